Source: an optimization exercise on an open RTL-to-GDS flow (aim: a short achievable clock period and few clock cycles). Production flows keep margins and buffers that such runs may drop.
In this exercise RTL edits were held to simulation tests only and were not proved equivalent to the original.
The runs stand in the order in which they began. Some may have run side by side, so a run need not build on the results above it, and the first need not be the original design.
Not every run is shown, and edits may drop behaviour that the tests do not exercise.
Power figures rest on the tool's default switching activity, not on a simulated workload.

## config.mk

```make
export PLATFORM = sky130hd
export DESIGN_NAME = KGP_RISC
export DESIGN_NICKNAME = KGP_RISC
export VERILOG_FILES = /design/flow/design.v
export SDC_FILE = /design/flow/constraint.sdc
export NUM_CORES = 4
export LEC_CHECK = 0
export CAP_MARGIN = 20
export CORE_MARGIN = 2
export CORE_UTILIZATION = 40
export SETUP_SLACK_MARGIN = 0.8
export SLEW_MARGIN = 20
```

## constraint.sdc

```tcl
create_clock -name core_clock -period 12.0 [get_ports {clk}]
set_input_delay 2.4000 -clock core_clock [delete_from_list [all_inputs] [get_ports {clk}]]
set_output_delay 2.4000 -clock core_clock [all_outputs]
set_load 0.01 [all_outputs]
```

## design.v

```verilog
`timescale 1ns / 1ps
module CLA(
    input a,
    input b,
    input in,
    output S,
    output G,
    output P
    );
	xor G1(P,a,b); 
	and G2(G,a,b); 
	xor G0(S,P,in); 
endmodule
`timescale 1ns / 1ps
module CLA4(A,B,in,S,C,G,P);
	input [3:0] A;
	input [3:0] B;
	input in;
	output [3:0] S;
	output C;	
	output G;
	output P;
	wire w1,w2,w3,w4,w5,w6,w9,w10,w11,w12;
	wire C0,C1,C2,P0,P1,P2,P3,G0,G1,G2,G3;
	CLA U1(A[0],B[0],in,S[0],G0,P0);	
	and U5(w1,in,P0);
	or U6(C0,G0,w1);
	CLA U2(A[1],B[1],C0,S[1],G1,P1);	
	and U7(w2,G0,P1);
	and U11(w5,P1,P0,in);
	or U8(C1,G1,w2,w5);
	CLA U3(A[2],B[2],C1,S[2],G2,P2);	
	and U9(w3,G1,P2);
	and U12(w6,G0,P2,P1);
	and U13(w7,P2,P1,P0,in);
	or U10(C2,G2,w3,w6,w7);
	CLA U4(A[3],B[3],C2,S[3],G3,P3);	
	and U14(w8,G2,P3);
	and U15(w9,G1,P3,P2);
	and U16(w10,G0,P3,P2,P1);
	and U17(w11,P3,P2,P1,P0,in);
	or U18(C,G3,w8,w9,w10,w11);
	and U19(P,P3,P2,P1,P0);
	or U20(G,G3,w8,w9,w10);
endmodule
`timescale 1ns / 1ps
module LCU(P,G,in,C,Pout,Gout);
	input [3:0] P;
	input [3:0] G; 
	input in;
	output [3:0] C;
	output Pout,Gout;
	wire w1,w2,w3,w4;
	and U5(w1,in,P[0]);
	or U6(C[0],G[0],w1);
	and U7(w2,G[0],P[1]);
	and U11(w5,P[1],P[0],in);
	or U8(C[1],G[1],w2,w5);
	and U9(w3,G[1],P[2]);
	and U12(w6,G[0],P[2],P[1]);
	and U13(w7,P[2],P[1],P[0],in);
	or U10(C[2],G[2],w3,w6,w7);;
	and U14(w8,G[2],P[3]);
	and U15(w9,G[1],P[3],P[2]);
	and U16(w10,G[0],P[3],P[2],P[1]);
	and U17(w11,P[3],P[2],P[1],P[0],in);
	or U18(C[3],G[3],w8,w9,w10,w11);
	and U19(Pout,P[3],P[2],P[1],P[0]);
	or U20(Gout,G[3],w8,w9,w10);
endmodule
`timescale 1ns / 1ps
module CLA16_CLU(A,B,in,S,Cout,Pout,Gout);
	input [15:0] A,B;
	input in;
	output[15:0] S;
	output Pout,Gout,Cout;
	wire [3 :0] P;
	wire	[3:0] G;
	wire [3:0] C;
	wire w1,w2,w3,w4;
	CLA4 U1(A[3:0],B[3:0],in,S[3:0],C5,G[0],P[0]);	
	CLA4 U2(A[7:4],B[7:4],C[0],S[7:4],C6,G[1],P[1]);	
	CLA4 U3(A[11:8],B[11:8],C[1],S[11:8],C7,G[2],P[2]);	
	CLA4 U4(A[15:12],B[15:12],C[2],S[15:12],C8,G[3],P[3]);	
	LCU U5(P,G,in,C,Pout,Gout);
	assign Cout = C[3];
endmodule
`timescale 1ns / 1ps
module mux_2_1_1(A0,A1,res,sel);
	input sel,A0,A1;
	output reg res;
	always @(*)
	begin
			if(sel)
			begin
				res = A1;
			end
			else
			begin
				res = A0;
			end			
	end
endmodule
`timescale 1ns / 1ps
module mux_2_1_5(A0,A1,sel,res);
	input sel;
	output reg [4:0] res;
	input [4:0] A0,A1;
	always @(*)
	begin
		if(sel)
		begin
			res = A1;
		end
		else
		begin
			res = A0;
		end
	end
endmodule
`timescale 1ns / 1ps
module mux_2_1_32(A0,A1,sel,res);
	output reg [31:0] res;
	 input  sel;
	 input [31:0] A0,A1;
	 always @(*)
	 begin
		if(sel)
		begin
			res = A1;
		end
		else 
		begin
			res = A0;
		end
	 end
endmodule
`timescale 1ns / 1ps
module mux_3_1_32(A0,A1,A2,sel,res
    );
	 output reg [31:0] res;
	 input [1:0] sel;
	 input [31:0] A0,A1,A2;
	 always @(*)
	 begin
		if(sel==2'b00)
		begin
			res = A0;
		end
		else if(sel==2'b01)
		begin
			res = A1;
		end
		else
		begin
			res = A2;
		end
	 end
endmodule
`timescale 1ns / 1ps
module mux_4_1_1(A0,A1,A2,A3,sel,res
    );
	output reg  res;
	 input [1:0] sel;
	 input  A0,A1,A2,A3;
	 always @(*)
	 begin
		if(sel==2'b00)
		begin
			res = A0;
		end
		else if(sel==2'b01)
		begin
			res = A1;
		end
		else if(sel==2'b10)
		begin
			res = A2;
		end
		else 
		begin
			res = A3;
		end
	 end
endmodule
`timescale 1ns / 1ps
module mux_4_1_32(A0,A1,A2,A3,sel,res);
	output reg [31:0] res;
	 input [1:0] sel;
	 input [31:0] A0,A1,A2,A3;
	 always @(*)
	 begin
		if(sel==2'b00)
		begin
			res = A0;
		end
		else if(sel==2'b01)
		begin
			res = A1;
		end
		else if(sel==2'b10)
		begin
			res = A2;
		end
		else 
		begin
			res = A3;
		end
	 end
endmodule
`timescale 1ns / 1ps
module mux_32_1_32(Datain,Out,Sel);
	input [1023:0] Datain;
	output reg [31:0] Out;
	input [4:0] Sel;
	always @(*)
	begin
		case(Sel)
			5'b00000: Out = Datain[31:0];
			5'b00001: Out = Datain[63:32];
			5'b00010: Out = Datain[95:64];
			5'b00011: Out = Datain[127:96];
			5'b00100: Out = Datain[159:128];
			5'b00101: Out = Datain[191:160];
			5'b00110: Out = Datain[223:192];
			5'b00111: Out = Datain[255:224];
			5'b01000: Out = Datain[287:256];
			5'b01001: Out = Datain[319:288];
			5'b01010: Out = Datain[351:320];
			5'b01011: Out = Datain[383:352];
			5'b01100: Out = Datain[415:384];
			5'b01101: Out = Datain[447:416];
			5'b01110: Out = Datain[479:448];
			5'b01111: Out = Datain[511:480];
			5'b10000: Out = Datain[543:512];
			5'b10001: Out = Datain[575:544];
			5'b10010: Out = Datain[607:576];
			5'b10011: Out = Datain[639:608];
			5'b10100: Out = Datain[671:640];
			5'b10101: Out = Datain[703:672];
			5'b10110: Out = Datain[735:704];
			5'b10111: Out = Datain[767:736];
			5'b11000: Out = Datain[799:768];
			5'b11001: Out = Datain[831:800];
			5'b11010: Out = Datain[863:832];
			5'b11011: Out = Datain[895:864];
			5'b11100: Out = Datain[927:896];
			5'b11101: Out = Datain[959:928];
			5'b11110: Out = Datain[991:960];
			5'b11111: Out = Datain[1023:992];
			default :Out = 32'b0;
		endcase
	end
endmodule
`timescale 1ns / 1ps
module ALU_decoder(In,Out);
	input [2:0] In;
	output reg [1:0]  Out;
	always @(*)
	begin
		if(In==3'b011)
		begin
			Out = 2'b01;
		end
		else if(In==3'b100)
		begin
			Out = 2'b10;
		end
		else if(In==3'b101)
		begin
			Out = 2'b11;
		end
		else
		begin
			Out = 2'b00;
		end
	end
endmodule
`timescale 1ns / 1ps
module ALU_32bit(
		A,B,Cin,Op,B_inv,BranchType,Cout,Result,willBranch
    );
	 input [31:0] A, B;
	 input B_inv;
	 input [2:0]Op;
	 input [1:0]BranchType;
	 input Cin;
	 output Cout;
	 output [31:0]Result;
	 output willBranch;
	 wire [31:0] S;
	 wire Cout1;
	 wire [31:0] B_xor;
	 assign B_xor = B ^ {32{B_inv}};
	 wire  Pout1, Gout1;
	 wire  Pout2, Gout2;
	 CLA16_CLU U1(.A(A[15:0]),.B(B_xor[15:0]),.in(Cin),.S(S[15:0]),.Cout(Cout1),.Pout(Pout1),.Gout(Gout1));
	 CLA16_CLU U2(.A(A[31:16]),.B(B_xor[31:16]),.in(Cout1),.S(S[31:16]),.Cout(Cout),.Pout(Pout2),.Gout(Gout2));
	 wire [31:0] S_xor,S_and;
	 wire [31:0] Res1;
	 assign S_xor = A ^ B;
	 assign S_and = A & B;
	 mux_3_1_32 U6(.A0(S_and),.A1(S_xor),.A2(S),.sel(Op[1:0]),.res(Res1));
	 wire [1:0] select1;
	 ALU_decoder U7(.In(Op),.Out(select1));
	 wire [31:0] S_sll,S_slr,S_sra;
	 assign S_sll = A<<B;  
	 assign S_slr = A>>B;  
	 assign S_sra = $signed(A)>>>B;  
	 mux_4_1_32 U8(.A0(Res1),.A1(S_sll),.A2(S_slr),.A3(S_sra),.sel(select1),.res(Result));
	 wire w1,w2,w3,w4,w5,w6;
	 or U9(w1,S[0],S[1],S[2],S[3],S[4],S[5],S[6],S[7],S[8]);
	 or U10(w2,S[9],S[10],S[11],S[12],S[13],S[14],S[15],S[16],S[17]);
	 or U11(w3,S[18],S[19],S[20],S[21],S[22],S[23],S[24],S[25],S[26]);
	 or U12(w4,S[27],S[28],S[29],S[30],S[31]);
	 or U13(w5,w1,w2,w3,w4);
	 not U14(w6,w5);
	 mux_4_1_1 U15(.A0(w6),.A1(w5),.A2(S[31]),.A3(1'b0),.sel(BranchType),.res(willBranch));
endmodule
`timescale 1ns / 1ps
module ALU_Control(
	input[2:0] alu_op,
	input[5:0] func,
	output reg[6:0] alu_control  
    );
	always @(alu_op, func)
		begin
		 if(alu_op == 3'b000)
			begin
			 case(func)
					6'b00000:  
						begin
							alu_control = 7'b0100011;
						end
					6'b00001:  
						begin
							alu_control = 7'b0101111;
						end
					6'b00010:  
						begin
							alu_control = 7'b0000011;
						end
					6'b00011:  
						begin
							alu_control = 7'b0010011;
						end
					6'b00100:  
						begin
							alu_control = 7'b0110011;
						end
					6'b00101:  
						begin
							alu_control = 7'b1000011;
						end
					6'b00110:  
						begin
							alu_control = 7'b1010011;
						end
					default:
						begin
							alu_control = 7'b0;
						end
					endcase
				end
			else if(alu_op == 3'b001)  
				begin
					alu_control = 7'b0100011;
				end
			else if(alu_op == 3'b010)  
				begin
					alu_control = 7'b0100010;
				end
			else if(alu_op == 3'b011)  
				begin
					alu_control = 7'b0100000;
				end
			else if(alu_op == 3'b100)  
				begin
					alu_control = 7'b0100001;
				end
			else if(alu_op==3'b101) 
			begin
				alu_control = 7'b0100011;
			end
			else if(alu_op==3'b110) 
			begin
				alu_control = 7'b0101111;
			end
			else
				begin
					alu_control = 7'b0;
				end
		end
endmodule
`timescale 1ns / 1ps
module controller(
	input[5:0] opcode,
	output reg[2:0] alu_op,
	output reg[1:0] alusrc,
	output reg memWrite, memToReg, branch, jump, regWrite, write_rs, A_0, B_0, write31, chkcarry,carryval
    );
	 always @(opcode)
	 begin
			case(opcode)
				6'b000000:
					begin
						alusrc = 2'b00;
						alu_op = 3'b000;
						memWrite = 1'b0;
						memToReg = 1'b0;
						branch = 1'b0;
						jump = 1'b0;
						regWrite = 1'b1;
						write_rs = 1'b0;
						A_0 = 1'b0;
						B_0 = 1'b0;
						write31 = 1'b0;
						chkcarry = 1'b0;
						carryval = 1'b0;
					end
				6'b000001:
					begin
						alusrc = 2'b00;
						alu_op = 3'b000;
						memWrite = 1'b0;
						memToReg = 1'b0;
						branch = 1'b0;
						jump = 1'b0;
						regWrite = 1'b1;
						write_rs = 1'b0;
						A_0 = 1'b1;
						B_0 = 1'b0;
						write31 = 1'b0;
						chkcarry = 1'b0;
						carryval = 1'b0;
					end
				6'b000010:
					begin
						alusrc = 2'b01;
						alu_op = 3'b101;
						memWrite = 1'b0;
						memToReg = 1'b0;
						branch = 1'b0;
						jump = 1'b0;
						regWrite = 1'b1;
						write_rs = 1'b0;
						A_0 = 1'b0;
						B_0 = 1'b0;
						write31 = 1'b0;
						chkcarry = 1'b0;
						carryval = 1'b0;
					end
				6'b000011:
					begin
						alusrc = 2'b01;
						alu_op = 3'b110;
						memWrite = 1'b0;
						memToReg = 1'b0;
						branch = 1'b0;
						jump = 1'b0;
						regWrite = 1'b1;
						write_rs = 1'b0;
						A_0 = 1'b1;
						B_0 = 1'b0;
						write31 = 1'b0;
						chkcarry = 1'b0;
						carryval = 1'b0;
					end
				6'b000100:
					begin
						alusrc = 2'b10;
						alu_op = 3'b000;
						memWrite = 1'b0;
						memToReg = 1'b0;
						branch = 1'b0;
						jump = 1'b0;
						regWrite = 1'b1;
						write_rs = 1'b0;
						A_0 = 1'b0;
						B_0 = 1'b0;
						write31 = 1'b0;
						chkcarry = 1'b0;
						carryval = 1'b0;
					end
				6'b000101:
					begin
						alusrc = 2'b00;
						alu_op = 3'b000;
						memWrite = 1'b0;
						memToReg = 1'b0;
						branch = 1'b0;
						jump = 1'b1;
						regWrite = 1'b0;
						write_rs = 1'b0;
						A_0 = 1'b0;
						B_0 = 1'b0;
						write31 = 1'b0;
						chkcarry = 1'b0;						
						carryval = 1'b0;
					end
				6'b000110:
					begin
						alusrc = 2'b00;
						alu_op = 3'b000;
						memWrite = 1'b0;
						memToReg = 1'b0;
						branch = 1'b0;
						jump = 1'b1;
						regWrite = 1'b1;
						write_rs = 1'b0;
						A_0 = 1'b0;
						B_0 = 1'b0;
						write31 = 1'b1;
						chkcarry = 1'b0;
						carryval = 1'b0;
					end
				6'b000111:
					begin
						alusrc = 2'b00;
						alu_op = 3'b000;
						memWrite = 1'b0;
						memToReg = 1'b0;
						branch = 1'b0;
						jump = 1'b1;
						regWrite = 1'b0;
						write_rs = 1'b0;
						A_0 = 1'b0;
						B_0 = 1'b0;
						write31 = 1'b0;
						chkcarry = 1'b1;
						carryval = 1'b1;
					end
				6'b001000:
					begin
						alusrc = 2'b00;
						alu_op = 3'b000;
						memWrite = 1'b0;
						memToReg = 1'b0;
						branch = 1'b0;
						jump = 1'b1;
						regWrite = 1'b0;
						write_rs = 1'b0;
						A_0 = 1'b0;
						B_0 = 1'b0;
						write31 = 1'b0;
						chkcarry = 1'b1;
						carryval = 1'b0;
					end
				6'b001001:
					begin
						alusrc = 2'b01;
						alu_op = 3'b001;
						memWrite = 1'b0;
						memToReg = 1'b1;
						branch = 1'b0;
						jump = 1'b0;
						regWrite = 1'b1;
						write_rs = 1'b1;
						A_0 = 1'b0;
						B_0 = 1'b0;
						write31 = 1'b0;
						chkcarry = 1'b0;
						carryval = 1'b0;
					end
				6'b001010:
					begin
						alusrc = 2'b01;
						alu_op = 3'b001;
						memWrite = 1'b1;
						memToReg = 1'b0;
						branch = 1'b0;
						jump = 1'b0;
						regWrite = 1'b0;
						write_rs = 1'b0;
						A_0 = 1'b0;
						B_0 = 1'b0;
						write31 = 1'b0;
						chkcarry = 1'b0;
						carryval = 1'b0;
					end
				6'b001011:
					begin
						alusrc = 2'b00;
						alu_op = 3'b000;
						memWrite = 1'b0;
						memToReg = 1'b0;
						branch = 1'b1;
						jump = 1'b1;
						regWrite = 1'b0;
						write_rs = 1'b0;
						A_0 = 1'b0;
						B_0 = 1'b0;
						write31 = 1'b0;
						chkcarry = 1'b0;
						carryval = 1'b0;
					end
				6'b001100:
					begin
						alusrc = 2'b00; 
						alu_op = 3'b010;
						memWrite = 1'b0;
						memToReg = 1'b0;
						branch = 1'b1;
						jump = 1'b0;
						regWrite = 1'b0;
						write_rs = 1'b0; 
						A_0 = 1'b0;
						B_0 = 1'b1;
						write31 = 1'b0;
						chkcarry = 1'b0;
						carryval = 1'b0;
					end
				6'b001101:
					begin
						alusrc = 2'b00; 
						alu_op = 3'b011;
						memWrite = 1'b0;
						memToReg = 1'b0;
						branch = 1'b1;
						jump = 1'b0;
						regWrite = 1'b0;
						write_rs = 1'b0; 
						A_0 = 1'b0;
						B_0 = 1'b1;
						write31 = 1'b0;
						chkcarry = 1'b0;
						carryval = 1'b0;
					end
				6'b001110:
					begin
						alusrc = 2'b00; 
						alu_op = 3'b100;
						memWrite = 1'b0;
						memToReg = 1'b0;
						branch = 1'b1;
						jump = 1'b0;
						regWrite = 1'b0;
						write_rs = 1'b0; 
						A_0 = 1'b0;
						B_0 = 1'b1;
						write31 = 1'b0;
						chkcarry = 1'b0;
						carryval = 1'b0;
					end
				default:
					begin
						alusrc = 2'b00;
						alu_op = 3'b000;
						memWrite = 1'b0;
						memToReg = 1'b0;
						branch = 1'b0;
						jump = 1'b0;
						regWrite = 1'b0;
						write_rs = 1'b0;
						A_0 = 1'b0;
						B_0 = 1'b0;
						write31 = 1'b0;
						chkcarry = 1'b0;
						carryval = 1'b0;
					end
			endcase
	 end
endmodule
`timescale 1ns / 1ps
module DFF_32(D,Q,rst,clk);	
	input [31:0] D;
	output reg [31:0] Q;
	input rst,clk;
	always @(posedge clk or posedge rst)
	begin
		if(rst)
		begin
			Q <= 32'b0;
		end
		else
		begin
			Q <= D; 
		end
	end
endmodule
`timescale 1ns / 1ps
module RegDecoder(RegWrite,WriteReg,WriteFlag);
	input RegWrite;
	input [4:0] WriteReg;
	output [31:0] WriteFlag;
	wire [31:0] w1;
	assign w1 = 1<<WriteReg;
	assign WriteFlag = RegWrite?w1:32'b0;
endmodule
`timescale 1ns / 1ps
module RegFile(WriteReg,WriteData,RegWrite,ReadReg1,ReadReg2,ReadData1,ReadData2,rst,Clk,rout);
	input [4:0] WriteReg;
	input Clk;
	input [31:0] WriteData;	
	input rst;
	input RegWrite;
	output [31:0] rout; 
	input [4:0] ReadReg1,ReadReg2;
	output  [31:0] ReadData1,ReadData2;
	wire [31:0] writeOneHot;
	RegDecoder U1(.RegWrite(RegWrite),.WriteReg(WriteReg),.WriteFlag(writeOneHot));
	wire [1023:0] D; 
	wire [1023:0] Q; 
	mux_2_1_32 U2(.A0(Q[31:0]),.A1(WriteData),.sel(writeOneHot[0]),.res(D[31:0]));
	mux_2_1_32 U3(.A0(Q[63:32]),.A1(WriteData),.sel(writeOneHot[1]),.res(D[63:32]));
	mux_2_1_32 U4(.A0(Q[95:64]),.A1(WriteData),.sel(writeOneHot[2]),.res(D[95:64]));
	mux_2_1_32 U5(.A0(Q[127:96]),.A1(WriteData),.sel(writeOneHot[3]),.res(D[127:96]));
	mux_2_1_32 U6(.A0(Q[159:128]),.A1(WriteData),.sel(writeOneHot[4]),.res(D[159:128]));
	mux_2_1_32 U7(.A0(Q[191:160]),.A1(WriteData),.sel(writeOneHot[5]),.res(D[191:160]));
	mux_2_1_32 U8(.A0(Q[223:192]),.A1(WriteData),.sel(writeOneHot[6]),.res(D[223:192]));
	mux_2_1_32 U9(.A0(Q[255:224]),.A1(WriteData),.sel(writeOneHot[7]),.res(D[255:224]));
	mux_2_1_32 U10(.A0(Q[287:256]),.A1(WriteData),.sel(writeOneHot[8]),.res(D[287:256]));
	mux_2_1_32 U11(.A0(Q[319:288]),.A1(WriteData),.sel(writeOneHot[9]),.res(D[319:288]));
	mux_2_1_32 U12(.A0(Q[351:320]),.A1(WriteData),.sel(writeOneHot[10]),.res(D[351:320]));
	mux_2_1_32 U13(.A0(Q[383:352]),.A1(WriteData),.sel(writeOneHot[11]),.res(D[383:352]));
	mux_2_1_32 U14(.A0(Q[415:384]),.A1(WriteData),.sel(writeOneHot[12]),.res(D[415:384]));
	mux_2_1_32 U15(.A0(Q[447:416]),.A1(WriteData),.sel(writeOneHot[13]),.res(D[447:416]));
	mux_2_1_32 U16(.A0(Q[479:448]),.A1(WriteData),.sel(writeOneHot[14]),.res(D[479:448]));
	mux_2_1_32 U17(.A0(Q[511:480]),.A1(WriteData),.sel(writeOneHot[15]),.res(D[511:480]));
	mux_2_1_32 U18(.A0(Q[543:512]),.A1(WriteData),.sel(writeOneHot[16]),.res(D[543:512]));
	mux_2_1_32 U19(.A0(Q[575:544]),.A1(WriteData),.sel(writeOneHot[17]),.res(D[575:544]));
	mux_2_1_32 U20(.A0(Q[607:576]),.A1(WriteData),.sel(writeOneHot[18]),.res(D[607:576]));
	mux_2_1_32 U21(.A0(Q[639:608]),.A1(WriteData),.sel(writeOneHot[19]),.res(D[639:608]));
	mux_2_1_32 U22(.A0(Q[671:640]),.A1(WriteData),.sel(writeOneHot[20]),.res(D[671:640]));
	mux_2_1_32 U23(.A0(Q[703:672]),.A1(WriteData),.sel(writeOneHot[21]),.res(D[703:672]));
	mux_2_1_32 U24(.A0(Q[735:704]),.A1(WriteData),.sel(writeOneHot[22]),.res(D[735:704]));
	mux_2_1_32 U25(.A0(Q[767:736]),.A1(WriteData),.sel(writeOneHot[23]),.res(D[767:736]));
	mux_2_1_32 U26(.A0(Q[799:768]),.A1(WriteData),.sel(writeOneHot[24]),.res(D[799:768]));
	mux_2_1_32 U27(.A0(Q[831:800]),.A1(WriteData),.sel(writeOneHot[25]),.res(D[831:800]));
	mux_2_1_32 U28(.A0(Q[863:832]),.A1(WriteData),.sel(writeOneHot[26]),.res(D[863:832]));
	mux_2_1_32 U29(.A0(Q[895:864]),.A1(WriteData),.sel(writeOneHot[27]),.res(D[895:864]));
	mux_2_1_32 U30(.A0(Q[927:896]),.A1(WriteData),.sel(writeOneHot[28]),.res(D[927:896]));
	mux_2_1_32 U31(.A0(Q[959:928]),.A1(WriteData),.sel(writeOneHot[29]),.res(D[959:928]));
	mux_2_1_32 U32(.A0(Q[991:960]),.A1(WriteData),.sel(writeOneHot[30]),.res(D[991:960]));
	mux_2_1_32 U33(.A0(Q[1023:992]),.A1(WriteData),.sel(writeOneHot[31]),.res(D[1023:992]));
	DFF_32 U34(.D(D[31:0]),.Q(Q[31:0]),.rst(rst),.clk(Clk));
	DFF_32 U35(.D(D[63:32]),.Q(Q[63:32]),.rst(rst),.clk(Clk));
	DFF_32 U36(.D(D[95:64]),.Q(Q[95:64]),.rst(rst),.clk(Clk));
	DFF_32 U37(.D(D[127:96]),.Q(Q[127:96]),.rst(rst),.clk(Clk));
	DFF_32 U38(.D(D[159:128]),.Q(Q[159:128]),.rst(rst),.clk(Clk));
	DFF_32 U39(.D(D[191:160]),.Q(Q[191:160]),.rst(rst),.clk(Clk));
	DFF_32 U40(.D(D[223:192]),.Q(Q[223:192]),.rst(rst),.clk(Clk));
	DFF_32 U41(.D(D[255:224]),.Q(Q[255:224]),.rst(rst),.clk(Clk));
	DFF_32 U42(.D(D[287:256]),.Q(Q[287:256]),.rst(rst),.clk(Clk));
	DFF_32 U43(.D(D[319:288]),.Q(Q[319:288]),.rst(rst),.clk(Clk));
	DFF_32 U44(.D(D[351:320]),.Q(Q[351:320]),.rst(rst),.clk(Clk));
	DFF_32 U45(.D(D[383:352]),.Q(Q[383:352]),.rst(rst),.clk(Clk));
	DFF_32 U46(.D(D[415:384]),.Q(Q[415:384]),.rst(rst),.clk(Clk));
	DFF_32 U47(.D(D[447:416]),.Q(Q[447:416]),.rst(rst),.clk(Clk));
	DFF_32 U48(.D(D[479:448]),.Q(Q[479:448]),.rst(rst),.clk(Clk));
	DFF_32 U49(.D(D[511:480]),.Q(Q[511:480]),.rst(rst),.clk(Clk));
	DFF_32 U50(.D(D[543:512]),.Q(Q[543:512]),.rst(rst),.clk(Clk));
	DFF_32 U51(.D(D[575:544]),.Q(Q[575:544]),.rst(rst),.clk(Clk));
	DFF_32 U52(.D(D[607:576]),.Q(Q[607:576]),.rst(rst),.clk(Clk));
	DFF_32 U53(.D(D[639:608]),.Q(Q[639:608]),.rst(rst),.clk(Clk));
	DFF_32 U54(.D(D[671:640]),.Q(Q[671:640]),.rst(rst),.clk(Clk));
	DFF_32 U55(.D(D[703:672]),.Q(Q[703:672]),.rst(rst),.clk(Clk));
	DFF_32 U56(.D(D[735:704]),.Q(Q[735:704]),.rst(rst),.clk(Clk));
	DFF_32 U57(.D(D[767:736]),.Q(Q[767:736]),.rst(rst),.clk(Clk));
	DFF_32 U58(.D(D[799:768]),.Q(Q[799:768]),.rst(rst),.clk(Clk));
	DFF_32 U59(.D(D[831:800]),.Q(Q[831:800]),.rst(rst),.clk(Clk));
	DFF_32 U60(.D(D[863:832]),.Q(Q[863:832]),.rst(rst),.clk(Clk));
	DFF_32 U61(.D(D[895:864]),.Q(Q[895:864]),.rst(rst),.clk(Clk));
	DFF_32 U62(.D(D[927:896]),.Q(Q[927:896]),.rst(rst),.clk(Clk));
	DFF_32 U63(.D(D[959:928]),.Q(Q[959:928]),.rst(rst),.clk(Clk));
	DFF_32 U64(.D(D[991:960]),.Q(Q[991:960]),.rst(rst),.clk(Clk));
	DFF_32 U65(.D(D[1023:992]),.Q(Q[1023:992]),.rst(rst),.clk(Clk));
	assign rout = Q[991:960]; 
	mux_32_1_32 U66(.Datain(Q),.Out(ReadData1),.Sel(ReadReg1));
	mux_32_1_32 U67(.Datain(Q),.Out(ReadData2),.Sel(ReadReg2));
endmodule
`timescale 1ns / 1ps
module signExtend(In,Out
    );
	input [15:0] In;
	output [31:0] Out;
	assign Out = In[15]?{16'b1111111111111111,In}:{16'b0,In};
endmodule
`timescale 1ns / 1ps
module unsignedExtend(In,Out
    );
	input [4:0] In;
	output [31:0] Out;
	assign Out = {27'b0,In};
endmodule
`timescale 1ns / 1ps
module LftShft2(In,Out
    );
	input [31:0] In;
	output [31:0] Out;
	assign Out = {In[29:0],{1'b0,1'b0}};
endmodule
`timescale 1ns / 1ps
module LftShft2_26(In,Out
    );
	input [25:0] In;
	output [27:0] Out;
	assign Out = {In[25:0],{1'b0,1'b0}};
endmodule
`timescale 1ns / 1ps
module datapath(currInstrAdr,nextInstrAdr_,currInstr,MemtoReg,ALU_src,A_0,B_0,write31,
				MemWrite,jump,chkCarry,branch,RegWrite,CarVal,writeRs,clk,phaseA,phaseB,setCarry,rst,ALU_control,
				imem_rdata,dmem_addr,dmem_wdata,dmem_we,dmem_rdata,
				rout);
	input MemtoReg,writeRs,A_0,B_0,write31,MemWrite,jump,chkCarry,branch,RegWrite;
	input [1:0] ALU_src;
	output [31:0] rout; 
	input CarVal;
	input [6:0] ALU_control;
	input clk,phaseA,phaseB,setCarry,rst;
	input [31:0] imem_rdata;
	output [31:0] dmem_addr,dmem_wdata;
	output dmem_we;
	input [31:0] dmem_rdata;
	input [31:0] currInstrAdr;
	wire [31:0] nextInstrAdr; 
	output [31:0] nextInstrAdr_; 
	output reg [31:0] currInstr;
	always @(posedge clk)
	begin
		if(phaseA) currInstr <= imem_rdata;
	end
	assign nextInstrAdr = currInstrAdr + 32'b100;
	wire [27:0] w1;
	wire [31:0] nextJump;
	LftShft2_26 shft2l(.In(currInstr[25:0]),.Out(w1));
	assign nextJump = {nextInstrAdr[31:28],w1}; 
	wire [4:0] w2;    
	mux_2_1_5 _regDest(.A0(currInstr[25:21]),.A1(currInstr[20:16]),.sel(writeRs),.res(w2));
	wire [4:0] _wrtReg;
	mux_2_1_5 _aluDest2(.A1(5'b11111),.A0(w2),.sel(write31),.res(_wrtReg));
	wire [31:0] _writeData; 
	wire [31:0] readRs,readRt;
	RegFile _regFile(.WriteReg(_wrtReg),.WriteData(_writeData),
						.RegWrite(RegWrite & phaseB),.ReadReg1(currInstr[25:21]),.ReadReg2(currInstr[20:16]),
						.ReadData1(readRs),.ReadData2(readRt),.Clk(clk),.rst(rst),.rout(rout));
	wire [31:0] extdImm;
	signExtend _sgnEndt(.In(currInstr[15:0]),.Out(extdImm));
	wire [31:0] extdShmt;	
	unsignedExtend _usgnEndt(.In(currInstr[15:11]),.Out(extdShmt));
	wire [31:0] b_src; 
	mux_3_1_32 __alu_src(.A0(readRt),.A1(extdImm),.A2(extdShmt),.sel(ALU_src),.res(b_src));
	wire [31:0] ALU_arg1,ALU_arg2;
	mux_2_1_32 __alu_src2(.A0(readRs),.A1(32'b0),.sel(A_0),.res(ALU_arg1));
	mux_2_1_32 __alu_src3(.A0(b_src),.A1(32'b0),.sel(B_0),.res(ALU_arg2));
	wire [31:0] ALU_res;   
	wire CarryOut,willBranch;
	ALU_32bit cpu_ALU(	
		.A(ALU_arg1),.B(ALU_arg2),.Cin(ALU_control[2]),.Op(ALU_control[6:4]),.B_inv(ALU_control[3]),.BranchType(ALU_control[1:0]),.Cout(CarryOut),.Result(ALU_res),.willBranch(willBranch)
    );
	reg CarryFlag;
	always @(posedge clk or posedge rst)
	begin
		if(rst) CarryFlag <= 1'b0;
		else if(phaseB & setCarry) CarryFlag <= CarryOut;
	end
	wire notCar;
	assign notCar = ~ CarryFlag; 
	wire [31:0] MemOut;
	assign dmem_addr = ALU_res;
	assign dmem_wdata = readRt;
	assign dmem_we = MemWrite & phaseB;
	assign MemOut = dmem_rdata;
	wire [31:0] temp_writeData;
	mux_2_1_32 __writeReg(.A0(ALU_res),.A1(MemOut),.sel(MemtoReg),.res(temp_writeData));
	mux_2_1_32 __writeReg2(.A0(temp_writeData),.A1(nextInstrAdr),.sel(write31),.res(_writeData));
	wire [31:0] IncBrnc; 
	LftShft2 _shft_brnc(.In(extdImm),.Out(IncBrnc));
	wire [31:0] nxtBrncAdr;
	assign nxtBrncAdr = IncBrnc + nextInstrAdr;
	wire b1;
	and _brnc1(b1,branch,willBranch);
	wire [31:0] nxtAdr1;
	mux_2_1_32 _brnc2(.A0(nextInstrAdr),.A1(nxtBrncAdr),.sel(b1),.res(nxtAdr1));
	wire _chkCar; 
	mux_2_1_1 _t2(.A0(notCar),.A1(CarryFlag),.sel(CarVal),.res(_chkCar));
	wire jmpCond1; 
	and _t3(jmpCond1,jump,_chkCar);
	wire jmpCond2;
	mux_2_1_1 _t7(.A0(jump),.A1(jmpCond1),.sel(chkCarry),.res(jmpCond2));
	wire jmpCond3;
	and _t4(jmpCond3,jump,branch); 
	wire [31:0] nxtAdr2;
	mux_2_1_32 _t5(.A0(nxtAdr1),.A1(nextJump),.sel(jmpCond2),.res(nxtAdr2));
	mux_2_1_32 _t6(.A0(nxtAdr2),.A1(readRs),.sel(jmpCond3),.res(nextInstrAdr_));
endmodule
`timescale 1ns / 1ps
module KGP_RISC(rst,clk,imem_addr,imem_rdata,dmem_addr,dmem_wdata,dmem_we,dmem_rdata,rout,halted
    );
	 input clk,rst;
	 output [31:0] imem_addr;
	 input [31:0] imem_rdata;
	 output [31:0] dmem_addr,dmem_wdata;
	 output dmem_we;
	 input [31:0] dmem_rdata;
	 output reg halted;
	 wire [31:0] prevVal,nxtVal;
	 wire [31:0] currInstr;
	 assign imem_addr = nxtVal;
	 reg [1:0] counter;
	 wire phaseA,phaseB,phaseC;
	 always @(posedge clk or posedge rst)
	 begin
		if(rst) counter <= 2'b0;
		else if(counter>=2'b10)	counter <= 2'b0;
		else counter <= counter + 2'b1;
	 end
	 assign phaseA = (counter==2'b00);
	 assign phaseB = (counter==2'b01);
	 assign phaseC = (counter==2'b10);
	 wire halt;
	 assign halt = (currInstr[31:26]==6'b111111);
	 always @(posedge clk or posedge rst)
	 begin
		if(rst) halted <= 1'b0;
		else if(phaseC & halt) halted <= 1'b1;
	 end
	 wire [31:0] pcD;
	 assign pcD = (phaseC & ~halt) ? prevVal : nxtVal;
	 DFF_32 PC(.D(pcD),.Q(nxtVal),.rst(rst),.clk(clk)); 
	 output [31:0] rout;
	 wire MemtoReg,writeRs,A_0,B_0,write31,MemWrite,jump,chkCarry,branch,RegWrite;
	 wire [1:0] ALU_src;
	 wire CarVal;
	 wire [6:0] ALU_control;
	 wire setCarry;
	 assign setCarry = ((currInstr[31:26]==6'b000000) & (currInstr[10:6]==5'b0)) | (currInstr[31:26]==6'b000001) | (currInstr[31:26]==6'b000010) | (currInstr[31:26]==6'b000011);
	 datapath _Datapath(.currInstrAdr(nxtVal),.nextInstrAdr_(prevVal),.currInstr(currInstr),.MemtoReg(MemtoReg),
				.ALU_src(ALU_src),.A_0(A_0),.B_0(B_0),.write31(write31),
				.MemWrite(MemWrite),.jump(jump),.chkCarry(chkCarry),.branch(branch),
				.RegWrite(RegWrite),.CarVal(CarVal),.writeRs(writeRs),.clk(clk),.phaseA(phaseA),.phaseB(phaseB),.setCarry(setCarry),.rst(rst),.ALU_control(ALU_control),
				.imem_rdata(imem_rdata),.dmem_addr(dmem_addr),.dmem_wdata(dmem_wdata),.dmem_we(dmem_we),.dmem_rdata(dmem_rdata),
				.rout(rout));
	wire [2:0] ALU_op;
	controller CPU_control(
	.opcode(currInstr[31:26]),
	.alu_op(ALU_op),
	.alusrc(ALU_src),
	.memWrite(MemWrite), .memToReg(MemtoReg), .branch(branch), .jump(jump), .regWrite(RegWrite), .write_rs(writeRs), 
	.A_0(A_0), .B_0(B_0), .write31(write31), .chkcarry(chkCarry),.carryval(CarVal)
    );
	 ALU_Control ALU_controller(
		.alu_op(ALU_op),
		.func(currInstr[10:5]),
		.alu_control(ALU_control) 
    );
endmodule
```

## run.sh

```bash
#!/bin/bash
# synth_recipe.tcl (not shown) runs the flow's synth.tcl, then flattens the netlist and writes it again
# the make line also repeats each setting of config.mk as NAME=value (left out here)
make -C /OpenROAD-flow-scripts/flow DESIGN_CONFIG=/design/flow/config.mk WORK_HOME=/design/flow/orfs CLKGATE_MAP_FILE= SYNTH_SCRIPT=/design/flow/synth_recipe.tcl finish
```

==> results of run 1 <==
report_power, final:
group          internal [W]  switching (W)  total [W]
Sequential          0.00394       0.000305    0.00424
Combinational       0.00119        0.00292    0.00411
Clock               0.00256        0.00187    0.00442
Total               0.00768        0.00510     0.0128
critical path, delay by kind of cell (launching register included):
kind                   cells  cell delay [ns]
AO/OA/AOI/OAI              7             3.15
flip-flops                 1             0.38
buffers and inverters      6             1.96
AND/OR/NAND/NOR            6             2.38
cell usage in the layout, fill, tap and decap left out, drive strengths merged, types with 67 or more instances in the layout:
cell type         n
nand3          1131
nand2          1105
dfrtp          1060
o21ai           849
buf             442
nor2            405
nand4           306
a22oi           258
mux2            202
and3            200
a21oi           197
clkdlybuf4s50   195
clkbuf          186
o31ai           130
inv             114
ha              100
a31oi            99
nor3             89
mux2i            82
xnor2            78
nor4             67
repair_timing:
action,4_1_cts,5_1_grt
setup buffers,12,18
gates resized for setup,9,37
hold endpoints to repair,0,0
gates cloned,1,5
endpoints found under the setup margin,44,45
pin swaps,3,9
cells by family (layout without fill, tap and decap cells):
kind of cell	Yosys count	count (layout)	synth area share
other cells	0	61	0
simple gates	3545	3551	0.250
mux	288	288	0.0467
compound gates	2129	2129	0.205
fa+ha+maj	109	109	0.0208
buf+inv	909	984	0.0564
xor+xnor	107	107	0.0137
flops	1107	1107	0.407
path summary, 6_finish.rpt:
path	startpoint	end	slack, ns	depth (start not counted)
max	_Datapath.currInstr[19]$_DFFE_PN_	dmem_addr[14]	0.74	19
min	halted$_DFFE_PP0P_	halted$_DFFE_PP0P_	0.49	1
max reg2reg	_Datapath.currInstr[20]$_DFFE_PN_	PC.Q[28]$_DFFE_PP0P_	0.81	38
min reg2reg	halted$_DFFE_PP0P_	halted$_DFFE_PP0P_	0.49	1
max in group asynchronous	rst	_Datapath._regFile.U57.Q[21]$_DFFE_PP0P_	7.66	5
min in group asynchronous	rst	_Datapath._regFile.U44.Q[3]$_DFFE_PP0P_	1.98	3
metal layers:
layer | routed length, um | GRT usage | vias up | share of wire
li1 | - | - | 30372 | -
met1 | 177000 | 0.683 | 38916 | 0.37
met2 | 184000 | 0.713 | 7474 | 0.38
met3 | 69900 | 0.215 | 2181 | 0.15
met4 | 47100 | 0.405 | 50 | 0.098
met5 | 563 | 0.00750 | - | 0.0012
layout make-up:
class                      instances  area, sq um
tap                             2218         2780
timing repair buffer             638         5600
clock inverter                    57          791
inverter                         104          394
sequential                      1107        27800
antenna                           61          153
fill                           16686        90500
clock buffer                     185         3860
multi-input combinational       6184        37600
metrics by stage:
step	instances	area, sq um	utilization	TNS [ns]
2_1_floorplan	8194	68300	-	-5318.54
3_3_place_gp	10209	73500	0.434	0
3_5_place_dp	10211	73600	0.434	0
6_report	10554	79000	0.466	0
4_1_cts	10466	78300	0.462	0
5_1_grt	10500	78800	0.465	0
==> impl_metrics.csv, run 1 <==
group,metric,value,unit
synthesis,mappedNetlistArea,68200,sq um
floorplanning,fp.coreArea,169000,sq um
drt,detailroute.via_count,78993,
drt,drc,0,
global_route,global_route_usage_over_all_layers,0.534,
synthesis,synth_edf_count,32,
sta,grt_setup_unrepaired,"no",
power_and_ir_drop,power.density_cell_area,162,nW/um^2
power_and_ir_drop,power_leakage,33.9,nW
synthesis,synth_fp_nets,8368,
floorplanning,die_outline_area,174000,sq um
sta,slew_viol_final,0,
place,port_buffers,195,
power_and_ir_drop,power.ir.vdd_worst,0.131,mV
cts,holdBufCountCts,0,
cts,cts-root-to-sink-buffers,3,
sta,maxSlewHeadroom,0.107,
cells_and_area,design.final.nets,8343,
synthesis,yosys_register_bits,1107,
cts,insertion_delay_to_the_later_sink_of_the_worst_skew_pair,0.87,ns
global_route,antenna_found_initial,67,
synthesis,synth_top_flop_cell,"dfrtp_1",
sta,finalHoldViolCount,0,
cells_and_area,post_route_cells_drive_above_1_share,0.133,
critical_path,timing.critical_path.mode_cell,"buf_4",
critical_path,critical-path-slowest-cell,"or4_1",
floorplanning,initial_standard_cell_utilization_of_the_core,0.403,
synthesis,syn-instance-count,8194,
cts,tritoncts,"done",
drt,totalWireLength,479,mm
synthesis,synthDominantAreaCellType,"dfrtp_1",
place,detailedPlacementHpwl,336,mm
cells_and_area,flow.area_growth_from_synthesis,15.7,%
synthesis,yosys-top-cells-area,"dfrtp_1 39%, nand3_1 8.3%, nand2_1 6.1%, o21ai_0 5.6%, mux2_2 3.3%",
cts,numClockSinks,1107,
sta,worst_slew_pin_slew,1.34,ns
floorplanning,row_count,151,
place,globalplace.congestion,1.10,
run,cap_viol_max_count,0,
critical_path,worst_path_largest_cell_delay,0.86,ns
synthesis,yosysWarningCount,26,
global_route,grt_overflow,0,
global_route,grt_pass1_wl,636,mm
global_route,first_global_vias,70781,
critical_path,worst-endpoint-arrival,8.86,ns
place,place_worst_setup_slack,0.448,ns
cts,cts_root_buf,"clkbuf_16",
drt,drt.antenna.violating_nets,0,
cts,path_clk_slew,0.06,ns
floorplanning,chipWidth,417,um
synthesis,yosys.cell_types.count,107,
drt,drt_pre_antenna_iters,16,
cts,cts_max_level,4,
global_route,grt_max_degree,172,
synthesis,proportion_of_synthesized_chip_area_in_sequential_cells,0.407,
drt,detail_route.vias_per_cell,7.48,
sta,final_min_period_over_clock_period,0.939,
outcome,run_status,"no timing/DRC/antenna violations",
critical_path,path_class,"flop to output pin",
floorplanning,pin_count,196,
critical_path,cp-end-kind,"output pin",
min_path,hp-class,"flop to flop",
sta,post-route-min-period,11.26,ns
synthesis,synth.most_common_cell,"nand3_1",
synthesis,mean_instance_size_in_the_synthesized_netlist,8.33,sq um
drt,route.detailed.wl_per_inst,45.4,um
critical_path,timing.critical_path.cells,"buf_12 > nor2_4 > buf_4 > nand2_2 > buf_4 > nand4_1 > or4_1 > o32a_1 > o221ai_2 > nand3_1 > or4_1 > o21ai_2 > o21ai_1 > a2111oi_1 > buf_4 > o32ai_1 > o21bai_1 > inv_1 > clkdlybuf4s50_1",
power_and_ir_drop,totalPowerFinal,0.0128,W
sta,timing.fmax,88.8,MHz
sta,timing.final.ws_setup,0.736,ns
floorplanning,height_of_the_die,417,um
sta,setup_violations,0,
cts,cts_made_buffers,134,
sta,clock_skew,0.0689,ns
sta,finalHoldWorstSlack,0.492,ns
synthesis,most_used_standard_cells_in_the_synthesized_netlist,"1131 x nand3_1, 1104 x nand2_1, 1060 x dfrtp_1, 768 x o21ai_0, 514 x clkbuf_1",
critical_path,critical_path.startpoint_type,"flop",
synthesis,yosys.area.top_type_share,0.389,
critical_path,timing.critical_path.required,9.60,ns
critical_path,critPathMaxFanout,35,
drt,detailedRoute.firstIterationViolations,15332,
synthesis,synthArstFlopShare,0.958,
Testbench counts, summed over its fixed seeds: cycles 173,535.
==> inputs of run 2 (changes only) <==
==> design.v (replaced) <==
`timescale 1ns / 1ps
module CLA #(parameter W = 32) (A, B, CI, S, CO);
	input [W-1:0] A, B;
	input CI;
	output [W-1:0] S;
	output CO;
	parameter L = 5;           
	wire [W-1:0] g [0:L];
	wire [W-1:0] p [0:L];
	wire [W-1:0] hp = A ^ B;
	assign g[0] = (A & B) | {{(W-1){1'b0}}, hp[0] & CI};
	assign p[0] = hp;
	genvar k, i;
	generate
		for (k = 0; k < L; k = k + 1) begin : lvl
			for (i = 0; i < W; i = i + 1) begin : bit_
				if (i >= (1 << k)) begin : m
					assign g[k+1][i] = g[k][i] | (p[k][i] & g[k][i - (1 << k)]);
					assign p[k+1][i] = p[k][i] & p[k][i - (1 << k)];
				end else begin : t
					assign g[k+1][i] = g[k][i];
					assign p[k+1][i] = p[k][i];
				end
			end
		end
	endgenerate
	assign S = hp ^ {g[L][W-2:0], CI};
	assign CO = g[L][W-1];
endmodule
`timescale 1ns / 1ps
module KGP_RISC(rst,clk,imem_addr,imem_rdata,dmem_addr,dmem_wdata,dmem_we,dmem_rdata,rout,halted);
	input clk,rst;
	output [31:0] imem_addr;
	input [31:0] imem_rdata;
	output [31:0] dmem_addr,dmem_wdata;
	output dmem_we;
	input [31:0] dmem_rdata;
	output [31:0] rout;
	output reg halted;
	reg [31:0] pc_o;           
	reg [31:0] m_ao;           
	reg m_we;
	reg [31:0] r30_o;          
	integer i;
	reg [31:0] pc;
	reg stopped;
	reg [31:0] link;           
	reg lp_v;                  
	reg [31:0] lp_pc, lp_tgt;
	reg d_v;
	reg [31:0] d_ir, d_pc, d_pc4;
	reg d_pt;                  
	reg hA_E, hA_M, hA_W, hB_E, hB_M, hB_W;
	reg [31:0] rs_oh, rt_oh;
	reg [31:0] d_ptgt;         
	reg e_v;
	reg [31:0] e_a, e_bx, e_sd, e_pc4, e_tgt, e_ptgt;
	reg e_af1, e_bf1, e_sf1;    
	reg e_inv, e_setc, e_wen, e_lw, e_sw, e_halt;
	reg [4:0] e_rd;
	reg [6:0] e_rsel;      
	reg e_chk;             
	reg [2:0] e_bty;       
	reg e_pred;            
	reg e_azero;           
	reg e_brchk;           
	reg e_tbad;            
	reg m_v;
	reg [31:0] m_res, m_sd;
	reg m_wen, m_lw, m_sw, m_halt;
	reg [4:0] m_rd;
	reg w_v;
	reg [31:0] w_val;
	reg w_wen;
	reg [4:0] w_rd;
	reg cflag;
	reg [31:0] rf [0:31];
	reg [31:0] zf;
	wire [31:0] rv [0:31];
	genvar g;
	generate for (g = 0; g < 32; g = g + 1) begin : rd_
		assign rv[g] = zf[g] ? 32'd0 : rf[g];
	end endgenerate
	assign imem_addr = pc_o;
	assign rout = r30_o;
	assign dmem_addr = m_ao;
	assign dmem_wdata = m_sd;
	assign dmem_we = m_we;
	wire [29:0] pcw = pc[31:2];
	wire [29:0] pc_all1;
	assign pc_all1[0] = 1'b1;
	genvar q;
	generate for (q = 1; q < 30; q = q + 1) begin : inc_
		assign pc_all1[q] = &pcw[q-1:0];
	end endgenerate
	wire [31:0] pc4 = {pcw ^ pc_all1, pc[1:0]};
	wire [5:0] f_op = imem_rdata[31:26];
	wire f_jmp = (f_op == 6'd5) | (f_op == 6'd6);
	wire f_ret = (f_op == 6'd11);
	wire f_lp  = lp_v & (pc == lp_pc);
	wire [31:0] f_jtgt = {pc4[31:28], imem_rdata[25:0], 2'b00};
	wire [31:0] f_otgt = f_ret ? link : lp_tgt;
	wire f_pt = f_jmp | f_ret | f_lp;
	wire [31:0] A  = e_af1 ? m_res : e_a;
	wire [31:0] Bx = e_bf1 ? (m_res ^ {32{e_inv}}) : e_bx;
	wire [31:0] SD = e_sf1 ? m_res : e_sd;
	wire [32:0] sum;
	CLA #(32) e_add(.A(A), .B(Bx), .CI(e_inv), .S(sum[31:0]), .CO(sum[32]));
	wire [31:0] axb = A ^ Bx;
	wire [31:0] aob = A | Bx;
	wire e_sumz = &(axb ~^ {aob[30:0], e_inv});
	wire [31:0] B = Bx;       
	wire big = |B[31:5];
	wire [31:0] sll = big ? 32'd0 : (A << B[4:0]);
	wire [31:0] srl = big ? 32'd0 : (A >> B[4:0]);
	wire [31:0] sra0 = $signed(A) >>> B[4:0];
	wire [31:0] sra = big ? {32{A[31]}} : sra0;
	wire [31:0] res_o = ({32{e_rsel[1]}} & (A & B)) |
	                  ({32{e_rsel[2]}} & (A ^ B)) |
	                  ({32{e_rsel[3]}} & sll) |
	                  ({32{e_rsel[4]}} & srl) |
	                  ({32{e_rsel[5]}} & sra) |
	                  ({32{e_rsel[6]}} & e_pc4);
	wire [31:0] res = e_rsel[0] ? sum[31:0] : res_o;
	wire a_zero = e_af1 ? m_zero : e_azero;
	wire e_taken = (e_bty == 3'd0) ? a_zero :
	               (e_bty == 3'd1) ? ~a_zero :
	               (e_bty == 3'd2) ? A[31] :
	               (e_bty == 3'd3) ? cflag : ~cflag;
	wire e_dirbad = e_chk & (e_taken != e_pred);
	wire e_brbad  = e_brchk & (A != e_ptgt);
	wire e_tgtbad = e_tbad & (e_tgt != e_ptgt) & (~e_chk | e_taken);
	wire e_redir = e_v & (e_dirbad | e_brbad | e_tgtbad);
	wire [31:0] e_target = e_brchk ? A : ((e_chk & ~e_taken) ? e_pc4 : e_tgt);
	wire [5:0] op = d_ir[31:26];
	wire [4:0] rs = d_ir[25:21];
	wire [4:0] rt = d_ir[20:16];
	wire [31:0] simm = {{16{d_ir[15]}}, d_ir[15:0]};
	wire [5:0] fn = d_ir[10:5];
	wire is_r    = (op == 6'd0);
	wire is_comp = (op == 6'd1);
	wire is_addi = (op == 6'd2);
	wire is_compi= (op == 6'd3);
	wire is_sh   = (op == 6'd4);
	wire is_b    = (op == 6'd5);
	wire is_bl   = (op == 6'd6);
	wire is_bcy  = (op == 6'd7);
	wire is_bncy = (op == 6'd8);
	wire is_lw   = (op == 6'd9);
	wire is_sw   = (op == 6'd10);
	wire is_br   = (op == 6'd11);
	wire is_bltz = (op == 6'd12);
	wire is_bz   = (op == 6'd13);
	wire is_bnz  = (op == 6'd14);
	wire is_halt = (op == 6'd63);
	wire is_rb   = is_bltz | is_bz | is_bnz;
	wire is_cb   = is_bcy | is_bncy;
	wire useA    = is_r | is_addi | is_sh | is_lw | is_sw | is_br | is_rb;
	wire useB    = is_r | is_comp | is_sw;
	wire wen     = is_r | is_comp | is_addi | is_compi | is_sh | is_lw | is_bl;
	wire [4:0] rd = is_lw ? rt : (is_bl ? 5'd31 : rs);
	wire mA = hA_M & m_v & m_wen & ~m_lw;
	wire mlA_ = hA_M & m_v & m_wen & m_lw;
	wire mlB_ = hB_M & m_v & m_wen & m_lw;
	wire wA = hA_W & w_v & w_wen;
	wire mB = hB_M & m_v & m_wen & ~m_lw;
	wire wB = hB_W & w_v & w_wen;
	reg [31:0] ra, rb;
	reg ra_zero;
	always @(*) begin
		ra = 32'd0;
		rb = 32'd0;
		ra_zero = 1'b0;
		for (i = 0; i < 32; i = i + 1) begin
			ra = ra | ({32{rs_oh[i]}} & rv[i]);
			rb = rb | ({32{rt_oh[i]}} & rv[i]);
			ra_zero = ra_zero | (rs_oh[i] & zf[i]);
		end
	end
	wire [31:0] va = mA ? m_res : (wA ? w_val : ra);
	wire [31:0] vb = mB ? m_res : (wB ? w_val : rb);
	wire [31:0] xa = mlA_ ? dmem_rdata : va;      
	wire [31:0] xb = mlB_ ? dmem_rdata : vb;
	wire ld_zero = (dmem_rdata == 32'd0);
	wire m_zero = (m_res == 32'd0);
	wire w_zero = (w_val == 32'd0);
	wire va_zero = mA ? m_zero : (wA ? w_zero : ra_zero);
	wire eA  = hA_E & e_v & e_wen;
	wire eB  = hB_E & e_v & e_wen;
	wire mlA = mlA_;
	wire mlB = mlB_;
	wire ld_use = e_v & e_lw & ((useA & hA_E) | (useB & hB_E));
	wire d_stall = d_v & ld_use;
	wire [29:0] d_btgt_w;
	wire d_btgt_co;
	CLA #(30) d_add(.A(d_pc4[31:2]), .B(simm[29:0]), .CI(1'b0), .S(d_btgt_w), .CO(d_btgt_co));
	wire [31:0] d_btgt = {d_btgt_w, d_pc4[1:0]};
	wire [31:0] d_jtgt = {d_pc4[31:28], d_ir[25:0], 2'b00};
	wire ez = is_bz | is_bnz;
	wire rb_ready = ~(eA | mlA);
	wire d_zero = va_zero;
	wire cb_ready = ~(e_v & e_setc);
	wire rb_taken = (is_bz & d_zero) | (is_bnz & ~d_zero) | (is_bltz & va[31]);
	wire cb_taken = (is_bcy & cflag) | (is_bncy & ~cflag);
	wire rb_pred = d_pt | d_ir[15];           
	wire d_taken = is_b | is_bl | (is_br & d_pt) |
	               (is_rb & (rb_ready ? rb_taken : rb_pred)) |
	               (is_cb & cb_ready & cb_taken);
	wire d_redir = d_v & ~d_stall & (d_taken != d_pt);
	wire [31:0] d_target = ~d_taken ? d_pc4 : (is_rb ? d_btgt : d_jtgt);
	wire d_halt = d_v & is_halt & ~e_redir;
	wire d_go = d_v & ~d_stall & ~e_redir;    
	wire f_go = ~e_redir & ~d_stall & ~(d_v & d_redir) & ~stopped & ~d_halt;
	wire [31:0] f_next = f_jmp ? f_jtgt : ((f_ret | f_lp) ? f_otgt : pc4);
	wire [31:0] pc_next = e_redir ? e_target :
	                      d_stall ? pc :
	                      d_redir ? d_target :
	                      (stopped | d_halt) ? pc : f_next;
	always @(posedge clk or posedge rst) begin
		if (rst) begin
			pc <= 32'd0;
			stopped <= 1'b0;
			d_v <= 1'b0;
		end else begin
			pc <= pc_next;
			if (e_redir | (~d_stall & (d_redir | stopped | d_halt))) d_v <= 1'b0;
			else if (~d_stall) d_v <= 1'b1;
			if (~e_redir & ~d_stall & ~d_redir & d_halt) stopped <= 1'b1;
		end
	end
	always @(posedge clk) begin
		pc_o <= rst ? 32'd0 : pc_next;
	end
	always @(posedge clk) begin
		if (~d_stall) begin
			d_ir <= imem_rdata;
			d_pc <= pc;
			d_pc4 <= pc4;
			d_pt <= f_pt;
			rs_oh <= 32'd1 << imem_rdata[25:21];
			rt_oh <= 32'd1 << imem_rdata[20:16];
			d_ptgt <= f_jmp ? f_jtgt : f_otgt;
		end
	end
	always @(posedge clk) begin
		if (~d_stall) begin
			hA_E <= (imem_rdata[25:21] == rd);
			hA_M <= (imem_rdata[25:21] == e_rd);
			hA_W <= (imem_rdata[25:21] == m_rd);
			hB_E <= (imem_rdata[20:16] == rd);
			hB_M <= (imem_rdata[20:16] == e_rd);
			hB_W <= (imem_rdata[20:16] == m_rd);
		end else begin
			hA_E <= 1'b0;
			hA_M <= hA_E;
			hA_W <= hA_M;
			hB_E <= 1'b0;
			hB_M <= hB_E;
			hB_W <= hB_M;
		end
	end
	always @(posedge clk or posedge rst) begin
		if (rst) begin
			lp_v <= 1'b0;
		end else if (d_v & is_rb & d_ir[15]) begin
			lp_v <= 1'b1;
		end
	end
	always @(posedge clk or posedge rst) begin
		if (rst) link <= 32'd0;
		else if (d_v & ~d_stall & is_bl) link <= d_pc4;
	end
	always @(posedge clk) begin
		if (d_v & is_rb & d_ir[15]) begin
			lp_pc <= d_pc;
			lp_tgt <= d_btgt;
		end
	end
	always @(posedge clk or posedge rst) begin
		if (rst) e_v <= 1'b0;
		else e_v <= d_go;
	end
	always @(posedge clk) begin
		begin
			e_a    <= (is_comp | is_compi) ? 32'd0 : xa;
			e_bx   <= ((is_r | is_comp) ? xb : (is_sh ? {27'd0, d_ir[15:11]} : simm)) ^
			          {32{(is_r & (fn == 6'd1)) | is_comp | is_compi}};
			e_sd   <= xb;
			e_af1  <= useA & eA;
			e_bf1  <= (is_r | is_comp) & eB;
			e_sf1  <= eB;
			e_inv  <= (is_r & (fn == 6'd1)) | is_comp | is_compi;
			e_setc <= (is_r & (fn[5:1] == 5'd0)) | is_comp | is_addi | is_compi;
			e_wen  <= wen;
			e_lw   <= is_lw;
			e_sw   <= is_sw;
			e_halt <= is_halt;
			e_rd   <= rd;
			e_rsel <= { is_bl,
			            (is_r | is_sh) & (fn == 6'd6),
			            (is_r | is_sh) & (fn == 6'd5),
			            (is_r | is_sh) & (fn == 6'd4),
			            is_r & (fn == 6'd3),
			            is_r & (fn == 6'd2),
			            (is_r & (fn[5:1] == 5'd0)) | is_comp | is_addi | is_compi | is_lw | is_sw };
			e_pc4  <= d_pc4;
			e_tgt  <= is_rb ? d_btgt : d_jtgt;
			e_ptgt <= d_pt ? d_ptgt : d_pc4;
			e_chk  <= (is_rb & ~rb_ready) | (is_cb & ~cb_ready);
			e_bty  <= is_bz ? 3'd0 : is_bnz ? 3'd1 : is_bltz ? 3'd2 : is_bcy ? 3'd3 : 3'd4;
			e_pred <= is_rb & rb_pred;
			e_azero <= mlA ? ld_zero : va_zero;
			e_brchk <= is_br;
			e_tbad <= is_rb & d_pt;
		end
	end
	always @(posedge clk or posedge rst) begin
		if (rst) cflag <= 1'b0;
		else if (e_v & e_setc) cflag <= sum[32];
	end
	always @(posedge clk or posedge rst) begin
		if (rst) begin
			m_v <= 1'b0;
			m_we <= 1'b0;
		end else begin
			m_v <= e_v;
			m_we <= e_v & e_sw;
		end
	end
	always @(posedge clk) begin
		m_res  <= res;
		m_ao   <= sum[31:0];
		m_sd   <= SD;
		m_wen  <= e_wen;
		m_lw   <= e_lw;
		m_sw   <= e_sw;
		m_halt <= e_halt;
		m_rd   <= e_rd;
	end
	always @(posedge clk or posedge rst) begin
		if (rst) halted <= 1'b0;
		else if (m_v & m_halt) halted <= 1'b1;
	end
	always @(posedge clk or posedge rst) begin
		if (rst) w_v <= 1'b0;
		else w_v <= m_v;
	end
	always @(posedge clk) begin
		w_val <= m_lw ? dmem_rdata : m_res;
		w_wen <= m_wen;
		w_rd  <= m_rd;
	end
	always @(posedge clk) begin
		if (w_v & w_wen) rf[w_rd] <= w_val;
	end
	always @(posedge clk or posedge rst) begin
		if (rst) r30_o <= 32'd0;
		else if (w_v & w_wen & (w_rd == 5'd30)) r30_o <= w_val;
	end
	always @(posedge clk or posedge rst) begin
		if (rst) zf <= 32'hffffffff;
		else if (w_v & w_wen) zf[w_rd] <= w_zero;
	end
endmodule
==> flow/run.sh (new file) <==
#!/bin/bash
set -euo pipefail
bash standard.sh finish SETUP_SLACK_MARGIN=8.4 "BUFFER_PORTS_ARGS=-buffer_cell sky130_fd_sc_hd__buf_4" > flow_make.log 2>&1
==> standard.sh (new file) <==
#!/bin/bash
# synth_recipe.tcl (not shown) runs the flow's synth.tcl, then flattens the netlist and writes it again
# the make line also repeats each setting of config.mk as NAME=value (left out here)
make -C /OpenROAD-flow-scripts/flow DESIGN_CONFIG=/design/flow/config.mk WORK_HOME=/design/flow/orfs CLKGATE_MAP_FILE= SYNTH_SCRIPT=/design/flow/synth_recipe.tcl "${@:-finish}"
--- a/config.mk
+++ b/config.mk
@@ -8,5 +8,4 @@
 export CAP_MARGIN = 20
 export CORE_MARGIN = 2
-export CORE_UTILIZATION = 40
-export SETUP_SLACK_MARGIN = 0.8
+export CORE_UTILIZATION = 35
 export SLEW_MARGIN = 20
removed: run.sh
==> run 2 against run 1 <==
Net effect:
- critical path depth shrank 3
- worst setup slack improved by 7.2 ns
- combinational power fell by 11%
- design area up 27%
- largest power group is now sequential cells
- sequential power grew 91%
- synthesized cell count is 18% lower
- flip-flop and latch count up 708
==> impl_metrics.csv, run 2 <==
group,metric,value,unit
outcome,run_status,"no timing/DRC/antenna violations",
sta,timing.fmax,243,MHz
cells_and_area,flow.area_growth_from_synthesis,23.3,%
cts,path_clk_slew,0.06,ns
power_and_ir_drop,power.ir.vdd_worst,0.140,mV
power_and_ir_drop,power_leakage,35.6,nW
critical_path,largest_delay_contributor_family_on_the_critical_path,"compound AO/OA/AOI/OAI gates",
global_route,first_global_vias,66774,
floorplanning,chipWidth,487,um
floorplanning,row_count,177,
synthesis,mean_instance_size_in_the_synthesized_netlist,12.2,sq um
cells_and_area,post_route_cells_drive_above_1_share,0.249,
synthesis,yosys_register_bits,1815,
power_and_ir_drop,power.density_cell_area,179,nW/um^2
sta,slew_viol_final,0,
critical_path,timing.critical_path.cells,"xnor2_2 > a21o_1 > buf_12 > inv_16 > ha_4 > or3_4 > nand2b_4 > a211o_1 > and3_4 > a221o_2 > a31oi_4 > nor2b_2 > or4_4 > a311oi_2 > xnor2_1 > a2bb2oi_1",
cells_and_area,final.fill_count,21076,
drt,detailedRoute.firstIterationViolations,15391,
sta,final_min_period_over_clock_period,0.342,
drt,detail_route.vias_per_cell,6.96,
sta,maxSlewHeadroom,0.144,
synthesis,yosys.cell_types.count,99,
cells_and_area,mostFrequentLayoutCells,"1277 x edfxtp_1, 738 x a22oi_1, 402 x buf_4, 379 x nand2_1, 344 x nor2_1",
synthesis,syn-instance-count,6694,
critical_path,path_class,"flop to flop",
drt,totalWireLength,425,mm
sta,setup-tns-final,0,ns
critical_path,critical_path.startpoint,"m_res[4]$_DFF_P_",
sta,post-route-min-period,4.11,ns
synthesis,synthDominantAreaCellType,"edfxtp_1",
place,port_buffers,195,
critical_path,ff2ff_setup_slack,7.89,ns
synthesis,synth_fp_nets,6834,
global_route,grt_max_degree,84,
synthesis,yosys-top-cells-area,"edfxtp_1 47%, dfxtp_1 9.8%, a22oi_1 6.8%, dfrtp_1 3.2%, mux2i_1 2.9%",
synthesis,mappedNetlistArea,81600,sq um
cts,insertion_delay_to_the_later_sink_of_the_worst_skew_pair,0.91,ns
min_path,min_from,"e_lw$_DFF_P_",
floorplanning,initial_standard_cell_utilization_of_the_core,0.351,
synthesis,synthArstFlopShare,0.0755,
floorplanning,fp.coreArea,232000,sq um
min_path,min_path_cells,0,
cells_and_area,final_cells,10317,
critical_path,regToRegStartpoint,"m_res[4]$_DFF_P_",
critical_path,critical_path.startpoint_type,"flop",
run,cap_viol_max_count,0,
critical_path,path_buf_inv,2,
cells_and_area,design.final.nets,7216,
sta,clock_skew,0.102,ns
synthesis,synth.most_common_cell,"edfxtp_1",
cts,holdBufCountCts,0,
global_route,grt_pass1_wl,563,mm
floorplanning,pin_count,196,
critical_path,worst_r2r_endpoint,"m_res[31]$_DFF_P_",
synthesis,most_used_standard_cells_in_the_synthesized_netlist,"1277 x edfxtp_1, 738 x a22oi_1, 401 x dfxtp_1, 399 x nor2_1, 390 x nand2_1",
cts,cts_root_buf,"clkbuf_16",
place,globalplace.congestion,1.02,
critical_path,critPathMaxFanout,21,
drt,route.detailed.wl_per_inst,41.2,um
cts,tritoncts,"done",
global_route,grt_overflow,0,
cells_and_area,registers.top_by_ff_count,"rf",
cts,cts_max_level,4,
critical_path,worst-endpoint-arrival,4.85,ns
synthesis,synth_top_flop_cell,"edfxtp_1",
drt,drc,0,
drt,drt.antenna.violating_nets,0,
cells_and_area,layout_commonest_cell,"edfxtp_1",
sta,grt_setup_unrepaired,"yes",
drt,detailroute.via_count,71769,
place,detailedPlacementHpwl,256,mm
floorplanning,height_of_the_die,487,um
sta,worst_slew_pin_slew,1.28,ns
floorplanning,die_outline_area,237000,sq um
critical_path,critical-path-slowest-cell,"dfxtp_2",
global_route,global_route_usage_over_all_layers,0.342,
critical_path,worst_path_largest_cell_delay,0.54,ns
sta,setup_violations,0,
cts,cts_made_buffers,186,
sta,finalHoldViolCount,0,
min_path,hp-class,"flop to flop",
global_route,antenna_found_initial,35,
synthesis,synth_edf_count,1277,
synthesis,yosysWarningCount,3,
critical_path,reg2reg_depth,16,
cts,numClockSinks,1815,
critical_path,cp-end-kind,"flop",
synthesis,yosys.area.top_type_share,0.470,
place,total_instance_count_after_detailed_placement,9676,
critical_path,timing.critical_path.required,12.74,ns
cells_and_area,flip_flop_count_of_the_largest_register_all_copies_and_words_added,1024,
min_path,timing.hold.worst_endpoint,"m_lw$_DFF_P_",
cts,cts-root-to-sink-buffers,3,
synthesis,proportion_of_synthesized_chip_area_in_sequential_cells,0.611,
drt,drt_pre_antenna_iters,21,
run 2: per-stage QoR:
step           cell area, sq um  power [W]  hold WS, ns  worst slack (ns)   util
3_5_place_dp              87700     0.0110        0.321              6.56  0.378
3_3_place_gp              87700     0.0110        0.318              6.66  0.378
4_1_cts                   98700     0.0176        0.345              7.93  0.425
2_1_floorplan             82100    0.00946        0.310              7.78      -
5_1_grt                  101000     0.0184        0.353              7.83  0.433
6_report                 101000     0.0180        0.346              7.89  0.433
run 2: worst max path at each step:
stage               slack, ns  depth (start not counted)                   to
detailed placement       6.56                         11  pc_o[12]$_SDFF_PP0_
global route             7.83                         17    m_res[31]$_DFF_P_
floorplan                7.78                         19    m_res[31]$_DFF_P_
CTS                      7.93                         17    m_res[31]$_DFF_P_
finish                   7.89                         16    m_res[31]$_DFF_P_
global placement         6.66                         10   pc_o[9]$_SDFF_PP0_
run 2: kinds of logic (layout without fill, tap and decap cells):
kind of cell             count (synthesis)  in the layout  share of synthesized area
flip-flops                            1815           1815                      0.611
other                                    0             32                          0
adder cells (fa/ha/maj)                 74             74                     0.0116
AO/OA/AOI/OAI                         1933           1935                      0.171
multiplexers                           417            417                     0.0539
XOR/XNOR                               271            271                     0.0291
AND/OR/NAND/NOR                       1594           1596                     0.0961
buffers and inverters                  590           1134                     0.0279
run 2: what timing repair did:
action | CTS | global route
buffers inserted | 156 | 70
cloned | 23 | 4
pin swaps | 110 | 115
gates resized for setup | 698 | 231
endpoints found under the setup margin | 475 | 261
run 2: area by class of cell:
cell class              count  area [sq um]  share of cell area
flip-flops and latches   1815         50100               0.498
diodes                     32          80.1            0.000796
repair inverters            2          20.0            0.000199
well taps                3043          3810              0.0378
multi-input cells        4293         32800               0.326
repair buffers            664          6710              0.0667
clock inverters           103          1300              0.0130
clock buffers             251          5300              0.0527
inverters                 114           517             0.00513
run 2: power by group:
part	internal [W]	total, W	switching, W	leakage [nW]
sequential	0.00735	0.00809	0.000743	17.1
combinational	0.00148	0.00364	0.00216	15.3
clock	0.00362	0.00631	0.00269	3.23
total	0.0125	0.0180	0.00559	35.6
run 2: layer usage:
layer,wire (um),global-route usage,up-vias,part of all wire
met5,668,0.0110,-,0.0016
met4,40100,0.240,40,0.094
met3,65900,0.140,2356,0.16
met2,175000,0.492,7582,0.41
met1,143000,0.413,34703,0.34
li1,-,-,27088,-
Testbench counts for the RTL of run 2, summed over its fixed seeds: cycles 65,200.
==> inputs of run 3 (changes only) <==
--- a/design.v
+++ b/design.v
@@ -64,4 +64,6 @@
 	reg e_pred;            
 	reg e_azero;           
+	reg e_wz;              
+	reg e_wzok;            
 	reg e_brchk;           
 	reg e_tbad;            
@@ -198,6 +200,12 @@
 	wire [31:0] d_jtgt = {d_pc4[31:28], d_ir[25:0], 2'b00};
 	wire ez = is_bz | is_bnz;
-	wire rb_ready = ~(eA | mlA);
-	wire d_zero = va_zero;
+	wire rb_ready = ~((eA & ~(e_wzok & ez)) | mlA);
+	wire d_zero = eA ? e_wz : va_zero;
+	wire d_inv = (is_r & (fn == 6'd1)) | is_comp | is_compi;
+	wire [31:0] za = (is_comp | is_compi) ? 32'd0 : xa;
+	wire [31:0] zb = ((is_r | is_comp) ? xb : simm) ^ {32{d_inv}};
+	wire [31:0] zaxb = za ^ zb;
+	wire [31:0] zaob = za | zb;
+	wire d_wz = &(zaxb ~^ {zaob[30:0], d_inv});
 	wire cb_ready = ~(e_v & e_setc);
 	wire rb_taken = (is_bz & d_zero) | (is_bnz & ~d_zero) | (is_bltz & va[31]);
@@ -283,5 +291,5 @@
 	always @(posedge clk) begin
 		begin
-			e_a    <= (is_comp | is_compi) ? 32'd0 : xa;
+			e_a    <= za;
 			e_bx   <= ((is_r | is_comp) ? xb : (is_sh ? {27'd0, d_ir[15:11]} : simm)) ^
 			          {32{(is_r & (fn == 6'd1)) | is_comp | is_compi}};
@@ -290,5 +298,8 @@
 			e_bf1  <= (is_r | is_comp) & eB;
 			e_sf1  <= eB;
-			e_inv  <= (is_r & (fn == 6'd1)) | is_comp | is_compi;
+			e_inv  <= d_inv;
+			e_wz   <= d_wz;
+			e_wzok <= ((is_r & (fn[5:1] == 5'd0)) | is_comp | is_addi | is_compi) &
+			          ~(useA & eA) & ~((is_r | is_comp) & eB);
 			e_setc <= (is_r & (fn[5:1] == 5'd0)) | is_comp | is_addi | is_compi;
 			e_wen  <= wen;
@@ -354,9 +365,9 @@
 		if (w_v & w_wen) rf[w_rd] <= w_val;
 	end
-	always @(posedge clk or posedge rst) begin
+	always @(posedge clk) begin
 		if (rst) r30_o <= 32'd0;
 		else if (w_v & w_wen & (w_rd == 5'd30)) r30_o <= w_val;
 	end
-	always @(posedge clk or posedge rst) begin
+	always @(posedge clk) begin
 		if (rst) zf <= 32'hffffffff;
 		else if (w_v & w_wen) zf[w_rd] <= w_zero;
==> run 3 against run 2 <==
Net effect:
- global-route usage is 0.27 points higher
- largest cell class unchanged
- critical path depth is 1 lower
- via count increased by 4.2%
- flip-flop and latch count up 2
- clock power is 1% lower
- first-iteration DRC count increased by 6.9%
- highest routed layer unchanged
- fmax down 7.4%
- wire length grew 3.5%
==> impl_metrics.csv, run 3 <==
group,metric,value,unit
synthesis,synth_fp_nets,7136,
sta,final_min_period_over_clock_period,0.370,
floorplanning,pin_count,196,
synthesis,proportion_of_synthesized_chip_area_in_sequential_cells,0.595,
synthesis,yosys_register_bits,1817,
critical_path,worst_r2r_endpoint,"e_wz$_DFF_P_",
synthesis,synthDominantAreaCellType,"edfxtp_1",
cts,holdBufCountCts,0,
min_path,timing.hold.worst_endpoint,"m_halt$_DFF_P_",
cts,cts_root_buf,"clkbuf_16",
floorplanning,initial_standard_cell_utilization_of_the_core,0.353,
cells_and_area,design.final.nets,7699,
place,globalplace.congestion,1.03,
sta,setup-tns-final,0,ns
synthesis,mean_instance_size_in_the_synthesized_netlist,11.9,sq um
power_and_ir_drop,power_leakage,37.1,nW
sta,clock_skew,0.0783,ns
cts,path_clk_slew,0.06,ns
synthesis,synth_edf_count,1277,
outcome,run_status,"no timing/DRC/antenna violations",
sta,worst_slew_pin_slew,1.14,ns
critical_path,timing.critical_path.required,12.78,ns
min_path,min_path_cells,0,
floorplanning,die_outline_area,242000,sq um
power_and_ir_drop,totalPowerFinal,0.0166,W
drt,detailedRoute.firstIterationViolations,16447,
drt,routed-wl-met2,179,mm
drt,dr_wl_met3,67.4,mm
drt,detailroute.via_count,74793,
cells_and_area,mostFrequentLayoutCells,"1277 x edfxtp_1, 694 x a22oi_1, 474 x buf_4, 418 x nand2_1, 356 x nor2_1",
place,port_buffers,195,
run,cap_viol_max_count,0,
power_and_ir_drop,power.ir.vdd_worst,0.137,mV
cells_and_area,post_route_cells_drive_above_1_share,0.269,
synthesis,yosys-top-cells-area,"edfxtp_1 46%, dfxtp_1 11%, a22oi_1 6.3%, mux2i_1 3.2%, xnor2_1 2.3%",
sta,timing.fmax,225,MHz
cts,cts_max_level,4,
cts,cts-root-to-sink-buffers,3,
cts,tritoncts,"done",
drt,highest-signal-layer,"met5",
sta,post-route-min-period,4.44,ns
critical_path,reg2reg_depth,15,
floorplanning,row_count,178,
cells_and_area,final_cells,10863,
drt,drt_pre_antenna_iters,13,
synthesis,syn-instance-count,6965,
critical_path,critPathMaxFanout,16,
synthesis,most_used_standard_cells_in_the_synthesized_netlist,"1277 x edfxtp_1, 703 x a22oi_1, 467 x dfxtp_1, 444 x nand2_1, 430 x nor2_1",
cells_and_area,flip_flop_count_of_the_largest_register_all_copies_and_words_added,1024,
drt,detail_route.vias_per_cell,6.89,
floorplanning,height_of_the_die,492,um
cells_and_area,fin_area,105000,sq um
critical_path,cp-end-kind,"flop",
cells_and_area,final.fill_count,21384,
synthesis,yosys.area.top_type_share,0.461,
drt,totalWireLength,440,mm
global_route,global_route_usage_over_all_layers,0.345,
global_route,first_global_vias,69332,
sta,grt_setup_unrepaired,"yes",
synthesis,synth_top_flop_cell,"edfxtp_1",
cells_and_area,flow.area_growth_from_synthesis,25.9,%
sta,finalHoldViolCount,0,
synthesis,yosysWarningCount,3,
power_and_ir_drop,power.density_cell_area,159,nW/um^2
place,total_instance_count_after_detailed_placement,10097,
critical_path,worst-endpoint-arrival,5.21,ns
critical_path,ff2ff_setup_slack,7.56,ns
synthesis,synthArstFlopShare,0.0402,
global_route,grt_max_degree,77,
place,postPlaceCellArea,90100,sq um
critical_path,path_class,"flop to flop",
cells_and_area,layout_commonest_cell,"edfxtp_1",
sta,setup_violations,0,
sta,slew_viol_final,0,
floorplanning,chipWidth,492,um
synthesis,mappedNetlistArea,83200,sq um
synthesis,synth.most_common_cell,"edfxtp_1",
place,detailedPlacementHpwl,265,mm
critical_path,critical_path.startpoint_type,"flop",
sta,finalHoldWorstSlack,0.345,ns
global_route,grt_overflow,0,
min_path,hp-class,"flop to flop",
sta,maxSlewHeadroom,0.243,
min_path,min_from,"e_halt$_DFF_P_",
cts,insertion_delay_to_the_later_sink_of_the_worst_skew_pair,0.92,ns
critical_path,regToRegStartpoint,"rs_oh[30]$_SDFFCE_PN0N_",
floorplanning,fp.coreArea,236000,sq um
synthesis,yosys.cell_types.count,106,
drt,met1_length,147,mm
cts,numClockSinks,1817,
drt,drc,0,
cts,cts_made_buffers,188,
cells_and_area,registers.top_by_ff_count,"rf",
global_route,grt_pass1_wl,581,mm
drt,route.detailed.wl_per_inst,40.5,um
drt,drt.antenna.violating_nets,0,
global_route,antenna_found_initial,27,
-- run 3: cell types whose count changed in the layout (fill, tap and decap cells not counted), sizes merged, moves of 31 or more --
cell,delta
inv,+45
nor2,+32
buf,+154
mux2,-34
a22oi,-35
or2,+41
dfstp,-32
nand2,+57
ha,+31
dfxtp,+66
a21oi,+33
dfrtp,-32
o21ai,-35
-- run 3: cell families after synthesis --
group / after synthesis / synth area share
and+or+nand+nor: 1713 / 0.102
muxes: 406 / 0.0510
AOI/OAI and AO/OA: 1994 / 0.175
xor gates and xnor gates: 303 / 0.0319
buffers and inverters: 627 / 0.0292
adders and majority gates: 105 / 0.0161
DFF: 1817 / 0.595
-- run 3: layer usage --
layer	vias to the layer above	global-route usage
met5	-	0.00496
met4	36	0.261
met3	2518	0.147
met2	7782	0.496
met1	36082	0.406
li1	28375	-
-- run 3: stage by stage --
stage	worst slack [ns]	utilization
global placement	6.59	0.382
finish	7.56	0.444
floorplan	7.78	-
detailed placement	6.70	0.382
global route	7.68	0.444
CTS	7.93	0.433
-- run 3: cell type report --
class,count,area (sq um),area share
inverters,164,678,0.00647
well taps,3150,3940,0.0376
diodes,20,50.0,0.000478
clock buffers,248,5210,0.0497
repair buffers,828,8720,0.0833
flip-flops and latches,1817,49800,0.476
multi-input cells,4529,35000,0.334
clock inverters,107,1300,0.0124
-- run 3: worst max-delay path by stage --
stage,startpoint,endpoint,slack (ns),cells past startpoint
after floorplan,imem_rdata[31],pc[2]$_DFF_PP0_,7.78,11
after global placement,e_af1$_DFF_P_,m_res[27]$_DFF_P_,6.59,12
after detailed placement,imem_rdata[27],pc[2]$_DFF_PP0_,6.70,12
after CTS,rt_oh[18]$_SDFFCE_PN0N_,e_wz$_DFF_P_,7.93,17
after global routing,rt_oh[15]$_SDFFCE_PP0N_,e_wz$_DFF_P_,7.68,17
final,rs_oh[30]$_SDFFCE_PN0N_,e_wz$_DFF_P_,7.56,15
-- run 3: critical path: stages, from the launching register on --
cell and delay [ns]:
edfxtp_1 0.44, nor2b_4 0.36, buf_6 0.37, buf_6 0.33, a22oi_1 0.12, nand3_1 0.11
nor4_1 0.07, a211oi_2 0.61, a21oi_1 0.10, or2_2 0.35, ha_1 0.32, xor2_1 0.20
nand4_1 0.15, nor4_1 0.27, nand4_1 0.29, a21oi_2 0.20
-- run 3: power by group --
part | internal [W] | total (W) | leakage [nW] | switching (W)
Clock | 0.00352 | 0.00625 | 3.15 | 0.00273
Combinational | 0.00104 | 0.00246 | 17.6 | 0.00143
Sequential | 0.00723 | 0.00790 | 16.4 | 0.000667
Total | 0.0118 | 0.0166 | 37.1 | 0.00483
-- run 3: repair_timing --
action / CTS / global route
endpoints found under the setup margin: 446 / 271
setup buffers: 229 / 126
gates resized for setup: 816 / 283
pin swaps: 96 / 103
gates cloned: 21 / 15
Testbench counts for the RTL of run 3, summed over its fixed seeds: cycles 63,771.
==> inputs of run 4 (changes only) <==
--- a/design.v
+++ b/design.v
@@ -107,9 +107,11 @@
 	wire [31:0] Bx = e_bf1 ? (m_res ^ {32{e_inv}}) : e_bx;
 	wire [31:0] SD = e_sf1 ? m_res : e_sd;
-	wire [32:0] sum;
-	CLA #(32) e_add(.A(A), .B(Bx), .CI(e_inv), .S(sum[31:0]), .CO(sum[32]));
-	wire [31:0] axb = A ^ Bx;
-	wire [31:0] aob = A | Bx;
-	wire e_sumz = &(axb ~^ {aob[30:0], e_inv});
+	wire [31:0] m_resx = m_res ^ {32{e_inv}};
+	wire [32:0] s00, s01, s10, s11;
+	CLA #(32) e_add00(.A(e_a),   .B(e_bx),   .CI(e_inv), .S(s00[31:0]), .CO(s00[32]));
+	CLA #(32) e_add01(.A(e_a),   .B(m_resx), .CI(e_inv), .S(s01[31:0]), .CO(s01[32]));
+	CLA #(32) e_add10(.A(m_res), .B(e_bx),   .CI(e_inv), .S(s10[31:0]), .CO(s10[32]));
+	CLA #(32) e_add11(.A(m_res), .B(m_resx), .CI(e_inv), .S(s11[31:0]), .CO(s11[32]));
+	wire [32:0] sum = e_af1 ? (e_bf1 ? s11 : s10) : (e_bf1 ? s01 : s00);
 	wire [31:0] B = Bx;       
 	wire big = |B[31:5];
==> run 4 against run 3 <==
Net effect:
- hold slack improved by 0.0071 ns
- sequential power grew 0.8%
- register-to-register slack better by 0.20 ns
- utilization grew 0.54 points
- flip-flop and latch count unchanged
- design area increased by 7.8%
- cell count rose by 9.5%
- clock power rose by 3%
- combinational power grew 13%
- still clean
- highest routed layer unchanged
- first-iteration DRC count increased by 5.9%
- via count grew 9.2%
- critical path type unchanged
==> impl_metrics.csv, run 4 <==
group,metric,value,unit
synthesis,proportion_of_synthesized_chip_area_in_sequential_cells,0.561,
critical_path,critical_path.startpoint_type,"flop",
cells_and_area,final_cells,11890,
critical_path,critPathMaxFanout,22,
critical_path,timing.critical_path.required,12.80,ns
cells_and_area,mostFrequentLayoutCells,"1277 x edfxtp_1, 752 x a22oi_1, 490 x nor2_1, 485 x buf_4, 450 x nand2_1",
drt,totalWireLength,472,mm
global_route,first_global_vias,76105,
global_route,global_route_usage_over_all_layers,0.350,
power_and_ir_drop,power.density_cell_area,152,nW/um^2
drt,route.detailed.wl_per_inst,39.7,um
synthesis,yosys_register_bits,1817,
synthesis,mappedNetlistArea,88300,sq um
sta,finalHoldWorstSlack,0.352,ns
drt,drc,0,
drt,detail_route.vias_per_cell,6.87,
floorplanning,chipWidth,506,um
cts,insertion_delay_to_the_later_sink_of_the_worst_skew_pair,0.93,ns
place,port_buffers,195,
synthesis,mean_instance_size_in_the_synthesized_netlist,11.4,sq um
floorplanning,fp.coreArea,251000,sq um
drt,drt.antenna.violating_nets,0,
synthesis,most_used_standard_cells_in_the_synthesized_netlist,"1277 x edfxtp_1, 759 x a22oi_1, 548 x nor2_1, 471 x nand2_1, 467 x dfxtp_1",
outcome,run_status,"no timing/DRC/antenna violations",
place,total_instance_count_after_detailed_placement,11051,
synthesis,synthArstFlopShare,0.0402,
sta,maxSlewHeadroom,0.160,
cells_and_area,registers.top_by_ff_count,"rf",
cts,path_clk_slew,0.06,ns
synthesis,synth_top_flop_cell,"edfxtp_1",
critical_path,ff2ff_setup_slack,7.77,ns
synthesis,synth.most_common_cell,"edfxtp_1",
critical_path,worst-endpoint-arrival,5.03,ns
sta,clock_skew,0.109,ns
cells_and_area,post_route_cells_drive_above_1_share,0.272,
min_path,hp-class,"flop to flop",
sta,timing.fmax,236,MHz
floorplanning,die_outline_area,256000,sq um
synthesis,synth_edf_count,1277,
cells_and_area,flip_flop_count_of_the_largest_register_all_copies_and_words_added,1024,
power_and_ir_drop,power.ir.vdd_worst,0.164,mV
synthesis,yosys.area.top_type_share,0.434,
critical_path,timing.critical_path.cells,"nor2b_4 > buf_12 > buf_12 > a22o_1 > a221oi_1 > nand3_1 > nor2_1 > nand3_1 > o211ai_1 > o21ai_1 > o21ai_2 > xnor2_2 > ha_2 > xor2_2 > nand4_1 > nor3_2 > nand4_1 > a21oi_1",
cts,cts-root-to-sink-buffers,3,
cells_and_area,design.final.nets,8651,
cts,cts_root_buf,"clkbuf_16",
floorplanning,row_count,184,
sta,worst_slew_pin_slew,1.25,ns
synthesis,syn-instance-count,7726,
synthesis,yosysWarningCount,3,
critical_path,critical-path-slowest-cell,"edfxtp_1",
global_route,grt_max_degree,82,
floorplanning,initial_standard_cell_utilization_of_the_core,0.352,
cts,tritoncts,"done",
cells_and_area,layout_commonest_cell,"edfxtp_1",
global_route,antenna_found_initial,39,
cts,cts_made_buffers,192,
cts,cts_max_level,4,
floorplanning,height_of_the_die,506,um
floorplanning,pin_count,196,
synthesis,synth_fp_nets,8026,
place,detailedPlacementHpwl,292,mm
sta,slew_viol_final,0,
drt,drt_pre_antenna_iters,12,
cells_and_area,flow.area_growth_from_synthesis,27.8,%
critical_path,cp-end-kind,"flop",
drt,detailroute.via_count,81687,
global_route,grt_pass1_wl,628,mm
cts,numClockSinks,1817,
sta,final_min_period_over_clock_period,0.353,
global_route,grt_overflow,0,
sta,setup_violations,0,
power_and_ir_drop,power_leakage,41.1,nW
place,globalplace.congestion,0.999,
synthesis,yosys-top-cells-area,"edfxtp_1 43%, dfxtp_1 11%, a22oi_1 6.4%, ha_1 3.2%, nor2_1 2.3%",
synthesis,synthDominantAreaCellType,"edfxtp_1",
critical_path,path_class,"flop to flop",
run,cap_viol_max_count,0,
drt,detailedRoute.firstIterationViolations,17410,
sta,finalHoldViolCount,0,
sta,post-route-min-period,4.23,ns
synthesis,yosys.cell_types.count,108,
sta,setup-tns-final,0,ns
sta,grt_setup_unrepaired,"yes",
critical_path,worst_path_largest_cell_delay,0.39,ns
run 4: cell types whose count changed after synthesis, moves of 56 or more:
cell     change
ha_1       +126
o21ai_0    +120
nor2_1     +118
mux2i_1     -79
xor2_1      +75
a22oi_1     +56
run 4: final cells by class:
class	count	area [sq um]
clock buffers	245	5190
inverters	187	787
diodes	26	65.1
multi-input cells	5241	41300
flip-flops and latches	1817	49800
well taps	3348	4190
repair buffers	910	9920
clock inverters	114	1580
fillers	22658	138000
repair inverters	2	22.5
run 4: metrics by stage:
| step | util | power (W) | setup WS, ns | instance area, sq um |
|---|---|---|---|---|
| final | 0.449 | 0.0172 | 7.77 | 113000 |
| after floorplan | - | 0.00905 | 7.65 | 89000 |
| after CTS | 0.437 | 0.0169 | 7.99 | 110000 |
| after detailed placement | 0.380 | 0.0102 | 6.47 | 95400 |
| after global routing | 0.449 | 0.0175 | 7.81 | 113000 |
| after global placement | 0.380 | 0.0102 | 6.44 | 95300 |
run 4: power breakdown:
group	switching [W]	internal (W)
Sequential	0.000731	0.00723
Combinational	0.00160	0.00118
Clock	0.00278	0.00366
run 4: cells by family (layout without fill, tap and decap cells):
logic type,count (synthesis),in the layout,share of synthesized area
mux,377,378,0.0478
flops,1817,1817,0.561
fa+ha+maj,234,234,0.0337
other cells,0,26,0
buf+inv,675,1458,0.0295
compound gates,2233,2233,0.179
xor+xnor,387,387,0.0384
simple gates,2003,2009,0.111
run 4: path summary, 6_finish.rpt:
path,start,end,depth (start not counted)
worst max-delay path,rt_oh[28]$_SDFFCE_PN0N_,e_wz$_DFF_P_,18
worst max register to register,rt_oh[28]$_SDFFCE_PN0N_,e_wz$_DFF_P_,18
worst min-delay path,e_halt$_DFF_P_,m_halt$_DFF_P_,0
worst min register to register,e_halt$_DFF_P_,m_halt$_DFF_P_,0
max in group asynchronous,rst,pc[2]$_DFF_PP0_,3
min in group asynchronous,rst,link[20]$_DFFE_PP0P_,2
run 4: layer usage:
| metal | global-route usage | vias to the layer above | part of all wire |
|---|---|---|---|
| met5 | 0.00593 | - | 0.0012 |
| met4 | 0.271 | 44 | 0.10 |
| met3 | 0.139 | 2623 | 0.15 |
| met2 | 0.504 | 8362 | 0.41 |
| met1 | 0.416 | 39356 | 0.34 |
| li1 | - | 31302 | - |
run 4: critical path: cells and delay by family, from the launching register on:
kind / cells / cell delay (ns)
DFF: 1 / 0.39
and+or+nand+nor: 7 / 1.07
xor gates and xnor gates: 2 / 0.34
AOI/OAI and AO/OA: 6 / 1.55
adders and majority gates: 1 / 0.32
buffers and inverters: 2 / 0.42
run 4: timing repair:
action | in CTS | in global routing
cloned | 30 | 10
gates resized for setup | 1110 | 381
pin swaps | 196 | 183
hold buffers | 0 | 0
buffers inserted | 279 | 133
endpoints found under the setup margin | 407 | 355
Testbench counts for the RTL of run 4, summed over its fixed seeds: cycles 63,771.
==> inputs of run 5 (changes only) <==
==> flow/run.sh (replaced) <==
#!/bin/bash
set -euo pipefail
bash standard.sh finish SETUP_SLACK_MARGIN=8.8 "BUFFER_PORTS_ARGS=-buffer_cell sky130_fd_sc_hd__buf_4" > flow_make.log 2>&1
==> run 5 against run 4 <==
Net effect:
- still clean
- synthesized cell count did not move
- critical path depth fell by 3
- power rose by 1.2%
- area after synthesis did not move
- sequential power barely moved
- fmax fell by 4.1%
- first-iteration DRC count rose by 3.3%
- global-route usage rose by 0.35 points
- flip-flop and latch count did not move
- via count rose by 0.53%
- die area did not move
- critical endpoint unchanged
- largest cell class unchanged
==> impl_metrics.csv, run 5 <==
group,metric,value,unit
outcome,run_status,"no timing/DRC/antenna violations",
sta,grt_setup_unrepaired,"yes",
sta,slew_viol_final,0,
cells_and_area,post_route_cells_drive_above_1_share,0.283,
sta,clock_skew,0.127,ns
cells_and_area,flow.area_growth_from_synthesis,28.9,%
cts,cts_max_level,4,
power_and_ir_drop,power.density_cell_area,153,nW/um^2
drt,detail_route.vias_per_cell,6.87,
critical_path,timing.critical_path.required,12.75,ns
floorplanning,initial_standard_cell_utilization_of_the_core,0.352,
cts,numClockSinks,1817,
global_route,first_global_vias,76283,
global_route,grt_overflow,0,
cts,cts_root_buf,"clkbuf_16",
synthesis,yosys.cell_types.count,108,
critical_path,worst-endpoint-arrival,5.17,ns
run,cap_viol_max_count,0,
sta,timing.fmax,226,MHz
critical_path,critical-path-slowest-cell,"a211oi_2",
floorplanning,height_of_the_die,506,um
drt,drt_pre_antenna_iters,13,
sta,setup_violations,0,
synthesis,synth_fp_nets,8026,
floorplanning,chipWidth,506,um
cells_and_area,mostFrequentLayoutCells,"1277 x edfxtp_1, 752 x a22oi_1, 510 x buf_4, 481 x nor2_1, 445 x nand2_1",
synthesis,synthArstFlopShare,0.0402,
critical_path,ff2ff_setup_slack,7.58,ns
synthesis,mappedNetlistArea,88300,sq um
critical_path,critPathMaxFanout,19,
critical_path,path_buf_inv,2,
sta,finalHoldViolCount,0,
sta,final_min_period_over_clock_period,0.368,
synthesis,syn-instance-count,7726,
cells_and_area,registers.top_by_ff_count,"rf",
sta,worst_slew_pin_slew,1.24,ns
critical_path,cp-end-kind,"flop",
synthesis,yosys_register_bits,1817,
sta,finalHoldWorstSlack,0.349,ns
critical_path,timing.critical_path.cells,"nor2b_4 > buf_4 > buf_8 > a22oi_1 > nand3_1 > nor4_2 > a211oi_2 > a21oi_1 > or2_2 > ha_1 > xor2_2 > nand4_1 > nor4_1 > nand4_1 > a21oi_1",
floorplanning,fp.coreArea,251000,sq um
drt,totalWireLength,475,mm
sta,maxSlewHeadroom,0.173,
synthesis,synthDominantAreaCellType,"edfxtp_1",
cts,insertion_delay_to_the_later_sink_of_the_worst_skew_pair,0.93,ns
critical_path,worst_path_largest_cell_delay,0.79,ns
cts,tritoncts,"done",
drt,drc,0,
floorplanning,row_count,184,
sta,post-route-min-period,4.42,ns
global_route,grt_pass1_wl,634,mm
power_and_ir_drop,power_leakage,41.5,nW
power_and_ir_drop,power.ir.vdd_worst,0.155,mV
cts,cts-root-to-sink-buffers,3,
place,port_buffers,195,
global_route,global_route_usage_over_all_layers,0.353,
floorplanning,die_outline_area,256000,sq um
cts,cts_made_buffers,193,
synthesis,synth_edf_count,1277,
cells_and_area,design.final.nets,8711,
synthesis,mean_instance_size_in_the_synthesized_netlist,11.4,sq um
synthesis,yosys.area.top_type_share,0.434,
global_route,grt_max_degree,76,
cells_and_area,flip_flop_count_of_the_largest_register_all_copies_and_words_added,1024,
synthesis,yosysWarningCount,3,
critical_path,critical_path.startpoint_type,"flop",
drt,detailedRoute.firstIterationViolations,17979,
cts,path_clk_slew,0.06,ns
drt,route.detailed.wl_per_inst,39.8,um
floorplanning,pin_count,196,
global_route,antenna_found_initial,44,
place,detailedPlacementHpwl,291,mm
cells_and_area,layout_commonest_cell,"edfxtp_1",
critical_path,largest_delay_contributor_family_on_the_critical_path,"simple AND/OR/NAND/NOR gates",
drt,drt.antenna.violating_nets,0,
drt,detailroute.via_count,82123,
place,globalplace.congestion,1.01,
synthesis,synth.most_common_cell,"edfxtp_1",
synthesis,most_used_standard_cells_in_the_synthesized_netlist,"1277 x edfxtp_1, 759 x a22oi_1, 548 x nor2_1, 471 x nand2_1, 467 x dfxtp_1",
min_path,hp-class,"flop to flop",
critical_path,path_class,"flop to flop",
synthesis,synth_top_flop_cell,"edfxtp_1",
synthesis,proportion_of_synthesized_chip_area_in_sequential_cells,0.561,
sta,setup-tns-final,0,ns
synthesis,yosys-top-cells-area,"edfxtp_1 43%, dfxtp_1 11%, a22oi_1 6.4%, ha_1 3.2%, nor2_1 2.3%",
run 5: cell counts after synthesis:
No cell type changed its count.
run 5: through the flow:
stage / cell area (sq um) / util / instances / total power, W / setup WS, ns
2_1_floorplan: 89100 / - / 7726 / 0.00906 / 7.65
3_3_place_gp: 95300 / 0.380 / 11042 / 0.0102 / 6.53
3_5_place_dp: 95300 / 0.380 / 11043 / 0.0102 / 6.55
4_1_cts: 111000 / 0.442 / 11788 / 0.0170 / 7.92
5_1_grt: 114000 / 0.453 / 11935 / 0.0177 / 7.82
6_report: 114000 / 0.453 / 11954 / 0.0174 / 7.58
run 5: logic make-up after synthesis:
kind of cell	Yosys count	share of synthesized area
fa+ha+maj	234	0.0337
flops	1817	0.561
mux	377	0.0478
xor+xnor	387	0.0384
buf+inv	675	0.0295
compound gates	2233	0.179
simple gates	2003	0.111
run 5: cell type report:
class                   count  area [sq um]
fillers                 22604        137000
flip-flops and latches   1817         49800
multi-input cells        5242         41500
repair buffers            969         10700
clock buffers             265          5440
well taps                3348          4190
clock inverters            99          1320
inverters                 187           791
diodes                     26          65.1
repair inverters            1          8.76
run 5: power by group:
part / internal [W] / switching, W / leakage, nW
logic: 0.00129 / 0.00170 / 21.2
registers: 0.00722 / 0.000746 / 17.0
clock network: 0.00364 / 0.00278 / 3.27
run 5: timing repair:
| item | 4_1_cts | 5_1_grt |
|---|---|---|
| gates cloned | 37 | 8 |
| hold endpoints to repair | 0 | 0 |
| gates resized for setup | 1226 | 332 |
| setup endpoints to repair | 1047 | 392 |
| pin swaps | 198 | 159 |
| hold buffers | 0 | 0 |
| setup buffers | 344 | 132 |
run 5: path summary, 6_finish.rpt:
| path | from | to | cells past startpoint |
|---|---|---|---|
| min in group asynchronous | rst | link[30]$_DFFE_PP0P_ | 2 |
| hold / removal | e_halt$_DFF_P_ | m_halt$_DFF_P_ | 0 |
| setup reg to reg | rs_oh[27]$_SDFFCE_PN0N_ | e_wz$_DFF_P_ | 15 |
| setup / recovery | rs_oh[27]$_SDFFCE_PN0N_ | e_wz$_DFF_P_ | 15 |
| max in group asynchronous | rst | halted$_DFFE_PP0P_ | 3 |
| hold reg to reg | e_halt$_DFF_P_ | m_halt$_DFF_P_ | 0 |
run 5: metal layers:
metal / wire (um) / global-route usage
met3: 73400 / 0.148
met1: 159000 / 0.419
met2: 194000 / 0.508
met5: 522 / 0.00407
met4: 47600 / 0.266
==> inputs of run 6 (changes only) <==
--- a/design.v
+++ b/design.v
@@ -64,5 +64,5 @@
 	reg e_pred;            
 	reg e_azero;           
-	reg e_wz;              
+	reg [3:0] e_wz;        
 	reg e_wzok;            
 	reg e_brchk;           
@@ -203,5 +203,5 @@
 	wire ez = is_bz | is_bnz;
 	wire rb_ready = ~((eA & ~(e_wzok & ez)) | mlA);
-	wire d_zero = eA ? e_wz : va_zero;
+	wire d_zero = eA ? (&e_wz) : va_zero;
 	wire d_inv = (is_r & (fn == 6'd1)) | is_comp | is_compi;
 	wire [31:0] za = (is_comp | is_compi) ? 32'd0 : xa;
@@ -209,5 +209,6 @@
 	wire [31:0] zaxb = za ^ zb;
 	wire [31:0] zaob = za | zb;
-	wire d_wz = &(zaxb ~^ {zaob[30:0], d_inv});
+	wire [31:0] zbit = zaxb ~^ {zaob[30:0], d_inv};
+	wire [3:0] d_wz = {&zbit[31:24], &zbit[23:16], &zbit[15:8], &zbit[7:0]};
 	wire cb_ready = ~(e_v & e_setc);
 	wire rb_taken = (is_bz & d_zero) | (is_bnz & ~d_zero) | (is_bltz & va[31]);
==> flow/run.sh (replaced) <==
#!/bin/bash
set -euo pipefail
bash standard.sh finish SETUP_SLACK_MARGIN=8.4 "BUFFER_PORTS_ARGS=-buffer_cell sky130_fd_sc_hd__buf_4" > flow_make.log 2>&1
==> run 6 against run 5 <==
Net effect:
- clock skew down 0.018 ns
- global-route usage up 0.40 points
- fmax up 12%
- die area up 0.65%
- critical path type unchanged
- cell count up 0.15%
- largest power group unchanged
- area after synthesis up 0.66%
- combinational power down 8.3%
- clock power down 1%
- worst setup slack better by 0.49 ns
- non-clock buffer count down 42
- first-iteration DRC count up 2.9%
- largest cell class unchanged
==> impl_metrics.csv, run 6 <==
group,metric,value,unit
outcome,run_status,"no timing/DRC/antenna violations",
synthesis,most_used_standard_cells_in_the_synthesized_netlist,"1277 x edfxtp_1, 737 x a22oi_1, 499 x nand2_1, 499 x nor2_1, 470 x dfxtp_1",
synthesis,yosys.area.top_type_share,0.431,
global_route,globalRouteMet1Util,0.458,
floorplanning,row_count,185,
cells_and_area,post_route_cells_drive_above_1_share,0.289,
drt,detailedRoute.firstIterationViolations,18501,
critical_path,worst-endpoint-arrival,4.74,ns
synthesis,synth_fp_nets,8058,
critical_path,critical_path.startpoint_type,"flop",
synthesis,syn-instance-count,7758,
cells_and_area,final_core_utilization,0.450,
global_route,grtUsageMet2,0.482,
floorplanning,chipWidth,508,um
power_and_ir_drop,switching_share,0.298,
synthesis,yosys.cell_types.count,99,
drt,totalWireLength,491,mm
power_and_ir_drop,clock_power_share,0.373,
global_route,global_routing_usage_on_met3,0.155,
cts,numClockSinks,1820,
synthesis,mean_instance_size_in_the_synthesized_netlist,11.5,sq um
power_and_ir_drop,power_report.internal_total,0.0119,W
sta,grt_setup_unrepaired,"yes",
min_path,hp-class,"flop to flop",
drt,drt.antenna.violating_nets,0,
place,postPlaceCellArea,96000,sq um
cells_and_area,fin_area,114000,sq um
floorplanning,fp.coreArea,253000,sq um
floorplanning,initial_standard_cell_utilization_of_the_core,0.351,
synthesis,synth_edf_count,1277,
drt,detail_route.vias_per_cell,6.97,
global_route,first_global_vias,76036,
power_and_ir_drop,power.ir.vdd_worst,0.177,mV
synthesis,proportion_of_synthesized_chip_area_in_sequential_cells,0.558,
place,detailedPlacementHpwl,292,mm
sta,final_min_period_over_clock_period,0.327,
critical_path,path_class,"flop to flop",
power_and_ir_drop,switchingPower,0.00506,W
critical_path,timing.critical_path.required,12.81,ns
global_route,antenna_found_initial,34,
cells_and_area,design.final.nets,8697,
power_and_ir_drop,power_frac_seq,0.465,
global_route,global_route_usage_over_all_layers,0.357,
cells_and_area,layout_commonest_cell,"edfxtp_1",
sta,post-route-min-period,3.93,ns
cts,cts_root_buf,"clkbuf_16",
global_route,global_route.peak_usage_layer,"met2",
cts,path_clk_slew,0.06,ns
cts,tritoncts,"done",
place,globalplace.congestion,1.02,
cts,insertion_delay_to_the_later_sink_of_the_worst_skew_pair,0.96,ns
place,port_buffers,195,
sta,finalHoldViolCount,0,
synthesis,yosysWarningCount,3,
synthesis,mappedNetlistArea,88900,sq um
drt,detailroute.via_count,83495,
critical_path,cp-end-kind,"flop",
cts,cts-root-to-sink-buffers,3,
sta,setup-tns-final,0,ns
sta,clock_skew,0.108,ns
floorplanning,height_of_the_die,508,um
global_route,grt_max_degree,78,
sta,worst_slew_pin_slew,1.43,ns
sta,timing.fmax,255,MHz
sta,setup_violations,0,
run,cap_viol_max_count,0,
cts,cts_max_level,4,
cells_and_area,mostFrequentLayoutCells,"1277 x edfxtp_1, 727 x a22oi_1, 529 x buf_4, 470 x nand2_1, 428 x nor2_1",
drt,route.detailed.wl_per_inst,41.0,um
drt,drt_pre_antenna_iters,17,
global_route,grt_pass1_wl,640,mm
sta,slew_viol_final,0,
cells_and_area,flow.area_growth_from_synthesis,28.2,%
synthesis,synth.most_common_cell,"edfxtp_1",
cts,cts_made_buffers,194,
synthesis,yosys_register_bits,1820,
critical_path,critPathMaxFanout,31,
drt,drc,0,
power_and_ir_drop,power.density_cell_area,149,nW/um^2
floorplanning,pin_count,196,
power_and_ir_drop,power_frac_comb,0.162,
global_route,grt_overflow,0,
power_and_ir_drop,power_leakage,41.5,nW
synthesis,synthArstFlopShare,0.0401,
floorplanning,die_outline_area,258000,sq um
synthesis,yosys-top-cells-area,"edfxtp_1 43%, dfxtp_1 11%, a22oi_1 6.2%, ha_1 3.2%, mux2i_1 2.6%",
cells_and_area,flip_flop_count_of_the_largest_register_all_copies_and_words_added,1024,
sta,maxSlewHeadroom,0.0433,
synthesis,synthDominantAreaCellType,"edfxtp_1",
cells_and_area,registers.top_by_ff_count,"rf",
synthesis,synth_top_flop_cell,"edfxtp_1",
==> run 6: layer usage <==
metal	vias to the layer above	part of all wire	routed length [um]
met4	32	0.090	44300
met3	2452	0.17	82800
met1	40719	0.35	174000
met2	8792	0.38	189000
li1	31500	-	-
met5	-	0.0020	985
==> run 6: repair_timing <==
action,CTS,global route
hold buffers,0,0
cloned,34,23
gates resized for setup,1034,441
setup endpoints to repair,519,345
buffers inserted,286,180
pin swaps,160,207
hold endpoints to repair,0,0
==> run 6: worst max-delay path, stage by stage, from the launching register on <==
cell,delay [ns]
edfxtp_1,0.47
nor2b_4,0.18
buf_4,0.80
a22oi_1,0.22
nand4_1,0.13
nor4_1,0.06
a21oi_1,0.51
a21oi_1,0.18
or2_2,0.36
ha_1,0.32
xor2_1,0.17
nand4_1,0.14
nor3_2,0.21
==> run 6: per-stage QoR <==
stage	worst slack, ns	hold WS, ns	instances	total power (W)
floorplan	7.60	0.310	7758	0.00900
global placement	6.78	0.316	11043	0.0101
detailed placement	6.71	0.317	11043	0.0101
CTS	8.14	0.324	11730	0.0166
global route	8.04	0.343	11949	0.0173
finish	8.07	0.320	11972	0.0170
==> run 6: power groups by stage <==
stage	registers (W)	logic [W]	clock network (W)
2_1_floorplan	0.00761	0.00139	0
3_3_place_gp	0.00793	0.00213	0
3_5_place_dp	0.00794	0.00215	0
4_1_cts	0.00782	0.00247	0.00630
5_1_grt	0.00788	0.00287	0.00653
6_report	0.00789	0.00275	0.00633
==> run 6: worst paths after layout <==
| kind | start | to | slack (ns) | depth (start not counted) |
|---|---|---|---|---|
| min in group asynchronous | rst | link[5]$_DFFE_PP0P_ | 1.76 | 2 |
| hold reg to reg | e_halt$_DFF_P_ | m_halt$_DFF_P_ | 0.32 | 0 |
| hold / removal | e_halt$_DFF_P_ | m_halt$_DFF_P_ | 0.32 | 0 |
| setup / recovery | rs_oh[10]$_SDFFCE_PP0N_ | e_wz[3]$_DFF_P_ | 8.07 | 12 |
| setup reg to reg | rs_oh[10]$_SDFFCE_PP0N_ | e_wz[3]$_DFF_P_ | 8.07 | 12 |
| max in group asynchronous | rst | cflag$_DFFE_PP0P_ | 9.02 | 3 |
==> run 6: area by class of cell <==
cell class | instances | area [sq um]
well taps | 3366 | 4210
flip-flops and latches | 1820 | 50000
clock buffers | 252 | 5420
fillers | 22979 | 139000
diodes | 38 | 95.1
clock inverters | 115 | 1220
repair buffers | 927 | 10200
inverters | 193 | 816
multi-input cells | 5261 | 42100
==> run 6: cell families after synthesis <==
kind of cell    synth area share
compound gates             0.177
xor+xnor                  0.0391
fa+ha+maj                 0.0334
buf+inv                   0.0301
flops                      0.558
mux                       0.0564
simple gates               0.106
Testbench counts for the RTL of run 6, summed over its fixed seeds: cycles 63,771.

## re-timing with driven ports
In the flow no input, the clock included, has a driving cell. The finished layouts below were timed again as built, in two steps.
Step 1 assumes that a clkbuf_16 drives the clock port and a buf_2 every other input.
Step 2 also shifts input and output timing later by t, the mid clock arrival at the registers, as if the neighbouring blocks saw the same clock.
Three values: ideal, step 1, step 2; two values: the first two.
run | shift t [ns] | setup WS [ns] | hold WS [ns] | slew at the worst register clock pin (ns) | worst data-port slew with drivers (ns)
run 1 | 0.940 | 0.736 / 0.629 / 0.807 | 0.492 / 0.492 / 0.492 | 0.09 / 0.09 | 0.14
run 2 | 0.946 | 7.893 / 7.893 / 7.218 | 0.346 / 0.346 / 0.346 | 0.07 / 0.07 | 0.10
run 3 | 0.976 | 7.564 / 7.564 / 6.956 | 0.345 / 0.345 / 0.345 | 0.08 / 0.08 | 0.11
run 4 | 0.962 | 7.767 / 7.767 / 7.138 | 0.352 / 0.352 / 0.352 | 0.08 / 0.08 | 0.12
run 5 | 0.954 | 7.584 / 7.584 / 6.966 | 0.349 / 0.349 / 0.349 | 0.07 / 0.07 | 0.09
run 6 | 1.004 | 8.075 / 8.013 / 7.204 | 0.320 / 0.320 / 0.320 | 0.07 / 0.07 | 0.07
After both steps setup and hold are still met in every run listed. For run 6, which loses most, drivers alone change the setup slack by -0.062 ns; drivers and shift together by -0.871 ns.
